Background: an optimization exercise with open tools, aiming at small area and a short achievable clock period. Do not read the settings as production practice. Only simulation tests tie the RTL to the original design; equivalence was not proved. Order is by start time. A run may have started before the one above it ended, and the first run may already hold edits. Some runs may be left out. An edit can pass the tests and still lose a function that they never use. Power figures rest on the tool's default switching activity, not on a simulated workload.

### config.mk
export PLATFORM = sky130hd
export DESIGN_NAME = nord10_arith
export DESIGN_NICKNAME = nord10_arith
export VERILOG_FILES = /design/flow/design.v
export SDC_FILE = /design/flow/constraint.sdc
export NUM_CORES = 4
export LEC_CHECK = 0
export CAP_MARGIN = 20
export CORE_MARGIN = 2
export CORE_UTILIZATION = 40
export PLACE_DENSITY = 0.6
export SLEW_MARGIN = 20
### constraint.sdc
create_clock -name core_clock -period 16.0 [get_ports {clk}]
set_input_delay 3.2000 -clock core_clock [delete_from_list [all_inputs] [get_ports {clk}]]
set_output_delay 3.2000 -clock core_clock [all_outputs]
set_load 0.01 [all_outputs]
### design.v
`timescale 1ns / 1ps
`default_nettype none
module status(
	input		clk,
	input [1:0]	CRSEL,
	input [31:0]	MIR,
	input		ACR16,
	input		BCR16,
	input [3:0]	LEV,
	input [7:0]	BSUM7_0,
	input		BSUM15,
	input		SKL,	 
	input		ASH15,
	input		BSH15,
	input		BC15,
	input		ASH0,
	input		BSH0,
	input		BSH6,
	input		AC0,
	input		BZRO,
	input		AZRO,
	input		STSRD,
	input		BAKL,
	input		WSHC,
	input		SHCKL,
	output [15:0]	IB_ut,
	output		TERM,
	output [5:0]	SHC,
	output		ASHM,
	output reg	BSHM,
	output		ASHX,
	output		BSHX,
	output [7:0]	STS,
	output		ACR0,
	output		BCR0
);
	wire [7:0]	DST = BSUM7_0;	 
	wire		PM, TG, M, Z, C, Q, O, K;
	reg [6:0] shcnt;
	always @(posedge clk) begin
		if (WSHC && SHCKL)
			shcnt <= { BSUM7_0[5], BSUM7_0[5:0] };
		else if (~TERM && SHCKL) begin
			if (shcnt[6])
				shcnt <= shcnt + 1;
			else
				shcnt <= shcnt - 1;
		end
	end
	assign SHC = shcnt[5:0];
	wire x_zero = ~|SHC;
	reg x_term;
	always @(*) begin
		casez ({MIR[3:2], BSH15})
		3'b00?: x_term = 0;	 
		3'b010: x_term = C;	 
		3'b011: x_term = ~C;	 
		3'b100: x_term = 0;	 
		3'b101: x_term = 1;	 
		3'b11?: x_term = BSH6;	 
		endcase
	end
	assign TERM = x_zero | x_term;
	wire TGSEL0 = MIR[8] & MIR[31];
	wire TGSEL1 = MIR[9] & MIR[31];
	(* ram_style = "DISTRIBUTED" *)
	reg [7:0]	rSTS[15:0];
	always @(posedge clk)
		if (SKL)
			rSTS[LEV] <= DST;
	assign STS = rSTS[LEV];
	reg [7:0] x_stff;
	always @(posedge clk) begin
		if (SKL)
			x_stff[7:2] <= STS[7:2];
		if (BAKL)
			x_stff[1:0] <= STS[1:0];
	end
	assign IB_ut = STSRD ? { 8'b0, x_stff } : 16'b0;
	assign PM = x_stff[0], TG = x_stff[1], K = x_stff[2];
	assign Z = x_stff[3], Q = x_stff[4], O = x_stff[5];
	assign C = x_stff[6], M = x_stff[7];
	assign ACR0 = ~CRSEL[0] ? 0 : CRSEL[1] ? 1 : C;
	assign BCR0 = MIR[31] ? ACR16 : ACR0;
	reg x_19d7, x_19d9, x_16d9;
	wire x_13d4, x_13d7;
	always @(*) begin	 
		case (MIR[14:13])
		2'b00: begin
			x_19d7 = 1'b0;
			x_19d9 = ASH15;
			BSHM = BSH15;
			x_16d9 = 0;
		end
		2'b01: begin
			x_19d7 = BSH15;
			x_19d9 = ASH0;
			BSHM = x_13d4;
			x_16d9 = x_13d7;
		end
		2'b10: begin
			x_19d7 = 1'b0;
			x_19d9 = 1'b0; 
			BSHM = 1'b0;
			x_16d9 = 1'b0;
		end
		2'b11: begin
			x_19d7 = M;
			x_19d9 = M;
			BSHM = M;
			x_16d9 = M;
		end
		endcase
	end
	assign x_13d4 = MIR[12] ? ASH0 : BSH0;
	assign x_13d7 = MIR[12] ? BSH15 : ASH15;
	assign BSHX = MIR[12] ? ASH15 : x_19d7;
	assign ASHM = MIR[12] ? BSH0 : x_19d9;
	reg x_10d5;
	always @(*) begin
		case ({ BC15, BCR16})
		2'b00: x_10d5 = 1'b0;
		2'b01: x_10d5 = ASH0;
		2'b10: x_10d5 = ASH0;
		2'b11: x_10d5 = 1'b1;
		endcase
	end
	assign ASHX = MIR[1] ? x_10d5 : x_16d9;
endmodule
`timescale 1ns / 1ps
`default_nettype none
module arithmetic (
	input			clk,
	input			C,
	input [15:0]		AA,
	input [15:0]		BB,
	input			ACKL,
	input			AKL,
	input [5:0]		SHC,
	input [1:0]		SHS,
	input			SHKL,
	input			SHM,
	input			SHX,
	input [2:0]		SL,
	input [3:0]		S,
	input			M,
	input			BC15,
	input			BC0,
	input [15:12]		MIR15_12,
	output			SH6,
	output			AC15,
	output			AC0,
	output			ZERO,
	output			SH15,
	output			SH0,
	output 			CO,
	output [15:0]		SUM
);
	reg [15:0]	A, B, AC, BH, SH;
	always @(posedge clk) begin
		if (SHKL) begin
			if (&SHS)
				SH <= SUM;
			else if (SHS[0])
				SH <= { SH[14:0], SHX };
			else if (SHS[1])
				SH <= { SHM, SH[15:1] };
		end
	end
	assign SH15 = SH[15];
	assign SH6 = SH[6];
	assign SH0 = SH[0];
	always @(*) begin
		case (MIR15_12)
		4'd00: BH = 16'o000001;
		4'd01: BH = 16'o000002;
		4'd02: BH = 16'o000004;
		4'd03: BH = 16'o000010;
		4'd04: BH = 16'o000020;
		4'd05: BH = 16'o000040;
		4'd06: BH = 16'o000100;
		4'd07: BH = 16'o000200;
		4'd08: BH = 16'o000400;
		4'd09: BH = 16'o001000;
		4'd10: BH = 16'o002000;
		4'd11: BH = 16'o004000;
		4'd12: BH = 16'o010000;
		4'd13: BH = 16'o020000;
		4'd14: BH = 16'o040000;
		4'd15: BH = 16'o100000;
		endcase
	end
	always @(posedge clk)
		if (AKL)
			A <= AA;
	always @(*) begin
		case (SL)
		3'o0: B = { {10{SHC[5]}}, SHC };
		3'o1: B = SH;
		3'o2: B = BH;
		3'o3: B = AC;
		3'o4: B = { BC0, AC[15:1] };
		3'o5: B = { AC[14:0], BC15 };
		3'o6: B = 0;	 
		3'o7: B = BB;
		endcase
	end
	wire [15:0]	invB = ~B, invA = ~A, mone = 16'o177777;
	reg [15:0]	xSUM;
	reg		xCO;
	always @(*) begin
		xCO = 1'b0;	 
		case ({ M, S })
		5'o00: { xCO, xSUM } = { 1'b0, B } + { 1'b0, mone} ;
		5'o01: { xCO, xSUM } = { 1'b0, B } + { 1'b0, A} ;
		5'o02: { xCO, xSUM } = { 1'b0, B } + { 1'b0, invA} ;
		5'o03: { xCO, xSUM } = { 1'b0, B } + { 17'b0 } ;
		5'o04: { xCO, xSUM } = { 1'b0, B } + { 1'b0, mone } + { 16'b0, C};
		5'o05: { xCO, xSUM } = { 1'b0, B } + { 1'b0, A } + { 16'b0, C};
		5'o06: { xCO, xSUM } = { 1'b0, B } + { 1'b0, invA } + { 16'b0, C};
		5'o07: { xCO, xSUM } = { 1'b0, B } + { 17'b0 } + { 16'b0, C};
		5'o10: { xCO, xSUM } = { 1'b0, B } + { 1'b0, mone} ; 
		5'o11: { xCO, xSUM } = { 1'b0, B } + { 1'b0, A} ;    
		5'o12: { xCO, xSUM } = { 1'b0, B } + { 1'b0, invA} ; 
		5'o13: { xCO, xSUM } = { 1'b0, B } + { 17'b0 } ;    
		5'o14: { xCO, xSUM } = { 1'b0, B } + { 1'b0, mone } + 1;
		5'o15: { xCO, xSUM } = { 1'b0, B } + { 1'b0, A } + 1;
		5'o16: { xCO, xSUM } = { 1'b0, B } + { 1'b0, invA } + 1;
		5'o17: { xCO, xSUM } = { 1'b0, B } + { 17'b0 } + 1;
		5'o20: xSUM = invB;
		5'o21: xSUM = ~(A & B);
		5'o22: xSUM = invB | A;
		5'o23: xSUM = 1;
		5'o24: xSUM = ~(A | B);
		5'o25: xSUM = invA;
		5'o26: xSUM = ~(A ^ B);
		5'o27: xSUM = A | invB;
		5'o30: xSUM = invB & A;
		5'o31: xSUM = A ^ B;
		5'o32: xSUM = A;
		5'o33: xSUM = A | B; 
		5'o34: xSUM = 0;
		5'o35: xSUM = B & invA;
		5'o36: xSUM = B & A;
		5'o37: xSUM = B;
		endcase
	end
	assign ZERO = ~|SUM;
	assign CO = xCO;
	assign SUM = xSUM;
	always @(posedge clk)
		if (ACKL)
			AC <= SUM;
	assign AC15 = AC[15];
	assign AC0 = AC[0];
endmodule
`timescale 1ns / 1ps
`default_nettype none
module nord10_arith (
	input		clk,
	input [15:0]	AA,
	input [15:0]	BB,
	input [31:0]	MIR,
	input [3:0]	S,
	input		ARM,
	input [2:0]	SL,
	input [3:0]	LEV,
	input		AAKL,
	input		BAKL,
	input		ACKL,
	input		BCKL,
	input		SHKL,
	input [1:0]	ASHS,
	input [1:0]	BSHS,
	input		SKL,
	input		STSRD,
	input		WSHC,
	input		SHCKL,
	output [15:0]	ASUM,
	output [15:0]	BSUM,
	output		ACR16,
	output		BCR16,
	output		AZERO,
	output		BZERO,
	output [15:0]	IB_STS,
	output [7:0]	STS,
	output		TERM,
	output [5:0]	SHC,
	output		ACR0,
	output		BCR0,
	output		ASHX,
	output		ASHM,
	output		BSHX,
	output		BSHM,
	output		ASH0,
	output		ASH15,
	output		BSH0,
	output		BSH15,
	output		BSH6,
	output		AC0,
	output		AC15,
	output		BC0,
	output		BC15
);
	wire [1:0]	CRSEL = S[3:2];	 
	status status (.clk(clk),
		.CRSEL(CRSEL), .MIR(MIR), .ACR16(ACR16), .BCR16(BCR16),
		.LEV(LEV), .BSUM7_0(BSUM[7:0]), .BSUM15(BSUM[15]), .SKL(SKL),
		.ASH0(ASH0), .ASH15(ASH15), .AZRO(AZERO), .BZRO(BZERO),
		.AC0(AC0), .BSH0(BSH0), .BSH6(BSH6), .STSRD(STSRD),
		.BSH15(BSH15), .BC15(BC15), .BAKL(BAKL), .WSHC(WSHC),
		.SHCKL(SHCKL),
		.TERM(TERM),
		.SHC(SHC), .ASHX(ASHX), .ASHM(ASHM), .IB_ut(IB_STS),
		.BSHM(BSHM), .BSHX(BSHX), .STS(STS), .ACR0(ACR0), .BCR0(BCR0));
	wire		BSH6_unused_a;
	arithmetic ar_b(.clk(clk),
		.C(BCR0), .AA(AA), .BB(BB), .ACKL(BCKL), .AKL(BAKL),
		.SHC(SHC), .SHS(BSHS), .SHKL(SHKL), .SHM(BSHM),
		.SHX(BSHX), .SL(SL), .S(S), .M(ARM), .BC15(AC15),
		.BC0(AC0),
		.MIR15_12(MIR[15:12]),
		.AC15(BC15), .AC0(BC0), .ZERO(BZERO), .SH6(BSH6),
		.SH15(BSH15), .SH0(BSH0), .CO(BCR16), .SUM(BSUM));
	arithmetic ar_a(.clk(clk),
		.C(ACR0), .AA(AA), .BB(BB), .ACKL(ACKL), .AKL(AAKL),
		.SHC(SHC), .SHS(ASHS), .SHKL(SHKL), .SHM(ASHM),
		.SHX(ASHX), .SL(SL), .S(S), .M(ARM), .BC15(BC0),
		.BC0(BC0),
		.MIR15_12(MIR[15:12]),
		.AC15(AC15), .AC0(AC0), .ZERO(AZERO), .SH6(BSH6_unused_a),
		.SH15(ASH15), .SH0(ASH0), .CO(ACR16), .SUM(ASUM));
endmodule
### run.sh
#!/bin/bash
# synth_recipe.tcl (not shown) runs the flow's synth.tcl, then flattens the netlist and writes it again
# the make line also repeats each setting of config.mk as NAME=value (left out here)
make -C /OpenROAD-flow-scripts/flow DESIGN_CONFIG=/design/flow/config.mk WORK_HOME=/design/flow/orfs CLKGATE_MAP_FILE= SYNTH_SCRIPT=/design/flow/synth_recipe.tcl finish
==> summary.md, run 1 <==
| Metric | Value |
|---|---|
| Worst Setup End Kind | `primary output` |
| Max_cap viols | `0` |
| Post-layout net count | `~3.5k` |
| H-tree level count | `1` |
| Critical Path Source Type | `input pin` |
| Vias per inst | `between 6 and 7` |
| EDFF count, synth | `239` |
| Total chip power | `3470 µW` |
| Initial antenna violation count | `2` |
| Reg2reg start | `ar_a.SH[0]$_DFFE_PP_` |
| Final TNS setup | `0 ns` |
| Core area | `approximately 65000 µm²` |
| Worst Tran Pin Value | `1.21 ns` |
| Post-synthesis compound-gate area fraction | `between 20% and 30%` |
| Max FO, Critical Path | `10` |
| Die X | `260 µm` |
| Critical Path Slowest Stage Cell | `or4b_1` |
| Worst EP arrival | `around 13 ns` |
| DRT iter0 DRCs | `3486` |
| Placed Area | `about 30000 µm²` |
| FF+latch count, synth | `roughly 240` |
| WL/cell | `around 31 µm` |
| Hold crit path type | `reg2reg` |
| Setup crit start | `SL[2]` |
| Vias in the first global route | `approximately 27k` |
| Num CTS Buffers | `30` |
| Peak VDD IR | `0.105 mV` |
| Mapped cell area | `26200 µm²` |
| Clk pwr share | `19.8%` |
| Required @ worst endpoint | `12.80 ns` |
| Cell mode on critical path | `buf_4` |
| Clock skew | `0.0240 ns` |
| Row Count | `93` |
| Clock transition at the registers of the reported paths | `roughly 0.060 ns` |
| DP HPWL | `around 97000 µm` |
| Top FF cell, synth | `edfxtp_1` |
| Grt total ovfl | `0` |
| Leak pwr | `0.0112 µW` |
| First-pass GRT wire length | `185000 µm` |
| Status | `finished clean` |
| Clock Latency Late Sink | `0.61 ns` |
| CTS tree | `built` |
| Layout cells sized above 1 | `15.3%` |
| Adder-cell area share of the yosys netlist | `8.48%` |
| Setup bufs post-CTS | `0` |
| Design area | `30800 µm²` |
| Area grow syn2layout | `17.6%` |
| Worst Setup Path Type | `in2out` |
| Register area share after synthesis | `roughly 27%` |
| Part of the cycle the worst path needs | `99.0%` |
| Fillers | `about 6.2k` |
| Net Sw Power | `1590 µW` |
| # IOs | `~170` |
| Distinct cells, synth | `between 100 and 150` |
| Routability congestion estimate from global placement | `between 1 and 1.5` |
| Routed Antenna Nets | `0` |
| Relative slew slack | `18.4%` |
| Tot GR Track Use | `a little under two fifths` |
| Setup Viol. Count Final | `0` |
| Max incr delay on CP | `0.54 ns` |
| Hold Startpoint | `ar_a.SH[9]$_DFFE_PP_` |
| CTS Sinks | `between 200 and 250` |
| Internal power | `1880 µW` |
| Number of port buffers | `139` |
| Final wirelength | `130000 µm` |
| Final Hold Fails | `0` |
| Avg Synthesized Cell Area | `8.57 µm²` |
| Asr flop ratio synth | `0%` |
| Comb pwr share | `55.7%` |
| Crit path time final | `15.84 ns` |
| Mux contribution to synthesized area | `between 7 and 8%` |
| Root buffer cell | `clkbuf_16` |
| Highest-count cells in the layout ignoring fill and taps | `nor2_1, buf_4, edfxtp_1` |
| Largest net degree at the start of global routing | `40` |
| Die height | `around 260 µm` |
| Vias | `between 20k and 30k` |
| Area of the die | `67500 µm²` |
| Simple-Gate Fraction of Synth Area | `19.7%` |
| Yosys warnings | `2` |
| Achievable frequency | `0.0631 GHz` |
| CTS Buffer Depth | `3` |
| Pins over their slew limit | `0` |
| Commonest non-fill, non-tap cell in the layout | `nor2_1` |
| Largest family of logic cells by synthesized area | `compound AO/OA/AOI/OAI gates` |
| DR pass1 iterations | `6` |
| Sw frac | `45.8%` |
| Pwr Density | `roughly 110 nW/µm²` |
| Reg power frac | `24.5%` |
| Initial Util | `around two fifths` |
| XOR/XNOR Fraction of Synth Area | `6.06%` |
| Synthesized instance count | `between 3k and 4k` |
| DRC Markers | `0` |
## area by class of cell
cell class / count / area, µm² / share of cell area, %
Antenna cell: 3 / 7.51 / 0.0244
Clock buffer: 36 / 773 / 2.51
Clock inverter: 19 / 216 / 0.704
Inverter: 131 / 497 / 1.61
Multi-Input combinational cell: 2462 / 17700 / 57.6
Sequential cell: 239 / 7180 / 23.3
Tap cell: 855 / 1070 / 3.48
Timing Repair Buffer: 394 / 3290 / 10.7
## synthesized netlist by cell type, types with 23 or more instances
cell       number  area, µm²
a211oi_1       44        330
a21o_1         27        203
a21oi_1       206       1030
a221o_1        30        300
a221oi_1       34        298
a22oi_1        30        225
a31oi_1        34        213
buf_2          41        205
buf_4          26        195
clkbuf_1      134        503
edfxtp_1      239       7180
ha_1          163       2040
inv_1         106        398
mux2i_1        84        841
mux4_2         40        901
nand2_1       239        897
nand2b_1       25        156
nand3_1        85        425
nand4_1        41        257
nor2_1        302       1130
nor2b_1        25        156
nor3_1         79        395
nor4_1         51        319
o2111ai_1      28        245
o211ai_1       33        248
o21ai_0       173        866
o221ai_1       27        236
o22ai_1        50        313
or3_1          23        144
xnor2_1       142       1240
xor2_1         39        342
## registers in the layout (all words and copies together) (netlist names)
| register | count |
|---|---|
| ar_b.SH | 16 |
| ar_b.A | 16 |
| ar_a.SH | 16 |
| status.shcnt | 7 |
| ar_a.A | 16 |
| ar_b.AC | 16 |
| status.x_stff | 8 |
| ar_a.AC | 16 |
| status.rSTS | 128 |
## cells by family (layout without fill, tap and decap cells)
kind of cell,count (synthesis),count (layout)
xor+xnor,181,181
mux,143,143
buf+inv,359,580
compound gates,940,940
simple gates,1018,1018
fa+ha+maj,172,172
other cells,1,11
flops,239,239
## through the flow
stage / utilization, % / hold slack (ns) / worst slack (ns) / cells
global route: 47.6 / 0.630 / -0.123 / 4136
floorplan: - / 0.529 / 1.75 / 3060
finish: 47.6 / 0.605 / 0.164 / 4139
global placement: 45.8 / 0.585 / -0.253 / 4081
CTS: 47.5 / 0.606 / 0.00303 / 4136
detailed placement: 45.9 / 0.577 / -0.181 / 4081
## routing by layer
metal  track usage (%)  vias to the layer above  wire (µm)
li1                  -                    12000          -
met1              46.9                    13500      49600
met2              57.4                     1827      56700
met3              7.24                      506      12600
met4              26.5                        0      10800
met5                 0                        -          0
## what timing repair did
item | 4_1_cts | 5_1_grt
pin swaps | 0 | 0
resized for setup | 12 | 20
endpoints found under the hold margin | 0 | 0
endpoints found under the setup margin | 1 | 1
hold buffers | 0 | 0
## final timing paths
kind | endpoint | slack [ns] | cells past startpoint
max | BZERO | 0.16 | 35
min | ar_a.SH[8]$_DFFE_PP_ | 0.60 | 1
max reg2reg | ar_a.SH[0]$_DFFE_PP_ | 7.26 | 38
min reg2reg | ar_a.SH[8]$_DFFE_PP_ | 0.60 | 1
## critical path, delay by kind of cell
| family | cells | cell delay (ns) |
|---|---|---|
| AO/OA/AOI/OAI | 9 | 2.20 |
| buffers and inverters | 7 | 1.86 |
| XOR/XNOR | 1 | 0.11 |
| adder cells (fa/ha/maj) | 3 | 0.93 |
| AND/OR/NAND/NOR | 14 | 3.97 |
| multiplexers | 1 | 0.37 |
## power groups by stage
stage	registers [µW]	logic [µW]	clock network [µW]
5_1_grt	854	2030	720
6_report	849	1930	686
3_3_place_gp	858	1840	0
2_1_floorplan	835	1100	0
4_1_cts	847	1860	695
3_5_place_dp	860	1850	0
==> run 2, diff against run 1 <==
==> design.v (replaced) <==
`timescale 1ns / 1ps
`default_nettype none
module status(
	input		clk,
	input [1:0]	CRSEL,
	input [31:0]	MIR,
	input		ACR16,
	input		BCR16,
	input [3:0]	LEV,
	input [7:0]	BSUM7_0,
	input		SKL,	 
	input		ASH15,
	input		BSH15,
	input		BC15,
	input		ASH0,
	input		BSH0,
	input		BSH6,
	input		STSRD,
	input		BAKL,
	input		WSHC,
	input		SHCKL,
	output [15:0]	IB_ut,
	output		TERM,
	output [5:0]	SHC,
	output		ASHM,
	output reg	BSHM,
	output		ASHX,
	output		BSHX,
	output [7:0]	STS,
	output		ACR0,
	output		BCR0
);
	wire [7:0]	DST = BSUM7_0;	 
	wire		M, C;
	reg [5:0] shcnt;
	always @(posedge clk) begin
		if (WSHC && SHCKL)
			shcnt <= BSUM7_0[5:0];
		else if (~TERM && SHCKL) begin
			if (shcnt[5])
				shcnt <= shcnt + 1;
			else
				shcnt <= shcnt - 1;
		end
	end
	assign SHC = shcnt;
	wire x_zero = ~|SHC;
	reg x_term;
	always @(*) begin
		casez ({MIR[3:2], BSH15})
		3'b00?: x_term = 0;	 
		3'b010: x_term = C;	 
		3'b011: x_term = ~C;	 
		3'b100: x_term = 0;	 
		3'b101: x_term = 1;	 
		3'b11?: x_term = BSH6;	 
		endcase
	end
	assign TERM = x_zero | x_term;
	reg [7:0]	rSTS[15:0];
	always @(posedge clk)
		if (SKL)
			rSTS[LEV] <= DST;
	assign STS = rSTS[LEV];
	reg [7:0] x_stff;
	always @(posedge clk) begin
		if (SKL)
			x_stff[7:2] <= STS[7:2];
		if (BAKL)
			x_stff[1:0] <= STS[1:0];
	end
	assign IB_ut = STSRD ? { 8'b0, x_stff } : 16'b0;
	assign C = x_stff[6], M = x_stff[7];
	assign ACR0 = ~CRSEL[0] ? 0 : CRSEL[1] ? 1 : C;
	assign BCR0 = MIR[31] ? ACR16 : ACR0;
	reg x_19d7, x_19d9, x_16d9;
	wire x_13d4, x_13d7;
	always @(*) begin	 
		case (MIR[14:13])
		2'b00: begin
			x_19d7 = 1'b0;
			x_19d9 = ASH15;
			BSHM = BSH15;
			x_16d9 = 0;
		end
		2'b01: begin
			x_19d7 = BSH15;
			x_19d9 = ASH0;
			BSHM = x_13d4;
			x_16d9 = x_13d7;
		end
		2'b10: begin
			x_19d7 = 1'b0;
			x_19d9 = 1'b0; 
			BSHM = 1'b0;
			x_16d9 = 1'b0;
		end
		2'b11: begin
			x_19d7 = M;
			x_19d9 = M;
			BSHM = M;
			x_16d9 = M;
		end
		endcase
	end
	assign x_13d4 = MIR[12] ? ASH0 : BSH0;
	assign x_13d7 = MIR[12] ? BSH15 : ASH15;
	assign BSHX = MIR[12] ? ASH15 : x_19d7;
	assign ASHM = MIR[12] ? BSH0 : x_19d9;
	reg x_10d5;
	always @(*) begin
		case ({ BC15, BCR16})
		2'b00: x_10d5 = 1'b0;
		2'b01: x_10d5 = ASH0;
		2'b10: x_10d5 = ASH0;
		2'b11: x_10d5 = 1'b1;
		endcase
	end
	assign ASHX = MIR[1] ? x_10d5 : x_16d9;
endmodule
`timescale 1ns / 1ps
`default_nettype none
module arithmetic (
	input			clk,
	input			C,
	input [15:0]		AA,
	input [15:0]		BCOM,	 
	input			ACKL,
	input			AKL,
	input [1:0]		SHS,
	input			SHKL,
	input			SHM,
	input			SHX,
	input [2:0]		SL,
	input [3:0]		S,
	input			M,
	input			BC15,
	input			BC0,
	output			SH6,
	output			AC15,
	output			AC0,
	output			ZERO,
	output			SH15,
	output			SH0,
	output 			CO,
	output [15:0]		SUM
);
	reg [15:0]	A, AC, SH;
	always @(posedge clk) begin
		if (SHKL) begin
			if (&SHS)
				SH <= SUM;
			else if (SHS[0])
				SH <= { SH[14:0], SHX };
			else if (SHS[1])
				SH <= { SHM, SH[15:1] };
		end
	end
	assign SH15 = SH[15];
	assign SH6 = SH[6];
	assign SH0 = SH[0];
	always @(posedge clk)
		if (AKL)
			A <= AA;
	wire sl1 = SL == 3'o1;
	wire sl3 = SL == 3'o3;
	wire sl4 = SL == 3'o4;
	wire sl5 = SL == 3'o5;
	wire [15:0] B = BCOM | ({16{sl1}} & SH) | ({16{sl3}} & AC) |
		({16{sl4}} & { BC0, AC[15:1] }) |
		({16{sl5}} & { AC[14:0], BC15 });
	reg [3:0] t;
	always @(*) begin
		case ({ M, S })
		5'o20: t = 4'b0101;	 
		5'o21: t = 4'b0111;	 
		5'o22: t = 4'b1101;	 
		5'o23: t = 4'b0000;	 
		5'o24: t = 4'b0001;	 
		5'o25: t = 4'b0011;	 
		5'o26: t = 4'b1001;	 
		5'o27: t = 4'b1101;	 
		5'o30: t = 4'b0100;	 
		5'o31: t = 4'b0110;	 
		5'o32: t = 4'b1100;	 
		5'o33: t = 4'b1110;	 
		5'o34: t = 4'b0000;	 
		5'o35: t = 4'b0010;	 
		5'o36: t = 4'b1000;	 
		5'o37: t = 4'b1010;	 
		default: t = { S[1], ~S[1], S[0], ~S[0] };
		endcase
	end
	wire logic1 = M & (S == 4'o3);
	wire [3:0] t0 = t | {4{logic1}};
	wire xs0 = ~S[0] & ~M;
	wire xs1 = ~S[1] & ~M;
	wire cin = ~M & S[2] & (S[3] | C);
	wire [15:0] X = (A & {16{xs1}}) | (~A & {16{xs0}});
	wire [15:0] g = B & X;
	wire [15:0] p = B | X;
	wire [15:0] Y;
	genvar i;
	generate
	for (i = 0; i < 16; i = i + 1) begin : yb
		wire [3:0] tt = (i == 0) ? t0 : t;
		wire y0 = A[i] ? tt[2] : tt[0];
		wire y1 = A[i] ? tt[3] : tt[1];
		assign Y[i] = B[i] ? y1 : y0;
	end
	endgenerate
	wire [15:0] gg [0:4];
	wire [15:0] pp [0:4];
	assign gg[0] = g;
	assign pp[0] = p;
	genvar k;
	generate
	for (k = 0; k < 4; k = k + 1) begin : lv
		for (i = 0; i < 16; i = i + 1) begin : bt
			if (i & (1 << k)) begin : m
				localparam integer j = ((i >> k) << k) - 1;
				assign gg[k+1][i] = gg[k][i] | (pp[k][i] & gg[k][j]);
				assign pp[k+1][i] = pp[k][i] & pp[k][j];
			end else begin : n
				assign gg[k+1][i] = gg[k][i];
				assign pp[k+1][i] = pp[k][i];
			end
		end
	end
	endgenerate
	wire [16:0] c;
	assign c[0] = cin;
	assign c[16:1] = gg[4] | (pp[4] & {16{cin}});
	assign SUM = Y ^ c[15:0];
	assign CO = c[16];
	assign ZERO = ~|SUM;
	always @(posedge clk)
		if (ACKL)
			AC <= SUM;
	assign AC15 = AC[15];
	assign AC0 = AC[0];
endmodule
`timescale 1ns / 1ps
`default_nettype none
module nord10_arith (
	input		clk,
	input [15:0]	AA,
	input [15:0]	BB,
	input [31:0]	MIR,
	input [3:0]	S,
	input		ARM,
	input [2:0]	SL,
	input [3:0]	LEV,
	input		AAKL,
	input		BAKL,
	input		ACKL,
	input		BCKL,
	input		SHKL,
	input [1:0]	ASHS,
	input [1:0]	BSHS,
	input		SKL,
	input		STSRD,
	input		WSHC,
	input		SHCKL,
	output [15:0]	ASUM,
	output [15:0]	BSUM,
	output		ACR16,
	output		BCR16,
	output		AZERO,
	output		BZERO,
	output [15:0]	IB_STS,
	output [7:0]	STS,
	output		TERM,
	output [5:0]	SHC,
	output		ACR0,
	output		BCR0,
	output		ASHX,
	output		ASHM,
	output		BSHX,
	output		BSHM,
	output		ASH0,
	output		ASH15,
	output		BSH0,
	output		BSH15,
	output		BSH6,
	output		AC0,
	output		AC15,
	output		BC0,
	output		BC15
);
	wire [1:0]	CRSEL = S[3:2];	 
	wire [15:0] SHCX = { {10{SHC[5]}}, SHC };
	wire [15:0] BH = 16'b1 << MIR[15:12];
	wire [15:0] BCOM = ({16{SL == 3'o0}} & SHCX) |
		({16{SL == 3'o2}} & BH) | ({16{SL == 3'o7}} & BB);
	status status (.clk(clk),
		.CRSEL(CRSEL), .MIR(MIR), .ACR16(ACR16), .BCR16(BCR16),
		.LEV(LEV), .BSUM7_0(BSUM[7:0]), .SKL(SKL),
		.ASH0(ASH0), .ASH15(ASH15),
		.BSH0(BSH0), .BSH6(BSH6), .STSRD(STSRD),
		.BSH15(BSH15), .BC15(BC15), .BAKL(BAKL), .WSHC(WSHC),
		.SHCKL(SHCKL),
		.TERM(TERM),
		.SHC(SHC), .ASHX(ASHX), .ASHM(ASHM), .IB_ut(IB_STS),
		.BSHM(BSHM), .BSHX(BSHX), .STS(STS), .ACR0(ACR0), .BCR0(BCR0));
	wire		BSH6_unused_a;
	arithmetic ar_b(.clk(clk),
		.C(BCR0), .AA(AA), .BCOM(BCOM), .ACKL(BCKL), .AKL(BAKL),
		.SHS(BSHS), .SHKL(SHKL), .SHM(BSHM),
		.SHX(BSHX), .SL(SL), .S(S), .M(ARM), .BC15(AC15),
		.BC0(AC0),
		.AC15(BC15), .AC0(BC0), .ZERO(BZERO), .SH6(BSH6),
		.SH15(BSH15), .SH0(BSH0), .CO(BCR16), .SUM(BSUM));
	arithmetic ar_a(.clk(clk),
		.C(ACR0), .AA(AA), .BCOM(BCOM), .ACKL(ACKL), .AKL(AAKL),
		.SHS(ASHS), .SHKL(SHKL), .SHM(ASHM),
		.SHX(ASHX), .SL(SL), .S(S), .M(ARM), .BC15(BC0),
		.BC0(BC0),
		.AC15(AC15), .AC0(AC0), .ZERO(AZERO), .SH6(BSH6_unused_a),
		.SH15(ASH15), .SH0(ASH0), .CO(ACR16), .SUM(ASUM));
endmodule
==> run 2 against run 1 <==
  * Still clean on timing, DRC and antenna
  * Wire length is 68% lower
  * Combinational power is about 70% lower
  * Fmax is 30% higher
  * Via count is 63% lower
  * Total power is 41% lower
  * Worst setup slack better by 3.6 ns
  * Register-to-register slack better by 3.4 ns
  * Non-clock buffer count is 229 lower
  * Flip-flop and latch count is 1 lower
  * Sequential share of layout area is 19 points higher
  * Largest cell class is now flip-flops and latches
  * Largest power group is now registers
==> summary.md, run 2 <==
| Metric | Value |
|---|---|
| Critical Path Slowest Stage Cell | `a211oi_1` |
| Relative slew slack | `27.4%` |
| Hold path depth | `2` |
| Max FO, Critical Path | `14` |
| Required @ worst endpoint | `12.80 ns` |
| CTS tree | `built` |
| Min-Delay Endpoint | `ar_a.SH[6]$_DFFE_PP_` |
| FF+latch count, synth | `238` |
| CP delay by family, top | `compound AO/OA/AOI/OAI gates` |
| Worst Tran Pin Value | `1.09 ns` |
| Setup Viol. Count Final | `0` |
| Layout cells sized above 1 | `16.6%` |
| Area contributors post-synth | `edfxtp_1, mux4_2, mux2i_1, nor2_1, a21oi_1` |
| DR pass1 iterations | `5` |
| CTS Buffer Depth | `3` |
| Distinct cells, synth | `92` |
| Vias in the first global route | `just under 10k` |
| Top-area cell type share of the netlist area | `50.9%` |
| Part of the cycle the worst path needs | `76.3%` |
| CTS Sinks | `238` |
| Pre-CTS setup slack | `3.69 ns` |
| Vias | `10.2k` |
| EDFF count, synth | `238` |
| Final TNS setup | `0 ns` |
| Largest area contributor in the netlist | `edfxtp_1` |
| Tot GR Track Use | `22.4%` |
| Vias per inst | `6.00` |
| Area grow syn2layout | `19.0%` |
| Ant diodes | `0` |
| Initial Util | `40.6%` |
| Hold Slack | `0.599 ns` |
| Pins over their slew limit | `0` |
| Status | `finished clean` |
| Asr flop ratio synth | `0%` |
| Initial antenna violation count | `2` |
| Commonest non-fill, non-tap cell in the layout | `edfxtp_1` |
| Reg area | `7150 µm²` |
| DRC Markers | `0` |
| Worst EP arrival | `around 9.0 ns` |
| Mapped cell area | `14000 µm²` |
| Area of the die | `36600 µm²` |
| Largest net degree at the start of global routing | `56` |
| Crit path cell chain | `clkdlybuf4s50_1 > and3_1 > a211oi_1 > o221ai_1 > maj3_1 > o21ai_2 > o211ai_1 > a211oi_2 > a21boi_2 > o22ai_1 > nand2_1 > a21oi_2 > maj3_1 > ha_1 > a21oi_1 > o21ai_0 > a21boi_0 > clkdlybuf4s50_1` |
| Clock Latency Late Sink | `0.56 ns` |
| Yosys warnings | `2` |
| Routed Antenna Nets | `0` |
| Worst R2R End | `ar_a.SH[0]$_DFFE_PP_` |
| Top FF cell, synth | `edfxtp_1` |
| Row Count | `just under 70` |
| Grt total ovfl | `0` |
| WL/cell | `~25 µm` |
| Cts hold-fix bufs | `0` |
| Hold Startpoint | `ar_a.SH[7]$_DFFE_PP_` |
| Post-synth top cells | `edfxtp_1, nor2_1, nand2_1, mux4_2, a21oi_1` |
| Peak VDD IR | `about 0.079 mV` |
| Pwr Density | `around 120 nW/µm²` |
| Die X | `roughly 190 µm` |
| Max incr delay on CP | `0.74 ns` |
| Hold crit path type | `reg2reg` |
| RSZ-0062 raised after global routing | `no` |
| Die height | `191 µm` |
| # IOs | `172` |
| Number of port buffers | `roughly 140` |
| Post-layout net count | `1324` |
| Reg2reg start | `status.shcnt[5]$_DFFE_PP_` |
| Critical Path Source Type | `input pin` |
| Crit path time final | `12.21 ns` |
| Routability congestion estimate from global placement | `about 0.89` |
| Avg Synthesized Cell Area | `12.6 µm²` |
| Fillers | `3103` |
| Root buffer cell | `clkbuf_16` |
| Worst reg-to-reg setup slack | `10.66 ns` |
| Number of flip-flops in the largest register | `128` |
| H-tree level count | `1` |
| Setup bufs post-CTS | `0` |
| Core area | `34500 µm²` |
| First-pass GRT wire length | `slightly above 60000 µm` |
| R2r worst-path depth | `18` |
| DP HPWL | `29600 µm` |
| DRT iter0 DRCs | `951` |
| Biggest register | `status.rSTS` |
| Number of buffers and inverters on the critical path | `2` |
| Area taken by multi-input logic gates | `around 6400 µm²` |
| Leak pwr | `0.00584 µW` |
| Worst Setup End Kind | `primary output` |
| Clock transition at the registers of the reported paths | `~0.06 ns` |
| Num CTS Buffers | `26` |
| Synthesized instance count | `1110` |
| Final worst slack | `3.79 ns` |
| Highest-count cells in the layout ignoring fill and taps | `edfxtp_1, clkdlybuf4s50_1, nor2_1` |
| Worst Setup Path Type | `in2out` |
| Final wirelength | `approximately 42000 µm` |
| Register area share after synthesis | `50.9%` |
| PostCTS Resize Cnt | `0` |
| Final Hold Fails | `0` |
| Max_cap viols | `0` |
| Clock skew | `0.0218 ns` |
| Achievable frequency | `0.0819 GHz` |
| Most numerous cell in the Yosys netlist | `edfxtp_1` |
==> run 2: cell count changes in the layout (fill, tap and decap cells not counted), moves of 50 or more <==
cell and change:
ha_1 -153, o21ai_0 -135, nand2_1 -157, xnor2_1 -126, nand3_1 -74, buf_4 -229, a21oi_1 -144, nor2_1 -204
inv_1 -79, nor3_1 -50
==> run 2: how the worst max path moves through the flow <==
stage	startpoint	end	slack (ns)	cells after the start
CTS	MIR[15]	ASHX	3.68	18
floorplan	SL[0]	ASHX	5.91	18
detailed placement	MIR[15]	ASHX	3.69	18
global route	MIR[13]	ASHX	3.52	18
finish	MIR[13]	ASHX	3.79	18
global placement	MIR[15]	ASHX	3.72	18
==> run 2: routing by layer <==
metal	global-route usage [%]	share of wire, %
met1	32.0	43
met2	35.4	47
met3	3.16	6.9
met4	7.19	3.3
met5	0	0.031
==> run 2: cells by family (layout without fill, tap and decap cells) <==
logic type / after synthesis / in the layout / share of synthesized area, %
AND/OR/NAND/NOR: 299 / 299 / 11.0
AO/OA/AOI/OAI: 252 / 252 / 12.8
flip-flops: 238 / 238 / 50.9
multiplexers: 149 / 149 / 17.0
buffers and inverters: 111 / 238 / 3.91
XOR/XNOR: 35 / 35 / 2.18
adder cells (fa/ha/maj): 25 / 25 / 2.03
other: 1 / 8 / 0.0267
==> run 2: tightest hold or removal path, stage by stage, from the launching register on <==
cell and delay (ns):
edfxtp_1 0.37, nand2_1 0.05, o21ai_0 0.06
==> run 2: cell type report <==
class / instances / area share (%)
multi-input cells: 768 / 38.4
well taps: 455 / 3.41
flip-flops and latches: 238 / 42.8
clock buffers: 28 / 3.94
inverters: 27 / 0.607
clock inverters: 18 / 1.43
repair buffers: 165 / 9.38
==> run 2: metrics by stage <==
stage	area (µm²)	std cells	utilization (%)	total power, µW
6_report	16700	1699	48.3	2030
5_1_grt	16700	1699	48.3	2110
4_1_cts	16700	1699	48.3	2040
3_5_place_dp	15800	1653	45.7	1410
3_3_place_gp	15800	1653	45.7	1410
2_1_floorplan	14100	1117	-	1160
==> run 2: where the power goes <==
group          total (µW)  switching (µW)  internal [µW]
Clock                 629             250            378
Sequential            832            48.3            784
Combinational         571             322            249
Total                2030             621           1410
==> run 3, diff against run 2 <==
--- a/config.mk
+++ b/config.mk
@@ -11,2 +11,3 @@
 export PLACE_DENSITY = 0.6
+export SETUP_SLACK_MARGIN = 5
 export SLEW_MARGIN = 20
==> run 3 against run 2 <==
  * Still clean
  * Clock skew barely moved
  * Worst hold slack gained 0.015 ns
  * Utilization grew 1.4 points
  * First-iteration DRC count shrank 4.1%
  * Flip-flop and latch count unchanged
  * Wire length up 1.9%
  * Total power grew 1.1%
  * Combinational power rose by 4.0%
==> summary.md, run 3 <==
| Metric | Value |
|---|---|
| Status | `finished clean` |
| Adder-cell area share of the yosys netlist | `a little over 2%` |
| Part of the cycle the worst path needs | `about two thirds` |
| Setup crit start | `SL[2]` |
| Avg Synthesized Cell Area | `12.6 µm²` |
| Num CTS Buffers | `26` |
| Post-Layout Cell Count | `1720` |
| Reg2reg start | `status.shcnt[3]$_DFFE_PP_` |
| Vias | `10.4k` |
| Worst Setup Path Type | `in2out` |
| Worst Setup End Kind | `primary output` |
| Clock transition at the registers of the reported paths | `0.06 ns` |
| Pre-CTS setup slack | `3.69 ns` |
| Largest area contributor in the netlist | `edfxtp_1` |
| Critical Path Source Type | `input pin` |
| Peak VDD IR | `0.0791 mV` |
| Most numerous cell in the Yosys netlist | `edfxtp_1` |
| Core area | `~35000 µm²` |
| Max FO, Critical Path | `56` |
| Vias in the first global route | `~9.8k` |
| Area grow syn2layout | `22.4%` |
| Final worst slack | `5.02 ns` |
| Tot GR Track Use | `22.8%` |
| DRT iter0 DRCs | `about 910` |
| Mapped cell area | `14000 µm²` |
| CTS Buffer Depth | `3` |
| Setup Viol. Count Final | `0` |
| Post-synthesis compound-gate area fraction | `12.8%` |
| Area of the die | `between 30000 and 40000 µm²` |
| Commonest non-fill, non-tap cell in the layout | `edfxtp_1` |
| Clock skew | `0.0217 ns` |
| DRC Markers | `0` |
| Simple-Gate Fraction of Synth Area | `between 10% and 20%` |
| Relative slew slack | `32.3%` |
| Synthesized instance count | `1110` |
| Yosys warnings | `2` |
| Routability congestion estimate from global placement | `between 0.8 and 0.9` |
| EDFF count, synth | `238` |
| Max_cap viols | `0` |
| FF+latch count, synth | `238` |
| Achievable frequency | `0.0910 GHz` |
| Post-synth top cells | `edfxtp_1, nor2_1, nand2_1, mux4_2, a21oi_1` |
| Largest net degree at the start of global routing | `57` |
| Layout cells sized above 1 | `20.7%` |
| Die height | `191 µm` |
| Hold crit path type | `reg2reg` |
| Top-area cell type share of the netlist area | `50.9%` |
| Root buffer cell | `clkbuf_16` |
| Biggest register | `status.rSTS` |
| Worst Tran Pin Value | `1.01 ns` |
| Hold Startpoint | `ar_a.SH[7]$_DFFE_PP_` |
| Die X | `between 150 and 200 µm` |
| Register area share after synthesis | `a little over 50%` |
| Final wirelength | `42600 µm` |
| Ant diodes | `0` |
| Required @ worst endpoint | `around 13 ns` |
| Leak pwr | `0.00604 µW` |
| Clock Latency Late Sink | `0.56 ns` |
| RSZ-0062 raised after global routing | `yes` |
| Row Count | `68` |
| Pwr Density | `120 nW/µm²` |
| CTS Sinks | `238` |
| Final Hold Fails | `0` |
| Asr flop ratio synth | `0%` |
| Grt total ovfl | `0` |
| Routed Antenna Nets | `0` |
| Critical Path Slowest Stage Cell | `clkdlybuf4s50_1` |
| Pins over their slew limit | `0` |
| Number of flip-flops in the largest register | `128` |
| Distinct cells, synth | `92` |
| Max incr delay on CP | `0.55 ns` |
| Area contributors post-synth | `edfxtp_1, mux4_2, mux2i_1, nor2_1, a21oi_1` |
| Worst EP arrival | `about 7.8 ns` |
| Initial antenna violation count | `2` |
| Number of port buffers | `about 140` |
| DP HPWL | `a little under 30000 µm` |
| Dpl cells | `1653` |
| Initial Util | `40.6%` |
| CTS tree | `built` |
| Post-layout net count | `around 1.3k` |
| Top FF cell, synth | `edfxtp_1` |
| Highest-count cells in the layout ignoring fill and taps | `edfxtp_1, clkdlybuf4s50_1, nor2_1` |
| DR pass1 iterations | `5` |
| Design area | `17200 µm²` |
| First-pass GRT wire length | `62400 µm` |
| Vias per inst | `6.04` |
| # IOs | `172` |
| Crit path time final | `10.98 ns` |
| Final TNS setup | `0 ns` |
| Crit path cell chain | `buf_2 > buf_12 > and3_4 > a221o_1 > or2_2 > maj3_2 > a32oi_2 > a211oi_4 > buf_4 > a2111oi_4 > nor2_1 > xnor2_2 > buf_4 > or3_1 > nor3_2 > nand4b_1 > nor3_2 > clkdlybuf4s50_1` |
| H-tree level count | `1` |
| WL/cell | `24.8 µm` |
| Mux contribution to synthesized area | `between 15 and 20%` |
| XOR/XNOR Fraction of Synth Area | `2.18%` |
| Largest family of logic cells by synthesized area | `multiplexers` |
| Placed Area | `15800 µm²` |
-- run 3: kinds of logic (layout without fill, tap and decap cells) --
group / after synthesis / after routing
AND/OR/NAND/NOR: 299 / 300
AO/OA/AOI/OAI: 252 / 252
flip-flops: 238 / 238
multiplexers: 149 / 149
buffers and inverters: 111 / 258
XOR/XNOR: 35 / 35
adder cells (fa/ha/maj): 25 / 25
other: 1 / 8
-- run 3: layout make-up --
class	count	area [µm²]
Multi-Input combinational cell	769	6640
Tap cell	455	569
Timing Repair inverter	2	12.5
Timing Repair Buffer	183	1800
Clock inverter	18	239
Fill cell	3057	17400
Inverter	27	109
Clock buffer	28	658
Sequential cell	238	7150
-- run 3: worst max-delay path: cells and delay by family --
kind / cells / cell delay, ns
and+or+nand+nor: 7 / 1.68
adders and majority gates: 1 / 0.31
buffers and inverters: 5 / 1.29
AOI/OAI and AO/OA: 4 / 1.13
xor gates and xnor gates: 1 / 0.15
-- run 3: power breakdown --
group / total (µW) / leakage, µW / switching (µW) / internal, µW
Combinational: 594 / 0.00337 / 332 / 262
Clock: 628 / 0.000443 / 250 / 378
Sequential: 833 / 0.00222 / 49.0 / 784
-- run 3: path summary, 6_finish.rpt --
kind	end	slack, ns	cells past startpoint
worst max-delay path	BZERO	5.02	18
worst min-delay path	ar_a.SH[6]$_DFFE_PP_	0.61	2
worst max register to register	ar_a.SH[0]$_DFFE_PP_	11.19	18
worst min register to register	ar_a.SH[6]$_DFFE_PP_	0.61	2
-- run 3: what timing repair did --
action                                  CTS  global route
pin swaps                                14            12
hold buffers                              0             0
endpoints found under the setup margin   22             3
cloned                                    4             1
resized for setup                        60            12
setup buffers                            13             3
-- run 3: through the flow --
| stage | util, % | hold slack (ns) | power, µW |
|---|---|---|---|
| CTS | 49.4 | 0.608 | 2050 |
| finish | 49.7 | 0.614 | 2050 |
| floorplan | - | 0.542 | 1160 |
| global placement | 45.7 | 0.588 | 1410 |
| detailed placement | 45.7 | 0.598 | 1410 |
| global route | 49.7 | 0.633 | 2130 |
-- run 3: routing by layer --
metal	routed length (µm)	share of wire, %	global-route usage, %	vias up
met2	20100	47	36.4	480
met3	3180	7.5	2.96	73
met5	13	0.031	0	-
met1	18000	42	32.4	5193
met4	1340	3.2	7.07	2
li1	-	-	-	4636
==> run 4, diff against run 3 <==
--- a/config.mk
+++ b/config.mk
@@ -9,4 +9,5 @@
 export CORE_MARGIN = 2
-export CORE_UTILIZATION = 40
-export PLACE_DENSITY = 0.6
+export CORE_UTILIZATION = 60
+export CTS_BUF_LIST = sky130_fd_sc_hd__clkbuf_4 sky130_fd_sc_hd__clkbuf_8
+export PLACE_DENSITY = 0.7
 export SETUP_SLACK_MARGIN = 5
==> run 4 against run 3 <==
  * Still clean on timing, DRC and antenna
  * Utilization up 24 points
  * Total power down 4.5%
  * Sequential share of layout area up 0.95 points
  * Combinational power about the same
  * Clock skew up 0.015 ns
  * Sequential power about the same
  * Critical path type unchanged
  * Largest cell class unchanged
  * Highest routed layer is now met4
==> summary.md, run 4 <==
| Metric | Value |
|---|---|
| Critical Path Slowest Stage Cell | `clkdlybuf4s50_1` |
| Pins over their slew limit | `0` |
| Yosys warnings | `2` |
| DRC Markers | `0` |
| Final wirelength | `40700 µm` |
| Pwr Density | `117 nW/µm²` |
| FF+latch count, synth | `238` |
| Part of the cycle the worst path needs | `67.7%` |
| Asr flop ratio synth | `0%` |
| Final core utilization | `73.7%` |
| Largest net degree at the start of global routing | `55` |
| Setup Viol. Count Final | `0` |
| DP HPWL | `around 28000 µm` |
| Initial Util | `61.6%` |
| Peak VDD IR | `slightly below 0.1 mV` |
| Ant diodes | `0` |
| DRT iter0 DRCs | `1417` |
| Post-layout net count | `1363` |
| Most numerous cell in the Yosys netlist | `edfxtp_1` |
| Required @ worst endpoint | `12.80 ns` |
| RSZ-0062 raised after global routing | `yes` |
| # IOs | `between 150 and 200` |
| Die X | `157 µm` |
| CTS Buffer Depth | `3` |
| CTS Sinks | `238` |
| Number of port buffers | `139` |
| Number of flip-flops in the largest register | `128` |
| Worst Setup Path Type | `in2out` |
| Critical Path Source Type | `input pin` |
| Post-Layout Cell Count | `1606` |
| Worst Setup End Kind | `primary output` |
| Top FF cell, synth | `edfxtp_1` |
| Max FO, Critical Path | `28` |
| Placed Area | `around 16000 µm²` |
| Design area | `16800 µm²` |
| Core area | `around 23000 µm²` |
| Dpl cells | `1511` |
| Avg Synthesized Cell Area | `between 10 and 15 µm²` |
| Register area share after synthesis | `50.9%` |
| Vias | `~11k` |
| Area contributors post-synth | `edfxtp_1, mux4_2, mux2i_1, nor2_1, a21oi_1` |
| Post-synth top cells | `edfxtp_1, nor2_1, nand2_1, mux4_2, a21oi_1` |
| Fillers | `roughly 1.6k` |
| Worst EP arrival | `7.63 ns` |
| Worst reg-to-reg setup slack | `about 11 ns` |
| H-tree level count | `2` |
| Num CTS Buffers | `40` |
| Area of the die | `24600 µm²` |
| CTS tree | `built` |
| Clock transition at the registers of the reported paths | `~0.06 ns` |
| Distinct cells, synth | `92` |
| Commonest non-fill, non-tap cell in the layout | `edfxtp_1` |
| Crit path cell chain | `buf_2 > buf_12 > or4bb_4 > o2111ai_4 > a211oi_1 > a2111oi_2 > nand4_1 > buf_4 > o211ai_1 > a211oi_4 > buf_4 > a31o_2 > maj3_2 > xor2_1 > clkdlybuf4s50_1` |
| Relative slew slack | `32.3%` |
| Grt total ovfl | `0` |
| Hold crit path type | `reg2reg` |
| Status | `finished clean` |
| Area grow syn2layout | `19.6%` |
| Vias in the first global route | `about 9.8k` |
| Routed Antenna Nets | `0` |
| Worst Tran Pin Value | `1.01 ns` |
| Largest area contributor in the netlist | `edfxtp_1` |
| Synthesized instance count | `1110` |
| Hold Slack | `0.614 ns` |
| Die height | `157 µm` |
| Routability congestion estimate from global placement | `between 0.9 and 1` |
| Tot GR Track Use | `between 30 and 40%` |
| Initial antenna violation count | `0` |
| Layout cells sized above 1 | `21.9%` |
| WL/cell | `25.4 µm` |
| Crit path time final | `10.83 ns` |
| Final Hold Fails | `0` |
| Root buffer cell | `clkbuf_8` |
| Final TNS setup | `0 ns` |
| EDFF count, synth | `238` |
| Row Count | `55` |
| Cell mode on critical path | `buf_4` |
| Biggest register | `status.rSTS` |
| Clock Latency Late Sink | `roughly 0.56 ns` |
| Clock skew | `0.0367 ns` |
| DR pass1 iterations | `5` |
| Max incr delay on CP | `about 0.65 ns` |
| Achievable frequency | `0.0923 GHz` |
| First-pass GRT wire length | `60000 µm` |
| Mapped cell area | `14000 µm²` |
| Highest-count cells in the layout ignoring fill and taps | `edfxtp_1, clkdlybuf4s50_1, nor2_1` |
| Cts hold-fix bufs | `0` |
| Max_cap viols | `0` |
| Top-area cell type share of the netlist area | `between 50% and 60%` |
| Vias per inst | `6.59` |
| Leak pwr | `0.00598 µW` |
## run 4: cell counts after synthesis
No cell type changed its count.
## run 4: layout make-up
cell class,instances,area [µm²],share of cell area (%)
Timing Repair inverter,2,15.0,0.0894
Multi-Input combinational cell,768,6560,39.1
Clock inverter,14,104,0.619
Inverter,27,109,0.648
Sequential cell,238,7150,42.6
Tap cell,313,392,2.33
Clock buffer,56,677,4.03
Timing Repair Buffer,188,1780,10.6
## run 4: cell families (layout without fill, tap and decap cells)
kind of cell / after synthesis / count (layout) / synth area share [%]
other: 1 / 8 / 0.0267
adder cells (fa/ha/maj): 25 / 25 / 2.03
AO/OA/AOI/OAI: 252 / 252 / 12.8
AND/OR/NAND/NOR: 299 / 299 / 11.0
buffers and inverters: 111 / 287 / 3.91
XOR/XNOR: 35 / 35 / 2.18
multiplexers: 149 / 149 / 17.0
flip-flops: 238 / 238 / 50.9
## run 4: final timing paths
kind,startpoint,endpoint,cells after the start
setup / recovery,SL[2],BSUM[10],15
hold reg to reg,ar_a.SH[4]$_DFFE_PP_,ar_a.SH[3]$_DFFE_PP_,1
hold / removal,ar_a.SH[4]$_DFFE_PP_,ar_a.SH[3]$_DFFE_PP_,1
setup reg to reg,status.shcnt[5]$_DFFE_PP_,ar_a.SH[0]$_DFFE_PP_,19
## run 4: critical path: cells and delay by family
kind | cells | cell delay [ns]
AO/OA/AOI/OAI | 6 | 1.47
XOR/XNOR | 1 | 0.48
adder cells (fa/ha/maj) | 1 | 0.31
buffers and inverters | 5 | 1.35
AND/OR/NAND/NOR | 2 | 0.81
## run 4: what timing repair did
action | CTS | global route
gates resized for setup | 59 | 14
buffers inserted | 17 | 5
pin swaps | 11 | 7
setup endpoints to repair | 16 | 3
cloned | 3 | 0
## run 4: metrics by stage
stage	worst slack (ns)	power, µW
floorplan	5.91	1160
global placement	3.99	1400
detailed placement	3.96	1410
CTS	4.95	1960
global route	4.99	2040
finish	5.17	1960
## run 4: power breakdown
part / switching, µW / internal, µW / total, µW
clock: 246 / 291 / 537
sequential: 48.3 / 784 / 832
combinational: 334 / 259 / 593
total: 629 / 1330 / 1960
## run 4: metal layers
layer	wire [µm]	track usage [%]	part of all wire, %	up-vias
met5	0	0	0	-
met1	16900	50.5	42	5139
met3	5470	10.6	13	69
met2	17400	46.7	43	683
li1	-	-	-	4687
met4	947	8.39	2.3	0
==> run 5, diff against run 4 <==
==> flow/run.sh (new file) <==
#!/bin/bash
cp standard.sh standard_sh.txt
cp config.mk config_mk.txt
export BUFFER_PORTS_ARGS="-buffer_cell sky130_fd_sc_hd__buf_1"
bash standard.sh > standard.log 2>&1
==> standard.sh (new file) <==
#!/bin/bash
# synth_recipe.tcl (not shown) runs the flow's synth.tcl, then flattens the netlist and writes it again
# the make line also repeats each setting of config.mk as NAME=value (left out here)
make -C /OpenROAD-flow-scripts/flow DESIGN_CONFIG=/design/flow/config.mk WORK_HOME=/design/flow/orfs CLKGATE_MAP_FILE= SYNTH_SCRIPT=/design/flow/synth_recipe.tcl "${@:-finish}"
removed: run.sh
==> run 5 against run 4 <==
  * Total power down 5.1%
  * Flip-flop and latch count unchanged
  * Global-route usage down 0.83 points
  * Utilization down 4.3 points
  * Critical path depth up 5
  * Non-clock buffer count down 10
  * Register-to-register slack worse by 0.03 ns
  * Synthesized cell count unchanged
  * Synthesized area unchanged
  * Sequential share of layout area up 2.7 points
==> summary.md, run 5 <==
| Metric | Value |
|---|---|
| Critical Path Source Type | `input pin` |
| CTS Sinks | `~240` |
| Cell mode on critical path | `buf_4` |
| Vias per inst | `roughly 6.7` |
| DRC Markers | `0` |
| DP HPWL | `27600 µm` |
| DRT iter0 DRCs | `between 1.5k and 2k` |
| Area contributors post-synth | `edfxtp_1, mux4_2, mux2i_1, nor2_1, a21oi_1` |
| Synthesized instance count | `about 1.1k` |
| Most numerous cell in the Yosys netlist | `edfxtp_1` |
| Reg2reg start | `status.shcnt[5]$_DFFE_PP_` |
| Asr flop ratio synth | `0%` |
| Hold Slack | `0.596 ns` |
| Final wirelength | `40200 µm` |
| Pre-CTS setup slack | `4.57 ns` |
| Sw frac | `between 30% and 40%` |
| Peak VDD IR | `0.103 mV` |
| Num CTS Buffers | `40` |
| Achievable frequency | `0.0921 GHz` |
| Clk pwr share | `a little over a quarter` |
| Largest area contributor in the netlist | `edfxtp_1` |
| Vias | `10.7k` |
| Reg area | `7150 µm²` |
| Ant diodes | `0` |
| Tot GR Track Use | `32.5%` |
| Post-layout net count | `approximately 1.4k` |
| Pwr Density | `118 nW/µm²` |
| CTS tree | `built` |
| Final TNS setup | `0 ns` |
| Worst Tran Pin Value | `1.04 ns` |
| Die height | `157 µm` |
| Clock skew | `0.0153 ns` |
| Row Count | `55` |
| Biggest register | `status.rSTS` |
| Die X | `157 µm` |
| Post-synth top cells | `edfxtp_1, nor2_1, nand2_1, mux4_2, a21oi_1` |
| Initial antenna violation count | `0` |
| Final worst slack | `around 5 ns` |
| Distinct cells, synth | `92` |
| Final core utilization | `69.4%` |
| # IOs | `roughly 170` |
| CTS Buffer Depth | `3` |
| Final Hold Fails | `0` |
| EDFF count, synth | `238` |
| Worst EP arrival | `roughly 7.7 ns` |
| Routability congestion estimate from global placement | `0.905` |
| Routed Antenna Nets | `0` |
| Status | `finished clean` |
| Area grow syn2layout | `12.6%` |
| Setup crit start | `SL[1]` |
| Hold crit path type | `reg2reg` |
| Relative slew slack | `a little under a third` |
| WL/cell | `25.2 µm` |
| Area taken by multi-input logic gates | `6520 µm²` |
| Reg power frac | `around 45%` |
| Max incr delay on CP | `between 0.3 and 0.4 ns` |
| Mapped cell area | `around 14000 µm²` |
| Part of the cycle the worst path needs | `67.9%` |
| Root buffer cell | `clkbuf_8` |
| Hold path depth | `1` |
| Clock Latency Late Sink | `0.56 ns` |
| Setup Viol. Count Final | `0` |
| R2r worst-path depth | `18` |
| FF+latch count, synth | `238` |
| DR pass1 iterations | `6` |
| Crit path time final | `between 10 and 15 ns` |
| Pins over their slew limit | `0` |
| Crit path cell chain | `clkbuf_2 > buf_12 > nor4b_4 > buf_4 > a221o_1 > or2_2 > maj3_2 > a32oi_2 > a211oi_4 > buf_4 > a2111oi_4 > o21bai_1 > a31oi_1 > xnor2_1 > inv_1 > buf_4 > nor4_1 > nand4b_1 > nor3_2 > buf_1` |
| Number of port buffers | `139` |
| Core area | `22800 µm²` |
| Number of flip-flops in the largest register | `128` |
| First-pass GRT wire length | `58500 µm` |
| Largest net degree at the start of global routing | `56` |
| Grt total ovfl | `0` |
| Hold Startpoint | `ar_a.SH[4]$_DFFE_PP_` |
| Vias in the first global route | `9415` |
| Critical Path Slowest Stage Cell | `a221o_1` |
| H-tree level count | `2` |
| RSZ-0062 raised after global routing | `no` |
| Commonest non-fill, non-tap cell in the layout | `edfxtp_1` |
| Yosys warnings | `2` |
| Register area share after synthesis | `50.9%` |
| Top FF cell, synth | `edfxtp_1` |
| Required @ worst endpoint | `approximately 13 ns` |
| Avg Synthesized Cell Area | `12.6 µm²` |
| Area of the die | `24600 µm²` |
| Worst Setup Path Type | `in2out` |
| Max FO, Critical Path | `between 50 and 60` |
| Layout cells sized above 1 | `20.2%` |
| Leak pwr | `0.00554 µW` |
| Fillers | `about 1.7k` |
| Worst Setup End Kind | `primary output` |
| Max_cap viols | `0` |
| Initial Util | `around three fifths` |
| Highest-count cells in the layout ignoring fill and taps | `edfxtp_1, buf_1, nor2_1` |
| Clock transition at the registers of the reported paths | `roughly 0.06 ns` |
| Top-area cell type share of the netlist area | `50.9%` |
| Comb pwr share | `28.2%` |
| Net Sw Power | `624 µW` |
| Internal power | `1240 µW` |
## run 5: cell counts after synthesis
Identical to the previous run, type by type.
## run 5: final timing paths
path	to	slack (ns)
max	BZERO	5.14
min	ar_a.SH[3]$_DFFE_PP_	0.60
max reg2reg	ar_a.SH[0]$_DFFE_PP_	11.16
min reg2reg	ar_a.SH[3]$_DFFE_PP_	0.60
## run 5: kinds of logic (layout without fill, tap and decap cells)
kind of cell,after synthesis,count (layout),synth area share [%]
fa+ha+maj,25,25,2.03
compound gates,252,252,12.8
other cells,1,8,0.0267
xor+xnor,35,35,2.18
simple gates,299,300,11.0
flops,238,238,50.9
buf+inv,111,275,3.91
mux,149,149,17.0
## run 5: repair_timing
action                                  CTS  global route
setup buffers                             4             4
pin swaps                                 2             7
endpoints found under the setup margin    2             2
resized for setup                        16            19
gates cloned                              2             3
hold buffers                              0             0
## run 5: cell type report
| cell class | instances | area share [%] |
|---|---|---|
| Sequential cell | 238 | 45.2 |
| Multi-Input combinational cell | 769 | 41.2 |
| Timing Repair Buffer | 178 | 5.69 |
| Clock buffer | 51 | 4.05 |
| Tap cell | 313 | 2.48 |
| Inverter | 27 | 0.689 |
| Clock inverter | 17 | 0.554 |
| Timing Repair inverter | 2 | 0.0634 |
## run 5: critical path, delay by kind of cell
family | cells | cell delay [ns]
AO/OA/AOI/OAI | 6 | 1.53
AND/OR/NAND/NOR | 5 | 1.21
buffers and inverters | 7 | 1.12
adder cells (fa/ha/maj) | 1 | 0.31
XOR/XNOR | 1 | 0.26
## run 5: stage by stage
| stage | total power [µW] | cells | cell area, µm² |
|---|---|---|---|
| global placement | 1340 | 1514 | 14800 |
| finish | 1860 | 1595 | 15800 |
| detailed placement | 1340 | 1514 | 14800 |
| CTS | 1850 | 1588 | 15600 |
| global route | 1940 | 1595 | 15800 |
| floorplan | 1160 | 1117 | 14100 |
## run 5: layer usage
metal / vias to the layer above / track usage [%] / part of all wire, %
met4: 0 / 9.39 / 2.7
li1: 4669 / - / -
met2: 720 / 44.9 / 43
met5: - / 0 / 0
met1: 5209 / 52.5 / 43
met3: 81 / 5.89 / 12
## run 5: power groups by stage
| stage | Clock [µW] | Sequential [µW] | Combinational [µW] |
|---|---|---|---|
| 2_1_floorplan | 0 | 826 | 330 |
| 3_3_place_gp | 0 | 840 | 495 |
| 3_5_place_dp | 0 | 842 | 502 |
| 4_1_cts | 512 | 829 | 508 |
| 5_1_grt | 538 | 836 | 564 |
| 6_report | 506 | 832 | 525 |
==> run 6, diff against run 5 <==
==> flow/run.sh (replaced) <==
#!/bin/bash
export BUFFER_PORTS_ARGS="-buffer_cell sky130_fd_sc_hd__buf_1"
export SETUP_SLACK_MARGIN=7
bash standard.sh > standard.log 2>&1
--- a/config.mk
+++ b/config.mk
@@ -12,3 +12,2 @@
 export PLACE_DENSITY = 0.7
-export SETUP_SLACK_MARGIN = 5
 export SLEW_MARGIN = 20
==> run 6 against run 5 <==
  * Still clean on timing, DRC and antenna
  * First-iteration DRC count is 11% higher
  * Utilization is 13 points higher
  * Total power is 18% higher
  * Register-to-register slack hardly changed
  * Clock-buffer cell count is 3 lower
  * Synthesized cell count stayed put
  * Synthesized area stayed put
  * Combinational power is about 50% higher
  * Worst hold slack better by 0.028 ns
  * Worst setup slack better by 0.35 ns
  * Global-route usage is 5.2 points higher
  * Critical endpoint is now ASHX
==> summary.md, run 6 <==
| Metric | Value |
|---|---|
| Biggest register | `status.rSTS` |
| Area contributors post-synth | `edfxtp_1, mux4_2, mux2i_1, nor2_1, a21oi_1` |
| Clk pwr share | `between 20% and 30%` |
| Vias per inst | `6.83` |
| Vias | `11.9k` |
| Post-synth top cells | `edfxtp_1, nor2_1, nand2_1, mux4_2, a21oi_1` |
| First-pass GRT wire length | `slightly below 70000 µm` |
| Vias in the first global route | `11.0k` |
| Register area share after synthesis | `50.9%` |
| Crit path time final | `10.51 ns` |
| Max FO, Critical Path | `7` |
| CTS tree | `built` |
| Hold crit path type | `reg2reg` |
| Yosys warnings | `2` |
| Post-layout net count | `1494` |
| Root buffer cell | `clkbuf_8` |
| DP HPWL | `28000 µm` |
| Commonest non-fill, non-tap cell in the layout | `edfxtp_1` |
| Asr flop ratio synth | `0%` |
| Worst Setup Path Type | `in2out` |
| Peak VDD IR | `0.118 mV` |
| DR pass1 iterations | `8` |
| DRT iter0 DRCs | `around 1.7k` |
| Pre-CTS setup slack | `4.39 ns` |
| H-tree level count | `2` |
| Crit path cell chain | `clkbuf_16 > buf_12 > nor4bb_4 > buf_4 > a221o_2 > nor3_4 > a2111oi_4 > nand4_1 > buf_4 > a211oi_4 > a211oi_4 > a21boi_4 > o22ai_1 > nand2_1 > a21oi_4 > maj3_2 > ha_4 > a21oi_2 > o21ai_1 > a21boi_4 > buf_6` |
| Most numerous cell in the Yosys netlist | `edfxtp_1` |
| Number of flip-flops in the largest register | `128` |
| Layout cells sized above 1 | `a little under two fifths` |
| Max_cap viols | `0` |
| Sw frac | `33.2%` |
| CTS Buffer Depth | `3` |
| Initial antenna violation count | `1` |
| Die height | `~160 µm` |
| Highest-count cells in the layout ignoring fill and taps | `edfxtp_1, buf_4, buf_1` |
| Final TNS setup | `0 ns` |
| Worst reg-to-reg setup slack | `11.17 ns` |
| Grt total ovfl | `0` |
| CTS Sinks | `238` |
| Pins over their slew limit | `0` |
| Ant diodes | `0` |
| Achievable frequency | `0.0952 GHz` |
| Initial Util | `61.6%` |
| Tot GR Track Use | `37.6%` |
| WL/cell | `approximately 27 µm` |
| Area grow syn2layout | `33.1%` |
| Die X | `157 µm` |
| # IOs | `172` |
| Final Hold Fails | `0` |
| Leak pwr | `slightly below 0.007 µW` |
| Critical Path Slowest Stage Cell | `nor4bb_4` |
| Distinct cells, synth | `92` |
| Row Count | `55` |
| Clock transition at the registers of the reported paths | `0.06 ns` |
| Top FF cell, synth | `edfxtp_1` |
| Synthesized instance count | `1110` |
| Comb pwr share | `35.9%` |
| Reg power frac | `~38%` |
| Core area | `approximately 23000 µm²` |
| Area of the die | `24600 µm²` |
| Worst Tran Pin Value | `around 1.1 ns` |
| Largest net degree at the start of global routing | `40` |
| Part of the cycle the worst path needs | `65.7%` |
| Worst EP arrival | `7.31 ns` |
| Routability congestion estimate from global placement | `0.960` |
| Clock skew | `0.0345 ns` |
| Required @ worst endpoint | `12.80 ns` |
| Largest area contributor in the netlist | `edfxtp_1` |
| Final wirelength | `46800 µm` |
| Pwr Density | `118 nW/µm²` |
| Net Sw Power | `728 µW` |
| Setup Viol. Count Final | `0` |
| RSZ-0062 raised after global routing | `yes` |
| Max incr delay on CP | `0.41 ns` |
| Final worst slack | `5.49 ns` |
| Status | `finished clean` |
| FF+latch count, synth | `around 240` |
| Worst Setup End Kind | `primary output` |
| DRC Markers | `0` |
| EDFF count, synth | `238` |
| Relative slew slack | `26.1%` |
| Critical Path Source Type | `input pin` |
| Top-area cell type share of the netlist area | `50.9%` |
| Internal power | `between 1000 and 1500 µW` |
| Clock Latency Late Sink | `between 0.5 and 0.6 ns` |
| Routed Antenna Nets | `0` |
| Avg Synthesized Cell Area | `~13 µm²` |
| Mapped cell area | `14000 µm²` |
| Num CTS Buffers | `40` |
| Number of port buffers | `139` |
[run 6: cell counts after synthesis]
No cell type changed its count.
[run 6: cell families after synthesis]
| group | after synthesis | share of synthesized area, % |
|---|---|---|
| AND/OR/NAND/NOR | 299 | 11.0 |
| flip-flops | 238 | 50.9 |
| multiplexers | 149 | 17.0 |
| XOR/XNOR | 35 | 2.18 |
| other | 1 | 0.0267 |
| buffers and inverters | 111 | 3.91 |
| adder cells (fa/ha/maj) | 25 | 2.03 |
| AO/OA/AOI/OAI | 252 | 12.8 |
[run 6: layer usage]
| layer | wire length (µm) | GRT usage [%] |
|---|---|---|
| met4 | 1800 | 13.4 |
| met1 | 18100 | 57.1 |
| met3 | 6770 | 9.50 |
| met5 | 11 | 0 |
| met2 | 20100 | 53.0 |
[run 6: path summary, 6_finish.rpt]
check | start | end | cells after the start
max | SL[0] | ASHX | 21
min | ar_a.SH[10]$_DFFE_PP_ | ar_a.SH[9]$_DFFE_PP_ | 2
max reg2reg | status.shcnt[5]$_DFFE_PP_ | ar_b.SH[8]$_DFFE_PP_ | 22
min reg2reg | ar_a.SH[10]$_DFFE_PP_ | ar_a.SH[9]$_DFFE_PP_ | 2
[run 6: cell type report]
class | instances | area (µm²)
Timing Repair Buffer | 314 | 2550
Fill cell | 1233 | 4100
Clock buffer | 48 | 617
Timing Repair inverter | 3 | 20.0
Clock inverter | 21 | 214
Sequential cell | 238 | 7150
Inverter | 27 | 125
Multi-Input combinational cell | 772 | 7620
Tap cell | 313 | 392
[run 6: stage by stage]
step | hold WS [ns] | cell area, µm² | instances | power [µW] | util (%)
2_1_floorplan | 0.542 | 14500 | 1117 | 1190 | -
3_3_place_gp | 0.597 | 15100 | 1508 | 1350 | 66.3
3_5_place_dp | 0.600 | 15100 | 1508 | 1370 | 66.3
4_1_cts | 0.615 | 18300 | 1708 | 2130 | 80.2
5_1_grt | 0.664 | 18700 | 1736 | 2270 | 82.0
6_report | 0.624 | 18700 | 1736 | 2200 | 82.0
[run 6: repair_timing]
item / in CTS / in global routing
buffers inserted: 113 / 27
endpoints found under the hold margin: 0 / 0
cloned: 18 / 1
resized for setup: 207 / 53
hold buffers: 0 / 0
pin swaps: 70 / 29
setup endpoints to repair: 38 / 38
[run 6: worst max-delay path: cells and delay by family]
kind | cells | cell delay [ns]
AOI/OAI and AO/OA | 10 | 1.79
adders and majority gates | 2 | 0.70
buffers and inverters | 5 | 0.79
and+or+nand+nor | 4 | 0.81
[run 6: power by group through the flow]
stage	Sequential [µW]	Clock (µW)	Combinational (µW)
2_1_floorplan	826	0	365
3_3_place_gp	841	0	513
3_5_place_dp	842	0	525
4_1_cts	830	578	723
5_1_grt	837	603	828
6_report	833	575	788
==> run 7, diff against run 6 <==
==> flow/run.sh (replaced) <==
#!/bin/bash
# The standard layout (standard.sh, unchanged synthesis), with plain
# buf_1 cells as the port buffers instead of the default buffer choice.
export BUFFER_PORTS_ARGS="-buffer_cell sky130_fd_sc_hd__buf_1"
bash standard.sh > standard.log 2>&1
--- a/config.mk
+++ b/config.mk
@@ -12,2 +12,3 @@
 export PLACE_DENSITY = 0.7
+export SETUP_SLACK_MARGIN = 5
 export SLEW_MARGIN = 20
==> run 7 against run 6 <==
  * Total power is 15% lower
  * Worst setup slack worse by 0.35 ns
  * Utilization down 13 points
  * Combinational power down 33%
  * Sequential power about the same
  * Critical path depth shrank 1
  * Clock skew fell by 0.019 ns
  * First-iteration DRC count down 9.9%
  * Global-route usage shrank 5.2 points
  * Synthesized area did not move
  * Critical path type unchanged
  * Still clean on timing, DRC and antenna
==> summary.md, run 7 <==
| Metric | Value |
|---|---|
| Hold Startpoint | `ar_a.SH[4]$_DFFE_PP_` |
| Worst Setup End Kind | `primary output` |
| Top FF cell, synth | `edfxtp_1` |
| Layout cells sized above 1 | `20.2%` |
| Required @ worst endpoint | `~13 ns` |
| Final Hold Fails | `0` |
| Post-synth top cells | `edfxtp_1, nor2_1, nand2_1, mux4_2, a21oi_1` |
| Setup crit start | `SL[1]` |
| Worst Setup Path Type | `in2out` |
| DRT iter0 DRCs | `1515` |
| Cts hold-fix bufs | `0` |
| Row Count | `55` |
| Area of the die | `around 25000 µm²` |
| Clock transition at the registers of the reported paths | `approximately 0.060 ns` |
| Worst reg-to-reg setup slack | `11.16 ns` |
| Reg2reg start | `status.shcnt[5]$_DFFE_PP_` |
| Ant diodes | `0` |
| Leak pwr | `around 0.0055 µW` |
| Achievable frequency | `~0.092 GHz` |
| Area contributors post-synth | `edfxtp_1, mux4_2, mux2i_1, nor2_1, a21oi_1` |
| Min-Delay Endpoint | `ar_a.SH[3]$_DFFE_PP_` |
| Critical Path Source Type | `input pin` |
| Die X | `157 µm` |
| Largest net degree at the start of global routing | `56` |
| Clock Latency Late Sink | `around 0.56 ns` |
| CTS Buffer Depth | `3` |
| Vias per inst | `6.70` |
| Fillers | `1688` |
| Asr flop ratio synth | `0%` |
| Routed Antenna Nets | `0` |
| Top-area cell type share of the netlist area | `approximately half` |
| Highest-count cells in the layout ignoring fill and taps | `edfxtp_1, buf_1, nor2_1` |
| Distinct cells, synth | `92` |
| Max FO, Critical Path | `55` |
| Grt total ovfl | `0` |
| Most numerous cell in the Yosys netlist | `edfxtp_1` |
| Part of the cycle the worst path needs | `67.9%` |
| Commonest non-fill, non-tap cell in the layout | `edfxtp_1` |
| EDFF count, synth | `238` |
| Num CTS Buffers | `40` |
| Max_cap viols | `0` |
| Hold path depth | `1` |
| Worst EP arrival | `about 7.7 ns` |
| H-tree level count | `2` |
| Die height | `roughly 160 µm` |
| Hold crit path type | `reg2reg` |
| DRC Markers | `0` |
| Initial antenna violation count | `0` |
| Avg Synthesized Cell Area | `between 10 and 15 µm²` |
| Status | `finished clean` |
| Core area | `approximately 23000 µm²` |
| Initial Util | `61.6%` |
| Tot GR Track Use | `32.5%` |
| Worst R2R End | `ar_a.SH[0]$_DFFE_PP_` |
| Routability congestion estimate from global placement | `0.905` |
| Number of port buffers | `139` |
| Pins over their slew limit | `0` |
| Final wirelength | `roughly 40000 µm` |
| CTS tree | `built` |
| Register area share after synthesis | `between 50% and 60%` |
| Relative slew slack | `30.4%` |
| Mapped cell area | `14000 µm²` |
| First-pass GRT wire length | `58500 µm` |
| Number of flip-flops in the largest register | `128` |
| DP HPWL | `27600 µm` |
| RSZ-0062 raised after global routing | `no` |
| Pwr Density | `118 nW/µm²` |
| FF+latch count, synth | `238` |
| R2r worst-path depth | `18` |
| Worst Tran Pin Value | `1.04 ns` |
| Peak VDD IR | `0.103 mV` |
| Final TNS setup | `0 ns` |
| DR pass1 iterations | `6` |
| Hold Slack | `0.596 ns` |
| WL/cell | `between 20 and 30 µm` |
| Root buffer cell | `clkbuf_8` |
| Setup Viol. Count Final | `0` |
| Synthesized instance count | `1110` |
| # IOs | `172` |
| Vias | `approximately 11k` |
| CTS Sinks | `around 240` |
| Vias in the first global route | `9415` |
| Crit path time final | `10.86 ns` |
| Area grow syn2layout | `12.6%` |
| Clock skew | `0.0153 ns` |
| Post-layout net count | `1354` |
| Biggest register | `status.rSTS` |
| Yosys warnings | `2` |
| Largest area contributor in the netlist | `edfxtp_1` |
-- run 7: changes by cell type in the layout (fill, tap and decap cells not counted), moves of 10 or more --
cell and delta:
xnor2_1 +13, bufbuf_16 -10, buf_2 -15, xor2_1 +14, xor2_4 -12, buf_1 +28, xnor2_4 -11, buf_4 -87
buf_6 -43
-- run 7: worst max-delay path by stage --
stage | to | slack, ns | cells after the start
5_1_grt | BZERO | 4.98 | 21
4_1_cts | ASHX | 5.01 | 19
6_report | BZERO | 5.14 | 20
3_5_place_dp | ASHX | 4.57 | 19
2_1_floorplan | ASHX | 5.91 | 18
3_3_place_gp | ASHX | 4.60 | 19
-- run 7: stage by stage --
stage | utilization (%) | std cells | power (µW) | setup WS, ns | area [µm²]
after floorplan | - | 1117 | 1160 | 5.91 | 14100
after global placement | 64.9 | 1514 | 1340 | 4.60 | 14800
after detailed placement | 64.9 | 1514 | 1340 | 4.57 | 14800
after CTS | 68.5 | 1588 | 1850 | 5.01 | 15600
after global routing | 69.4 | 1595 | 1940 | 4.98 | 15800
final | 69.4 | 1595 | 1860 | 5.14 | 15800
-- run 7: what timing repair did --
item	in CTS	in global routing
hold endpoints to repair	0	0
cloned	2	3
endpoints found under the setup margin	2	2
buffers inserted	4	4
pin swaps	2	7
gates resized for setup	16	19
-- run 7: worst max-delay path: stages --
cell and delay, ns:
clkbuf_2 0.10, buf_12 0.19, nor4b_4 0.19, buf_4 0.17, a221o_1 0.37, or2_2 0.36
maj3_2 0.31, a32oi_2 0.27, a211oi_4 0.13, buf_4 0.16, a2111oi_4 0.35, o21bai_1 0.15
a31oi_1 0.26, xnor2_1 0.26, inv_1 0.08, buf_4 0.23, nor4_1 0.25, nand4b_1 0.15
nor3_2 0.26, buf_1 0.19
-- run 7: logic make-up after synthesis --
logic type               synth area share, %
AO/OA/AOI/OAI                           12.8
adder cells (fa/ha/maj)                 2.03
other                                 0.0267
buffers and inverters                   3.91
AND/OR/NAND/NOR                         11.0
XOR/XNOR                                2.18
multiplexers                            17.0
flip-flops                              50.9
-- run 7: area by class of cell --
cell class	count	area, µm²	area share, %
inverters	27	109	0.689
well taps	313	392	2.48
clock inverters	17	87.6	0.554
repair inverters	2	10.0	0.0634
repair buffers	178	900	5.69
clock buffers	51	639	4.05
flip-flops and latches	238	7150	45.2
multi-input cells	769	6520	41.2
-- run 7: power by group --
group / switching, µW / leakage (µW) / internal [µW]
sequential: 48.1 / 0.00222 / 784
combinational: 331 / 0.00293 / 193
clock: 244 / 0.000387 / 262
total: 624 / 0.00554 / 1240
-- run 7: layer usage --
metal  vias to the layer above  GRT usage (%)  wire [µm]
met3                        81           5.89       4770
met4                         0           9.39       1080
met2                       720           44.9      17100
li1                       4669              -          -
met5                         -              0          0
met1                      5209           52.5      17200

## static timing again, ports no longer ideal
The flow's constraints put no driver on any port. The routed layouts listed below were extracted and timed again, unchanged, in two steps.
Step 1 sets driving cells, clkbuf_16 on the clock port and buf_2 on the other inputs (assumed; they add their load-dependent delay and slew).
Step 2 times the ports against the registers' clock, not the clock port: input delays grow and output delays shrink by t, the midpoint of the rising clock arrivals with the driver on.
Slacks: no drivers / after step 1 / after step 2; pairs: no drivers / after step 1.
run	shift t [ns]	slack for setup (ns)	worst setup path after step 2	pins driven straight from the clock port
run 1	0.666	0.164 / 0.133 / 0.133	input to output	1
run 2	0.598	3.791 / 3.766 / 3.766	input to output	1
run 3	0.597	5.015 / 4.994 / 4.994	input to output	1
run 4	0.592	5.165 / 5.127 / 5.127	input to output	1
run 5	0.594	5.140 / 5.117 / 5.117	input to output	1
run 6	0.593	5.491 / 5.445 / 5.445	input to output	1
run 7	0.594	5.140 / 5.117 / 5.117	input to output	1
After both steps every run listed still meets setup and hold. For run 6, which loses most, drivers alone change the setup slack by -0.046 ns; drivers and shift together by -0.046 ns.
